What follows belongs to an exercise in optimizing a design on an open flow for small area; a production flow would make more cautious choices.
At most, simulation tests tie the RTL to the original design; equivalence was not proved.
The runs stand in the order in which they began. Some may have run side by side, so a run need not build on the results above it, and the first need not be the original design.
The series may have gaps, and a smaller design here may also do less where the tests do not look.
Function not checked in run 9: the RTL went through the layout flow alone.
In runs 12 to 16 the design's own scripts or RTL, not TritonCTS, make the clock network.
No driver is modelled on the clock port, so clock power and skew are understated where the tree is cut down; a real chip needs a root buffer or a tree.
No activity file was given, so power comes from the tool's default toggle rates.

$ cat design.v
`timescale 1ns / 1ps
module BTr (
    input wire clk,               
    input wire reset,             
    input wire rx,                
    output reg [7:0] data_out,    
    output reg ready              
);
    parameter CLK_FREQ = 50000000;  
    parameter BAUD_RATE = 9600;     
    localparam BAUD_COUNT = (CLK_FREQ / (BAUD_RATE * 16)) - 1;
    reg [15:0] baud_counter;        
    reg [3:0] bit_index;            
    reg [7:0] data_reg;             
    reg [1:0] state;                
    localparam IDLE = 2'b00,        
               RECEIVE_START = 2'b01,  
               RECEIVE_DATA = 2'b10,   
               RECEIVE_STOP = 2'b11;   
    always @(posedge clk or posedge reset) begin
        if (reset) begin
            data_out <= 0;           
            ready <= 0;              
            baud_counter <= 0;       
            bit_index <= 0;          
            state <= IDLE;           
        end else begin
            case (state)
                IDLE: begin
                    if (rx == 0) begin   
                        baud_counter <= 0;  
                        state <= RECEIVE_START;  
                    end
                end
                RECEIVE_START: begin
                    if (baud_counter < BAUD_COUNT) begin
                        baud_counter <= baud_counter + 1;  
                    end else begin
                        baud_counter <= 0;  
                        state <= RECEIVE_DATA;  
                        bit_index <= 0;  
                    end
                end
                RECEIVE_DATA: begin
                    if (baud_counter < BAUD_COUNT) begin
                        baud_counter <= baud_counter + 1;  
                    end else begin
                        baud_counter <= 0;  
                        data_reg[bit_index] <= rx;  
                        if (bit_index < 7) begin
                            bit_index <= bit_index + 1;  
                        end else begin
                            state <= RECEIVE_STOP;  
                        end
                    end
                end
                RECEIVE_STOP: begin
                    if (baud_counter < BAUD_COUNT) begin
                        baud_counter <= baud_counter + 1;  
                    end else begin
                        ready <= 1;            
                        data_out <= data_reg;  
                        state <= IDLE;         
                    end
                end
            endcase
        end
    end
endmodule
`timescale 1ns / 1ps
module BTt (
    input wire clk,               
    input wire reset,             
    input wire [7:0] data_in,     
    input wire send,              
    output reg tx,                
    output reg busy               
);
    parameter CLK_FREQ = 50000000;  
    parameter BAUD_RATE = 9600;     
    localparam BAUD_COUNT = (CLK_FREQ / (BAUD_RATE * 16)) - 1;
    reg [3:0] bit_index;           
    reg [15:0] baud_counter;        
    reg [7:0] data_reg;             
    localparam IDLE = 2'b00,        
               SEND_START = 2'b01,  
               SEND_DATA = 2'b10,   
               SEND_STOP = 2'b11;   
    reg [1:0] state;                
    always @(posedge clk or posedge reset) begin
        if (reset) begin
            tx <= 1;                 
            busy <= 0;               
            state <= IDLE;           
            baud_counter <= 0;       
            bit_index <= 0;          
        end else begin
            case (state)
                IDLE: begin
                    if (send && !busy) begin
                        data_reg <= data_in;   
                        busy <= 1;             
                        baud_counter <= 0;     
                        state <= SEND_START;   
                        tx <= 0;               
                    end
                end
                SEND_START: begin
                    if (baud_counter < BAUD_COUNT) begin
                        baud_counter <= baud_counter + 1;  
                    end else begin
                        baud_counter <= 0;         
                        state <= SEND_DATA;       
                        bit_index <= 0;           
                    end
                end
                SEND_DATA: begin
                    if (baud_counter < BAUD_COUNT) begin
                        baud_counter <= baud_counter + 1;  
                    end else begin
                        baud_counter <= 0;                     
                        tx <= data_reg[bit_index];            
                        if (bit_index < 7) begin
                            bit_index <= bit_index + 1;       
                        end else begin
                            state <= SEND_STOP;               
                        end
                    end
                end
                SEND_STOP: begin
                    if (baud_counter < BAUD_COUNT) begin
                        baud_counter <= baud_counter + 1;  
                    end else begin
                        tx <= 1;                
                        busy <= 0;              
                        state <= IDLE;          
                    end
                end
            endcase
        end
    end
endmodule
`timescale 1ns / 1ps
module Leds (
    input wire clk,               
    input wire reset,             
    input wire [2:0] cmd,         
    output reg [2:0] leds         
);
    parameter CLK_FREQ = 50000000;  
    parameter LED_TOGGLE_TIME = 30;  
    localparam COUNT_MAX = CLK_FREQ * LED_TOGGLE_TIME;  
    reg [31:0] counter;            
    reg toggle;                    
    always @(posedge clk or posedge reset) begin
        if (reset) begin
            leds <= 3'b000;          
            counter <= 0;            
            toggle <= 0;             
        end else begin
            if (counter < COUNT_MAX - 1) begin
                counter <= counter + 1;  
            end else begin
                counter <= 0;            
                toggle <= ~toggle;       
            end
            if (toggle) begin
                leds <= 3'b111;          
            end else begin
                leds <= 3'b000;          
            end
            if (cmd) begin
                leds <= cmd;             
            end
        end
    end
endmodule
`timescale 1ns / 1ps
module Motor (
    input wire clk,                 
    input wire reset,               
    input wire [1:0] cmd,           
    input wire TopeA,               
    input wire TopeB,               
    output reg motor_up,            
    output reg motor_down,          
    output reg TopeA_S,             
    output reg TopeB_S              
);
    always @(posedge clk or posedge reset) begin
        if (reset) begin
            motor_up <= 0;
            motor_down <= 0;
            TopeA_S <= 0;
            TopeB_S <= 0;
        end else begin
            TopeA_S <= TopeA;  
            TopeB_S <= TopeB;  
            case (cmd)
                2'b01: begin  
                    if (!TopeA) begin  
                        motor_up <= 1;   
                        motor_down <= 0;  
                    end else begin
                        motor_up <= 0;    
                    end
                end
                2'b10: begin  
                    if (!TopeB) begin  
                        motor_down <= 1;  
                        motor_up <= 0;    
                    end else begin
                        motor_down <= 0;  
                    end
                end
                default: begin  
                    motor_up <= 0;      
                    motor_down <= 0;    
                end
            endcase
        end
    end
endmodule
`timescale 1ns / 1ps
module Move (
    input wire clk,                
    input wire reset,              
    input wire motion_detected,    
    output reg buzzer              
);
    parameter DEBOUNCE_TIME = 2500;  
    reg [11:0] debounce_counter;  
    reg motion_state;             
    always @(posedge clk or posedge reset) begin
        if (reset) begin
            buzzer <= 0;            
            debounce_counter <= 0;  
            motion_state <= 0;      
        end else begin
            if (motion_detected) begin
                if (debounce_counter < DEBOUNCE_TIME) begin
                    debounce_counter <= debounce_counter + 1;  
                end else begin
                    motion_state <= 1;  
                end
            end else begin
                debounce_counter <= 0;  
                motion_state <= 0;       
            end
            buzzer <= motion_state;
        end
    end
endmodule
`timescale 1ns / 1ps
module House (
    input wire clk,                 
    input wire reset,               
    input wire rx,                  
    output wire tx,                 
    input wire motion_detected,     
    input wire TopeA,               
    input wire TopeB,               
    output reg motor_up,            
    output reg motor_down,          
    output reg buzzer,              
    output reg led1,                
    output reg led2,                
    output reg led3                 
);
    reg [7:0] data_out;             
    wire ready;                     
    wire [7:0] data_in;             
    wire busy;                      
    wire TopeA_S;                   
    wire TopeB_S;                   
    reg [1:0] motor_cmd;            
    reg [2:0] led_cmd;              
    wire [2:0] leds;                
    BTr receiver (
        .clk(clk),
        .reset(reset),
        .rx(rx),
        .data_out(data_in),         
        .ready(ready)
    );
    BTt transmitter (
        .clk(clk),
        .reset(reset),
        .data_in(data_out),         
        .send(ready),               
        .tx(tx),
        .busy(busy)
    );
    Leds #(.CLK_FREQ(1000)) led_controller (
        .clk(clk),
        .reset(reset),
        .cmd(led_cmd),              
        .leds(leds)                 
    );
    Motor motor_controller (
        .clk(clk),
        .reset(reset),
        .cmd(motor_cmd),            
        .TopeA(TopeA),              
        .TopeB(TopeB),              
        .TopeA_S(TopeA_S),          
        .TopeB_S(TopeB_S)           
    );
    Move motion_detector (
        .clk(clk),
        .reset(reset),
        .motion_detected(motion_detected)  
    );
    always @(posedge clk or posedge reset) begin
        if (reset) begin
            motor_cmd <= 2'b00;  
            led_cmd <= 3'b000;    
            motor_up <= 1'b0;      
            motor_down <= 1'b0;    
            buzzer <= 1'b0;        
            led1 <= 1'b0;          
            led2 <= 1'b0;          
            led3 <= 1'b0;          
        end else begin
            motor_cmd <= data_in[1:0];  
            led_cmd <= data_in[7:5];  
            motor_up <= (motor_cmd == 2'b01);    
            motor_down <= (motor_cmd == 2'b10);  
            buzzer <= motion_detected;
            led1 <= leds[0];
            led2 <= leds[1];
            led3 <= leds[2];
        end
    end
    always @(posedge clk or posedge reset) begin
        if (reset) begin
            data_out <= 8'b00000000;  
        end else begin
            data_out[7:5] <= leds;     
            data_out[4]   <= TopeA_S;  
            data_out[3]   <= TopeB_S;  
            data_out[2:0] = 3'b000;    
        end
    end
endmodule
$ cat run.sh
#!/bin/bash
# synth_recipe.tcl (not shown) runs the flow's synth.tcl, then flattens the netlist and writes it again
# the make line also repeats each setting of config.mk as NAME=value (left out here)
make -C /OpenROAD-flow-scripts/flow DESIGN_CONFIG=/design/flow/config.mk WORK_HOME=/design/flow/orfs CLKGATE_MAP_FILE= SYNTH_SCRIPT=/design/flow/synth_recipe.tcl finish
$ cat config.mk
export PLATFORM = sky130hd
export DESIGN_NAME = House
export DESIGN_NICKNAME = House
export VERILOG_FILES = /design/flow/design.v
export SDC_FILE = /design/flow/constraint.sdc
export NUM_CORES = 4
export LEC_CHECK = 0
export CAP_MARGIN = 20
export CORE_MARGIN = 2
export CORE_UTILIZATION = 40
export SLEW_MARGIN = 20
$ cat constraint.sdc
create_clock -name core_clock -period 10.0 [get_ports {clk}]
set_input_delay 2.0000 -clock core_clock [delete_from_list [all_inputs] [get_ports {clk}]]
set_output_delay 2.0000 -clock core_clock [all_outputs]
set_load 0.01 [all_outputs]
==> flow_metrics.py, run 1 <==
metrics = {
    "detailed_routing": {
        "viasPerCell": 5.162,
        "ant_nets": 0,
        "vias": 3438,
        "wl_um": 8972,
        "drc": 0,
        "first_pass_iters": 5,
        "initialDrtViolationCount": 186,
        "wl_per_cell_um": 13.47,
    },
    "place": {
        "place_area_um2": 5441,
        "io_buffers": 12,
        "gp_congestion": 0.8124,
        "dp_hpwl_um": 6234,
        "dp.cells": 634,
    },
    "global_routing": {
        "antenna_found_initial": 0,
        "grt_pass1_vias": 3463,
        "track_usage_pct": 15.28,
        "grt_pass1_wl_um": 15970,
        "gr-total-overflow": 0,
        "grt_max_degree": 56,
    },
    "worst_setup_path": {
        "start_kind": "flop",
        "reg2reg_depth": 5,
        "path_delay_family": "flip-flops",
        "cp_num_buf_inv": 1,
        "endpoint_kind": "primary output",
        "crit_arrival_ns": 1.48,
        "r2r_start": "receiver.bit_index[0]$_DFFE_PP0P_",
        "crit_chain": "clkdlybuf4s50_1",
        "worst-setup-path-type": "reg -> out",
        "crit_slowest_cell": "dfstp_2",
        "r2r-end": "receiver.data_reg[0]$_DFFE_PP_",
        "cp_slowest_stage_delay_ns": 0.54,
        "required_ns": 8.00,
        "reg2reg_setup_slack_ns": 7.74,
        "worst-path-max-fanout": 3,
    },
    "floorplan": {
        "die_h_um": 116.7,
        "start_util_pct": 40.58,
        "io_pins": 13,
        "fp-row-count": 41,
        "coreArea_um2": 12520,
        "fp.dieW_um": 116.7,
        "die_area_um2": 13620,
    },
    "synth": {
        "seq_area_frac_synth_pct": 56.67,
        "synthFlopType": "dfrtp_1",
        "post-synth-top-count-cell": "dfrtp_1",
        "synth_area_leaders": "dfrtp_1, edfxtp_1, ha_1, nor2_1, nand2_1",
        "yosysWarnings": 6,
        "yosysTopAreaCell": "dfrtp_1",
        "synth_area_um2": 5080,
        "post_synth.cell_area_avg_um2": 11.49,
        "yosys_register_bits": 113,
        "synthArstFlopShare_pct": 91.15,
        "synth_edf_count": 10,
        "synth_commonest_cells": "dfrtp_1, nor2_1, nand2_1, ha_1, and3_1",
        "postSynthCellCount": 442,
        "yosysTopAreaCellShare_pct": 50.25,
        "ys_types": 60,
    },
    "timing": {
        "skew_ns": 0.005598,
        "hold_viol": 0,
        "rsz0062_at_grt": "false",
        "min_period_ns": 3.480,
        "relSlewSlack_pct": 52.92,
        "fmax_mhz": 287.3,
        "min_period_over_period_pct": 34.80,
        "totalNegativeSetupSlack_ns": 0,
        "drv_slew": 0,
        "finalSetupViolations": 0,
        "tightestPinTransition_ns": 0.7008,
    },
    "layout": {
        "finalNetCount": 509,
        "utilization_pct": 48.72,
        "largest_register": "led_controller.counter",
        "num-fill-cells": 1165,
        "multi_input_area_um2": 2168,
        "drive_gt1_share_pct": 11.54,
        "final_cells": 666,
        "diodes": 0,
        "largestRegisters": "led_controller.counter (32), receiver.baud_counter (16), transmitter.baud_counter (16)",
        "regArea_um2": 2879,
        "area_growth_pct": 20.05,
        "stdcell_area_um2": 6098,
        "largest_reg_flops": 32,
    },
    "cts": {
        "cts_buffers": 17,
        "postCtsSetupBuffers": 0,
        "clkSlewWorstSetupHoldPaths_ns": 0.06,
        "hold_buffers": 0,
        "clock_latency_ns": 0.41,
        "clk_root_buffer_cell": "clkbuf_16",
        "cts_sinks": 113,
        "tritoncts": "yes",
        "clk_path_buf_depth": 2,
        "cts_resized": 0,
        "cts_max_level": 4,
    },
    "power": {
        "power_density_nw_per_um2": 187.9,
        "p_leak_nw": 2.724,
        "peakVddDrop_mv": 0.1464,
    },
    "hold_path": {
        "hp-class": "reg -> reg",
        "hold_path_depth": 0,
        "holdPathEnd": "data_out[6]$_DFF_PP0_",
        "hold_start": "led_controller.leds[1]$_DFF_PP0_",
    },
    "job": {
        "max_cap_violations": 0,
    },
    "outcome": {
        "outcome": "finished clean",
    },
}
-- layout by cell type, fill, tap and decap left out, types with 4 or more instances in the layout --
cell / instances
a21oi_1: 14
a22o_1: 14
a31oi_1: 5
a41oi_1: 6
and2_1: 12
and3_1: 15
bufinv_16: 5
clkbuf_16: 17
clkdlybuf4s50_1: 12
conb_1: 17
dfrtp_1: 102
edfxtp_1: 10
ha_1: 22
inv_1: 12
inv_6: 4
mux2_2: 9
nand2_1: 33
nand2b_1: 6
nand3_1: 13
nor2_1: 38
nor2b_1: 13
nor3_1: 8
nor4_1: 10
o21ai_0: 12
o21ai_1: 7
o31ai_1: 7
xnor2_1: 4
xor2_1: 10
-- power breakdown --
part | total [W] | internal (W) | switching [W]
sequential | 0.000469 | 0.000467 | 0.00000139
combinational | 0.0000123 | 0.00000280 | 0.00000948
clock | 0.000665 | 0.000445 | 0.000220
-- per-layer routing --
metal	up-vias	routed length (um)	track usage, %
met5	-	0	0
met4	0	117	5.569
met3	9	337	6.331
met2	44	4415	25.05
met1	1704	4102	18.11
li1	1681	-	-
-- worst max path at each step --
stage	start	endpoint	slack, ns	depth (start not counted)
detailed placement	reset	receiver.data_reg[7]$_DFFE_PP_	6.20	3
global route	transmitter.tx$_DFFE_PP1P_	tx	6.48	1
floorplan	reset	receiver.data_reg[0]$_DFFE_PP_	5.03	2
finish	transmitter.tx$_DFFE_PP1P_	tx	6.52	1
CTS	transmitter.tx$_DFFE_PP1P_	tx	6.49	1
global placement	reset	receiver.data_reg[0]$_DFFE_PP_	6.24	3
-- layout make-up --
cell class,instances,share of cell area (%)
clock inverter,15,3.796
multi-input combinational,323,35.56
tap,172,3.529
inverter,13,0.8412
sequential,113,47.21
timing repair buffer,13,2.093
clock buffer,17,6.976
-- logic make-up after synthesis --
| kind of cell | Yosys count | synth area share [%] |
|---|---|---|
| other cells | 1 | 0.07382 |
| flops | 113 | 56.68 |
| mux | 10 | 2.438 |
| compound gates | 91 | 13.52 |
| fa+ha+maj | 22 | 5.419 |
| buf+inv | 22 | 1.823 |
| xor+xnor | 14 | 2.414 |
| simple gates | 169 | 17.64 |
-- per-stage QoR --
stage                     worst slack, ns  hold WS [ns]  total power, W
after floorplan                     5.031        0.3312       0.0004837
after global placement              6.240        0.3330       0.0004896
after detailed placement            6.200        0.3356       0.0004899
after CTS                           6.493        0.3482        0.001162
after global routing                6.478        0.3527        0.001186
final                               6.520        0.3450        0.001146
==> inputs of run 2 (changes only) <==
==> design.v (replaced) <==
`timescale 1ns / 1ps
`timescale 1ns / 1ps
`timescale 1ns / 1ps
`timescale 1ns / 1ps
`timescale 1ns / 1ps
`timescale 1ns / 1ps
module House (
    input  wire clk,
    input  wire reset,
    input  wire rx,
    output wire tx,
    input  wire motion_detected,
    input  wire TopeA,
    input  wire TopeB,
    output reg  motor_up,
    output reg  motor_down,
    output reg  buzzer,
    output wire led1,
    output wire led2,
    output wire led3
);
    reg       rbusy;
    reg [8:0] rcnt;
    reg [3:0] rph;
    reg [4:0] rdat;             
    wire rterm = (rcnt == 9'd324);
    wire rlast = rph[3] & rph[0];                      
    wire pub   = rbusy & rterm & rlast;
    wire rsamp = (rph == 4'd1) | (rph == 4'd2) | (rph == 4'd6) |
                 (rph == 4'd7) | (rph == 4'd8);
    always @(posedge clk or posedge reset)
        if (reset)
            rbusy <= 1'b0;
        else if (!rbusy)
            rbusy <= ~rx;
        else if (rterm & rlast)
            rbusy <= 1'b0;
    always @(posedge clk) begin
        if (!rbusy) begin
            rcnt <= 9'd0;
            rph  <= 4'd0;
        end else if (rterm) begin
            rcnt <= 9'd0;
            rph  <= rph + 4'd1;
        end else
            rcnt <= rcnt + 9'd1;
        if (rbusy & rterm & rsamp)
            rdat <= {rx, rdat[4:1]};
    end
    reg p1, p2, p3;
    reg [2:0] lcmd;
    always @(posedge clk)
        p1 <= pub;
    always @(posedge clk or posedge reset)
        if (reset) begin
            p2 <= 1'b0;
            p3 <= 1'b0;
            motor_up <= 1'b0;
            motor_down <= 1'b0;
            lcmd <= 3'b000;
            buzzer <= 1'b0;
        end else begin
            p2 <= p1;
            p3 <= p2;
            if (p2) begin
                motor_up   <= rdat[0] & ~rdat[1];
                motor_down <= rdat[1] & ~rdat[0];
            end
            if (p3)
                lcmd <= rdat[4:2];
            buzzer <= motion_detected;
        end
    reg [14:0] lcnt;
    reg        ltog;
    wire lwrap = (lcnt == 15'd29999);
    always @(posedge clk or posedge reset)
        if (reset) begin
            lcnt <= 15'h7ffe;
            ltog <= 1'b0;
        end else begin
            lcnt <= lwrap ? 15'd0 : lcnt + 15'd1;
            if (lwrap)
                ltog <= ~ltog;
        end
    wire [2:0] leds = (lcmd != 3'b000) ? lcmd : {3{ltog}};
    assign led1 = leds[0];
    assign led2 = leds[1];
    assign led3 = leds[2];
    reg [3:0] tph;
    reg [8:0] tcnt;
    reg [4:0] tdat;             
    wire tterm  = (tcnt == 9'd324);
    wire tnever = (tph == 4'd15);
    wire tgap   = (tph == 4'd10);
    wire tstart = tgap | (tnever & p1);
    wire ttope  = ((tph == 4'd9) & (tcnt == 9'd323)) |
                  (tnever & rbusy & rlast & (rcnt == 9'd323));
    always @(posedge clk or posedge reset)
        if (reset)
            tph <= 4'd15;
        else if (tstart)
            tph <= 4'd0;
        else if (!tnever & tterm)
            tph <= tph + 4'd1;
    always @(posedge clk) begin
        if (tnever | tgap | tterm)
            tcnt <= 9'd0;
        else
            tcnt <= tcnt + 9'd1;
        if (ttope)
            tdat[1:0] <= {TopeA, TopeB};
        if (tstart)
            tdat[4:2] <= leds;
    end
    reg tbit;
    always @(*)
        case (tph)
            4'd5:    tbit = tdat[0];
            4'd6:    tbit = tdat[1];
            4'd7:    tbit = tdat[2];
            4'd8:    tbit = tdat[3];
            4'd9:    tbit = tdat[4];
            4'd10,
            4'd15:   tbit = 1'b1;
            default: tbit = 1'b0;
        endcase
    assign tx = tbit;
endmodule
==> run 2 against run 1 <==
Against the previous run: synthesized cell count down 41%; count of clock-buffer cells in the layout is 3 lower; fmax down 19%; worst setup slack worse by 0.82 ns; final area shrank 46%; sequential share of layout area shrank 1.0 points; critical path depth is 6 higher; critical endpoint unchanged.
==> flow_metrics.py, run 2 <==
metrics = {
    "outcome": {
        "outcome": "finished clean",
    },
    "cts": {
        "postCtsSetupBuffers": 0,
        "cts_buffers": 9,
        "cts_sinks": 62,
        "tritoncts": "yes",
        "clk_root_buffer_cell": "clkbuf_8",
        "clkSlewWorstSetupHoldPaths_ns": 0.07,
        "clk_path_buf_depth": 2,
        "clock_latency_ns": 0.33,
        "cts_max_level": 3,
        "hold_buffers": 0,
        "cts_resized": 0,
    },
    "timing": {
        "drv_slew": 0,
        "skew_ns": 0.008450,
        "hold_viol": 0,
        "rsz0062_at_grt": "false",
        "min_period_over_period_pct": 43.04,
        "fmax_mhz": 232.3,
        "min_period_ns": 4.304,
        "relSlewSlack_pct": 60.28,
        "totalNegativeSetupSlack_ns": 0,
        "finalSetupViolations": 0,
        "tightestPinTransition_ns": 0.5881,
    },
    "worst_setup_path": {
        "cp_slowest_stage_delay_ns": 0.57,
        "worst-setup-path-type": "reg -> out",
        "start_kind": "flop",
        "worst-path-max-fanout": 5,
        "required_ns": 8.00,
        "path_delay_family": "flip-flops",
        "crit_chain": "inv_1, ha_1, a222oi_1, nor3b_1, a21oi_1, nand2_1, clkdlybuf4s50_1",
        "crit_slowest_cell": "dfstp_2",
        "endpoint_kind": "primary output",
        "crit_arrival_ns": 2.30,
        "cp_num_buf_inv": 2,
    },
    "detailed_routing": {
        "ant_nets": 0,
        "first_pass_iters": 4,
        "initialDrtViolationCount": 79,
        "wl_per_cell_um": 12.26,
        "viasPerCell": 4.824,
        "vias": 1862,
        "drc": 0,
        "wl_um": 4731,
    },
    "synth": {
        "synth_commonest_cells": "nor2_1, dfxtp_1, dfstp_2, xor2_1, inv_1",
        "synth_edf_count": 10,
        "synth_area_um2": 2825,
        "synth_compound_area_share_pct": 4.562,
        "synthArstFlopShare_pct": 46.77,
        "post-synth-top-count-cell": "nor2_1",
        "yosys_register_bits": 62,
        "synthMuxAreaShare_pct": 2.259,
        "synthFlopType": "dfxtp_1",
        "synth_xor_area_share_pct": 9.300,
        "post_synth.cell_area_avg_um2": 10.78,
        "synth_area_leaders": "dfstp_2, dfxtp_1, edfxtp_1, dfrtp_1, ha_1",
        "synth_fa_ha_area_share_pct": 5.757,
        "postSynthCellCount": 262,
        "yosys.area_share.simple_pct": 21.92,
        "synth_top_family_by_area": "simple AND/OR/NAND/NOR gates",
        "seq_area_frac_synth_pct": 53.41,
        "yosysWarnings": 1,
        "ys_types": 47,
        "yosysTopAreaCellShare_pct": 16.74,
        "yosysTopAreaCell": "dfstp_2",
    },
    "hold_path": {
        "hp-class": "reg -> reg",
    },
    "floorplan": {
        "die_h_um": 88.04,
        "start_util_pct": 41.36,
        "fp.dieW_um": 88.04,
        "coreArea_um2": 6832,
        "io_pins": 13,
        "fp-row-count": 30,
        "die_area_um2": 7751,
    },
    "place": {
        "io_buffers": 12,
        "dp_hpwl_um": 3318,
        "gp_congestion": 0.8008,
    },
    "layout": {
        "drive_gt1_share_pct": 17.93,
        "layout_commonest_cell": "nor2_1",
        "largest_register": "lcnt",
        "largest_reg_flops": 15,
        "area_growth_pct": 15.59,
        "finalNetCount": 304,
        "largestRegisters": "lcnt (15), rcnt (9), tcnt (9)",
        "diodes": 0,
        "most-common-layout-cells": "nor2_1, dfxtp_1, dfstp_2",
    },
    "global_routing": {
        "grt_max_degree": 30,
        "antenna_found_initial": 0,
        "gr-total-overflow": 0,
        "grt_pass1_vias": 1788,
        "track_usage_pct": 13.80,
        "grt_pass1_wl_um": 8183,
    },
    "job": {
        "max_cap_violations": 0,
    },
}
[run 2: cell types whose count changed after synthesis, moves of 11 or more]
cell and change:
dfstp_2 +17, and3_1 -13, dfrtp_1 -91, a22o_1 -14, dfxtp_1 +23, and2_1 -11
nand2_1 -20
[run 2: cell families (layout without fill, tap and decap cells)]
logic type	count (synthesis)	after routing
buf+inv	19	47
fa+ha+maj	13	13
compound gates	20	20
flops	62	62
mux	6	6
simple gates	112	112
xor+xnor	30	30
[run 2: final cells by class]
cell class / instances / area, um^2
flip-flops and latches: 62 / 1509
fillers: 654 / 3566
multi-input cells: 181 / 1237
clock buffers: 14 / 183.9
well taps: 96 / 120.1
repair buffers: 15 / 142.6
inverters: 16 / 60.06
clock inverters: 2 / 12.51
[run 2: metrics by stage]
| stage | instances | util [%] | area, um^2 | setup WS [ns] | hold slack [ns] |
|---|---|---|---|---|---|
| 3_5_place_dp | 370 | 44.93 | 3069 | 6.070 | 0.3709 |
| 3_3_place_gp | 370 | 44.93 | 3069 | 6.112 | 0.3725 |
| 2_1_floorplan | 262 | - | 2825 | 6.642 | 0.3326 |
| 5_1_grt | 386 | 47.80 | 3266 | 5.592 | 0.3796 |
| 4_1_cts | 386 | 47.80 | 3266 | 5.702 | 0.3737 |
| 6_report | 386 | 47.80 | 3266 | 5.696 | 0.3713 |
[run 2: final timing paths]
path	slack [ns]	start	to	cells past startpoint
max in group asynchronous	7.64	reset	tph[0]$_DFFE_PP1P_	3
worst max-delay path	5.70	tph[1]$_DFFE_PP1P_	tx	7
worst max register to register	7.83	lcnt[1]$_DFF_PP1_	ltog$_DFFE_PP0N_	6
worst min-delay path	0.37	p1$_DFF_P_	p2$_DFF_PP0_	0
worst min register to register	0.37	p1$_DFF_P_	p2$_DFF_PP0_	0
min in group asynchronous	2.04	reset	buzzer$_DFF_PP0_	3
[run 2: per-layer routing]
layer | wire [um] | track usage (%) | up-vias | share of wire, %
met3 | 117 | 3.110 | 7 | 2.5
li1 | - | - | 947 | -
met5 | 0 | 0 | - | 0
met4 | 70 | 7.438 | 0 | 1.5
met1 | 2438 | 19.35 | 888 | 52
met2 | 2105 | 19.83 | 20 | 44
Power of run 2 is not shown: the default activity estimate is doubtful for this run.
==> inputs of run 3 (changes only) <==
--- a/design.v
+++ b/design.v
@@ -23,7 +23,7 @@
     reg [8:0] rcnt;
     reg [3:0] rph;
     reg [4:0] rdat;             
-    wire rterm = (rcnt == 9'd324);
+    wire rterm = (rcnt == 9'h10e);
     wire rlast = rph[3] & rph[0];                      
     wire pub   = rbusy & rterm & rlast;
     wire rsamp = (rph == 4'd1) | (rph == 4'd2) | (rph == 4'd6) |
@@ -36,23 +36,22 @@
         else if (rterm & rlast)
             rbusy <= 1'b0;
     always @(posedge clk) begin
-        if (!rbusy) begin
+        if (!rbusy | rterm)
             rcnt <= 9'd0;
-            rph  <= 4'd0;
-        end else if (rterm) begin
-            rcnt <= 9'd0;
-            rph  <= rph + 4'd1;
-        end else
-            rcnt <= rcnt + 9'd1;
+        else
+            rcnt <= {rcnt[7:0], ~(rcnt[8] ^ rcnt[4])};
+        if (!rbusy)
+            rph <= 4'd0;
+        else if (rterm)
+            rph <= rph + 4'd1;
         if (rbusy & rterm & rsamp)
             rdat <= {rx, rdat[4:1]};
     end
     reg p1, p2, p3;
     reg [2:0] lcmd;
-    always @(posedge clk)
-        p1 <= pub;
     always @(posedge clk or posedge reset)
         if (reset) begin
+            p1 <= 1'b0;
             p2 <= 1'b0;
             p3 <= 1'b0;
             motor_up <= 1'b0;
@@ -60,6 +59,7 @@
             lcmd <= 3'b000;
             buzzer <= 1'b0;
         end else begin
+            p1 <= pub;
             p2 <= p1;
             p3 <= p2;
             if (p2) begin
@@ -70,17 +70,16 @@
                 lcmd <= rdat[4:2];
             buzzer <= motion_detected;
         end
-    reg [14:0] lcnt;
+    reg [14:0] lq;
     reg        ltog;
-    wire lwrap = (lcnt == 15'd29999);
+    wire lwrap = (lq == 15'h4144);
     always @(posedge clk or posedge reset)
         if (reset) begin
-            lcnt <= 15'h7ffe;
+            lq   <= 15'h00a6;
             ltog <= 1'b0;
         end else begin
-            lcnt <= lwrap ? 15'd0 : lcnt + 15'd1;
-            if (lwrap)
-                ltog <= ~ltog;
+            lq   <= {lq[13:4], lq[3] ^ lwrap, lq[2:0], lq[14] ^ lq[3]};
+            ltog <= ltog ^ lwrap;
         end
     wire [2:0] leds = (lcmd != 3'b000) ? lcmd : {3{ltog}};
     assign led1 = leds[0];
@@ -89,12 +88,12 @@
     reg [3:0] tph;
     reg [8:0] tcnt;
     reg [4:0] tdat;             
-    wire tterm  = (tcnt == 9'd324);
+    wire tterm  = (tcnt == 9'h10e);
     wire tnever = (tph == 4'd15);
     wire tgap   = (tph == 4'd10);
     wire tstart = tgap | (tnever & p1);
-    wire ttope  = ((tph == 4'd9) & (tcnt == 9'd323)) |
-                  (tnever & rbusy & rlast & (rcnt == 9'd323));
+    wire ttope  = ((tph == 4'd9) & (tcnt == 9'h187)) |
+                  (tnever & rbusy & rlast & (rcnt == 9'h187));
     always @(posedge clk or posedge reset)
         if (reset)
             tph <= 4'd15;
@@ -106,7 +105,7 @@
         if (tnever | tgap | tterm)
             tcnt <= 9'd0;
         else
-            tcnt <= tcnt + 9'd1;
+            tcnt <= {tcnt[7:0], ~(tcnt[8] ^ tcnt[4])};
         if (ttope)
             tdat[1:0] <= {TopeA, TopeB};
         if (tstart)
==> run 3 against run 2 <==
Against the previous run: via count fell by 25%; critical path type unchanged; sequential cell count is the same; count of clock-buffer cells in the layout shrank 2; critical path depth down 1; first-iteration DRC count rose by 100%; register-to-register slack got worse by 0.06 ns; still clean on timing, DRC and antenna; non-clock buffer count down 3; global-route usage up 1.2 points; core utilization increased by 1.2 points; synthesized cell count shrank 32%; final area shrank 17%; fmax rose by 2.0%.
==> flow_metrics.py, run 3 <==
metrics = {
    "timing": {
        "rsz0062_at_grt": "false",
        "tightestPinTransition_ns": 0.7214,
        "relSlewSlack_pct": 51.81,
        "finalSetupViolations": 0,
        "setup_slack_ns": 5.778,
        "min_period_ns": 4.222,
        "hold_viol": 0,
        "fmax_mhz": 236.9,
        "min_period_over_period_pct": 42.22,
        "totalNegativeSetupSlack_ns": 0,
        "skew_ns": 0.005842,
        "drv_slew": 0,
    },
    "worst_setup_path": {
        "crit_chain": "inv_1, ha_1, a222oi_1, nand2b_1, nand3_1, clkdlybuf4s50_1",
        "path_delay_family": "buffers and inverters",
        "required_ns": 8.00,
        "worst-path-max-fanout": 4,
        "r2r-end": "rdat[0]$_DFFE_PP_",
        "endpoint_kind": "primary output",
        "reg2reg_depth": 3,
        "cp_slowest_stage_delay_ns": 0.56,
        "reg2reg_setup_slack_ns": 7.77,
        "worst-setup-path-type": "reg -> out",
        "crit_slowest_cell": "dfstp_2",
        "crit_arrival_ns": 2.22,
        "start_kind": "flop",
        "cp_num_buf_inv": 2,
        "crit_path_start": "tph[0]$_DFFE_PP1P_",
        "r2r_start": "rcnt[4]$_SDFF_PP0_",
    },
    "synth": {
        "post_synth.cell_area_avg_um2": 12.83,
        "synth_area_um2": 2296,
        "yosysTopAreaCell": "dfrtp_1",
        "yosysTopAreaCellShare_pct": 23.98,
        "synth_area_leaders": "dfrtp_1, dfxtp_1, edfxtp_1, dfstp_2, ha_1",
        "yosysWarnings": 1,
        "synth_commonest_cells": "dfrtp_1, dfxtp_1, and2_1, edfxtp_1, inv_1",
        "ys_types": 39,
        "synthFlopType": "dfxtp_1",
        "synthArstFlopShare_pct": 48.39,
        "yosys_register_bits": 62,
        "seq_area_frac_synth_pct": 65.40,
        "postSynthCellCount": 179,
        "synth_edf_count": 10,
    },
    "layout": {
        "drive_gt1_share_pct": 14.15,
        "area_growth_pct": 18.15,
        "utilization_pct": 48.96,
        "largestRegisters": "lq (15), rcnt (9), tcnt (9)",
        "multi_input_area_um2": 752.0,
        "largest_reg_flops": 15,
        "most-common-layout-cells": "dfrtp_1, dfxtp_1, and2_1",
        "regArea_um2": 1501,
        "num-fill-cells": 520,
        "largest_register": "lq",
        "finalNetCount": 214,
        "stdcell_area_um2": 2713,
        "diodes": 0,
    },
    "place": {
        "place_area_um2": 2497,
        "io_buffers": 12,
        "dp_slack_ns": 6.129,
        "gp_congestion": 0.8560,
        "dp_hpwl_um": 2739,
    },
    "hold_path": {
        "hp-class": "reg -> reg",
        "hold_start": "lq[1]$_DFF_PP1_",
        "hold_path_depth": 0,
        "holdPathEnd": "lq[2]$_DFF_PP1_",
    },
    "floorplan": {
        "io_pins": 13,
        "die_area_um2": 6362,
        "coreArea_um2": 5540,
        "die_h_um": 79.76,
        "fp.dieW_um": 79.76,
        "start_util_pct": 41.44,
        "fp-row-count": 27,
    },
    "cts": {
        "hold_buffers": 0,
        "cts_buffers": 9,
        "cts_max_level": 3,
        "cts_sinks": 62,
        "clk_root_buffer_cell": "clkbuf_8",
        "clkSlewWorstSetupHoldPaths_ns": 0.06,
        "clk_path_buf_depth": 2,
        "cts_resized": 0,
        "postCtsSetupBuffers": 0,
        "clock_latency_ns": 0.33,
        "tritoncts": "yes",
    },
    "global_routing": {
        "grt_pass1_wl_um": 7031,
        "grt_pass1_vias": 1509,
        "grt_max_degree": 31,
        "track_usage_pct": 15.05,
        "gr-total-overflow": 0,
        "antenna_found_initial": 0,
    },
    "detailed_routing": {
        "drc": 0,
        "initialDrtViolationCount": 158,
        "ant_nets": 0,
        "wl_um": 3920,
        "vias": 1389,
        "first_pass_iters": 4,
        "wl_per_cell_um": 14.15,
        "viasPerCell": 5.014,
    },
    "job": {
        "max_cap_violations": 0,
    },
    "outcome": {
        "outcome": "finished clean",
    },
}
[run 3: kinds of logic after synthesis]
group           count (synthesis)  synth area share (%)
buf+inv                        11                 1.852
compound gates                 23                 6.757
simple gates                   65                 17.44
flops                          62                 65.40
mux                             4                 1.907
xor+xnor                        6                 2.289
fa+ha+maj                       8                 4.360
[run 3: worst max-delay path by stage]
stage	slack [ns]	end	depth (start not counted)
floorplan	6.70	tx	5
global placement	6.19	tx	6
detailed placement	6.13	tx	6
CTS	5.75	tx	6
global route	5.63	tx	6
finish	5.78	tx	6
[run 3: cell type report]
type | count | area share [%]
sequential | 62 | 55.35
clock buffer | 12 | 5.351
timing repair buffer | 12 | 4.428
tap | 72 | 3.321
inverter | 9 | 1.245
clock inverter | 4 | 2.583
multi-input combinational | 106 | 27.72
[run 3: metal layers]
layer / wire length, um / part of all wire (%) / GRT usage (%)
met5: 0 / 0 / 0
met4: 46 / 1.2 / 5.085
met3: 178 / 4.5 / 7.466
met2: 1996 / 51 / 24.71
met1: 1698 / 43 / 17.07
[run 3: per-stage QoR]
stage	cells	hold WS (ns)
global placement	261	0.3581
global route	277	0.3795
floorplan	179	0.3466
detailed placement	261	0.3594
finish	277	0.3707
CTS	277	0.3716
Power of run 3 is not shown: the default activity estimate is doubtful for this run.
==> inputs of run 4 (changes only) <==
==> flow/run.sh (new file) <==
#!/bin/bash
set -euo pipefail
export BUFFER_PORTS_ARGS="-buffer_cell sky130_fd_sc_hd__buf_1"
export CTS_ARGS="-sink_clustering_enable -repair_clock_nets -dont_use_dummy_load -buf_list sky130_fd_sc_hd__clkbuf_4 -sink_clustering_size 20 -sink_clustering_max_diameter 100"
bash standard.sh > standard.log 2>&1
==> standard.sh (new file) <==
#!/bin/bash
# synth_recipe.tcl (not shown) runs the flow's synth.tcl, then flattens the netlist and writes it again
# the make line also repeats each setting of config.mk as NAME=value (left out here)
make -C /OpenROAD-flow-scripts/flow DESIGN_CONFIG=/design/flow/config.mk WORK_HOME=/design/flow/orfs CLKGATE_MAP_FILE= SYNTH_SCRIPT=/design/flow/synth_recipe.tcl "${@:-finish}"
removed: run.sh
==> run 4 against run 3 <==
Against the previous run: first-iteration DRC count decreased by 29%; area after synthesis unchanged; final area decreased by 7.2%; via count decreased by 4.4%; global-route usage decreased by 1.4 points; die area unchanged; largest cell class unchanged.
==> flow_metrics.py, run 4 <==
metrics = {
    "outcome": {
        "outcome": "finished clean",
    },
    "synth": {
        "yosysTopAreaCellShare_pct": 23.98,
        "synth_edf_count": 10,
        "synth_compound_area_share_pct": 6.757,
        "synthMuxAreaShare_pct": 1.907,
        "synthArstFlopShare_pct": 48.39,
        "yosysWarnings": 1,
        "yosysTopAreaCell": "dfrtp_1",
        "synth_area_leaders": "dfrtp_1, dfxtp_1, edfxtp_1, dfstp_2, ha_1",
        "seq_area_frac_synth_pct": 65.40,
        "synth_fa_ha_area_share_pct": 4.360,
        "synth_area_um2": 2296,
        "synth_top_family_by_area": "simple AND/OR/NAND/NOR gates",
        "ys_types": 39,
        "synthFlopType": "dfxtp_1",
        "post_synth.cell_area_avg_um2": 12.83,
        "yosys.area_share.simple_pct": 17.44,
        "synth_commonest_cells": "dfrtp_1, dfxtp_1, and2_1, edfxtp_1, inv_1",
        "yosys_register_bits": 62,
        "synth_xor_area_share_pct": 2.289,
        "postSynthCellCount": 179,
    },
    "detailed_routing": {
        "vias": 1328,
        "wl_met1_um": 1714,
        "first_pass_iters": 4,
        "wl_met2_um": 1618,
        "drc": 0,
        "initialDrtViolationCount": 112,
        "wl_um": 3583,
        "ant_nets": 0,
        "viasPerCell": 4.900,
        "highest_layer": "met4",
        "dr_wl_met3_um": 156,
        "wl_per_cell_um": 13.22,
    },
    "layout": {
        "area_growth_pct": 9.646,
        "largestRegisters": "lq (15), rcnt (9), tcnt (9)",
        "largest_register": "lq",
        "most-common-layout-cells": "dfrtp_1, dfxtp_1, and2_1",
        "stdcell_area_um2": 2517,
        "diodes": 0,
        "drive_gt1_share_pct": 12.06,
        "largest_reg_flops": 15,
        "finalNetCount": 215,
    },
    "floorplan": {
        "fp.dieW_um": 79.76,
        "die_h_um": 79.76,
        "io_pins": 13,
        "coreArea_um2": 5540,
        "start_util_pct": 41.44,
        "die_area_um2": 6362,
        "fp-row-count": 27,
    },
    "global_routing": {
        "grt_max_degree": 20,
        "track_usage_pct": 13.60,
        "grt_pass1_wl_um": 6320,
        "antenna_found_initial": 0,
        "grt_pass1_vias": 1328,
        "gr-total-overflow": 0,
    },
    "timing": {
        "relSlewSlack_pct": 57.21,
        "drv_slew": 0,
        "fmax_mhz": 258.3,
        "rsz0062_at_grt": "false",
        "skew_ns": 0.02458,
        "finalSetupViolations": 0,
        "tightestPinTransition_ns": 0.6405,
        "min_period_ns": 3.871,
        "totalNegativeSetupSlack_ns": 0,
        "min_period_over_period_pct": 38.71,
        "hold_viol": 0,
    },
    "worst_setup_path": {
        "worst-path-max-fanout": 5,
        "crit_arrival_ns": 1.87,
        "reg2reg_setup_slack_ns": 7.82,
        "worst-setup-path-type": "reg -> out",
        "required_ns": 8.00,
        "r2r-end": "rdat[0]$_DFFE_PP_",
        "endpoint_kind": "primary output",
        "r2r_start": "rcnt[4]$_SDFF_PP0_",
        "crit_path_start": "tph[0]$_DFFE_PP1P_",
        "start_kind": "flop",
        "reg2reg_depth": 3,
    },
    "job": {
        "max_cap_violations": 0,
    },
    "cts": {
        "cts_sinks": 62,
        "cts_resized": 0,
        "clock_latency_ns": 0.40,
        "cts_buffers": 9,
        "postCtsSetupBuffers": 0,
        "clkSlewWorstSetupHoldPaths_ns": 0.08,
        "clk_path_buf_depth": 2,
        "tritoncts": "yes",
        "clk_root_buffer_cell": "clkbuf_4",
        "cts_max_level": 3,
        "hold_buffers": 0,
    },
    "hold_path": {
        "holdPathEnd": "lq[11]$_DFF_PP0_",
        "hold_start": "lq[10]$_DFF_PP0_",
        "hp-class": "reg -> reg",
        "hold_path_depth": 0,
    },
    "place": {
        "place_area_um2": 2450,
        "io_buffers": 12,
        "gp_congestion": 0.8345,
        "dp_hpwl_um": 2580,
    },
    "power": {
        "power_density_nw_per_um2": 148.1,
        "p_leak_nw": 1.076,
        "peakVddDrop_mv": 0.07268,
    },
}
==> run 4: final cells by class <==
type,count,area [um^2]
multi-input combinational,106,752.0
sequential,62,1501
inverter,9,33.78
tap,72,90.09
timing repair buffer,13,72.57
clock buffer,9,67.56
fill,522,3023
==> run 4: logic make-up after synthesis <==
logic type | count (synthesis)
buf+inv | 11
fa+ha+maj | 8
mux | 4
xor+xnor | 6
flops | 62
simple gates | 65
compound gates | 23
==> run 4: worst max path at each step <==
stage / cells after the start / to / slack, ns
floorplan: 5 / tx / 6.70
global placement: 6 / tx / 6.54
detailed placement: 6 / tx / 6.50
CTS: 6 / tx / 6.07
global route: 6 / tx / 5.91
finish: 6 / tx / 6.13
==> run 4: power by group <==
| part | leakage [nW] | switching [W] | internal, W |
|---|---|---|---|
| combinational | 0.385 | 0.00000289 | 0.00000162 |
| sequential | 0.650 | 0.0000000403 | 0.000255 |
| clock | 0.0414 | 0.0000718 | 0.0000417 |
==> run 4: layer usage <==
metal  vias to the layer above  GRT usage, %
met5                         -             0
met2                        17         19.58
li1                        676             -
met4                         0         7.288
met1                       624         16.63
met3                        11         6.787
==> run 4: worst max-delay path, cell delays in order, from the launching register on <==
cell	delay, ns
dfstp_2	0.56
inv_1	0.09
ha_1	0.21
nor2b_1	0.14
o21ai_1	0.24
nand3_1	0.12
buf_1	0.14
==> run 4: metrics by stage <==
| step | hold slack (ns) | cells | utilization [%] | setup WS [ns] | total power (W) |
|---|---|---|---|---|---|
| after global placement | 0.3546 | 261 | 43.72 | 6.540 | 0.0002634 |
| after CTS | 0.3666 | 271 | 45.44 | 6.066 | 0.0003815 |
| final | 0.3642 | 271 | 45.44 | 6.129 | 0.0003727 |
| after global routing | 0.3780 | 271 | 45.44 | 5.905 | 0.0003904 |
| after detailed placement | 0.3530 | 262 | 44.22 | 6.503 | 0.0002647 |
| after floorplan | 0.3466 | 179 | - | 6.696 | 0.0002619 |
==> inputs of run 5 (changes only) <==
==> flow/run.sh (replaced) <==
#!/bin/bash
set -euo pipefail
export BUFFER_PORTS_ARGS="-buffer_cell sky130_fd_sc_hd__buf_1"
export CTS_ARGS="-sink_clustering_enable -repair_clock_nets -dont_use_dummy_load"
bash standard.sh > standard.log 2>&1
==> run 5 against run 4 <==
Against the previous run: largest cell class unchanged; total power increased by 12%; via count increased by 0.23%; synthesized cell count unchanged; global-route usage decreased by 0.052 points; core utilization increased by 1.0 points.
==> flow_metrics.py, run 5 <==
metrics = {
    "outcome": {
        "outcome": "finished clean",
    },
    "synth": {
        "seq_area_frac_synth_pct": 65.40,
        "ys_types": 39,
        "synthFlopType": "dfxtp_1",
        "yosys.area_share.simple_pct": 17.44,
        "synth_commonest_cells": "dfrtp_1, dfxtp_1, and2_1, edfxtp_1, inv_1",
        "synthMuxAreaShare_pct": 1.907,
        "synth_edf_count": 10,
        "synth_top_family_by_area": "simple AND/OR/NAND/NOR gates",
        "post_synth.cell_area_avg_um2": 12.83,
        "synth_area_um2": 2296,
        "yosysTopAreaCellShare_pct": 23.98,
        "postSynthCellCount": 179,
        "synth_compound_area_share_pct": 6.757,
        "synthArstFlopShare_pct": 48.39,
        "yosys_register_bits": 62,
        "synth_area_leaders": "dfrtp_1, dfxtp_1, edfxtp_1, dfstp_2, ha_1",
        "yosysTopAreaCell": "dfrtp_1",
        "synth_xor_area_share_pct": 2.289,
        "synth_fa_ha_area_share_pct": 4.360,
        "yosysWarnings": 1,
    },
    "worst_setup_path": {
        "worst-path-max-fanout": 5,
        "path_delay_family": "flip-flops",
        "crit_arrival_ns": 1.81,
        "required_ns": 8.00,
        "worst-setup-path-type": "reg -> out",
        "endpoint_kind": "primary output",
        "start_kind": "flop",
        "crit_slowest_cell": "dfstp_2",
        "cp_num_buf_inv": 2,
        "cp_slowest_stage_delay_ns": 0.56,
        "crit_chain": "inv_1, ha_1, nor2b_1, o21ai_1, nand3_1, buf_1",
    },
    "place": {
        "io_buffers": 12,
        "dp_hpwl_um": 2580,
        "gp_congestion": 0.8345,
        "dp.cells": 262,
        "place_area_um2": 2450,
    },
    "cts": {
        "cts_max_level": 3,
        "clock_latency_ns": 0.33,
        "postCtsSetupBuffers": 0,
        "clk_root_buffer_cell": "clkbuf_8",
        "clkSlewWorstSetupHoldPaths_ns": 0.06,
        "hold_buffers": 0,
        "clk_path_buf_depth": 2,
        "cts_sinks": 62,
        "cts_buffers": 9,
        "cts_resized": 0,
        "tritoncts": "yes",
    },
    "timing": {
        "skew_ns": 0.01268,
        "hold_viol": 0,
        "min_period_ns": 3.814,
        "fmax_mhz": 262.2,
        "min_period_over_period_pct": 38.14,
        "fin_hold_ws_ns": 0.3618,
        "finalSetupViolations": 0,
        "tightestPinTransition_ns": 0.6421,
        "totalNegativeSetupSlack_ns": 0,
        "drv_slew": 0,
        "relSlewSlack_pct": 57.11,
        "rsz0062_at_grt": "false",
    },
    "detailed_routing": {
        "first_pass_iters": 4,
        "wl_per_cell_um": 13.34,
        "initialDrtViolationCount": 99,
        "wl_um": 3614,
        "vias": 1331,
        "drc": 0,
        "viasPerCell": 4.911,
        "ant_nets": 0,
    },
    "power": {
        "p_leak_nw": 1.099,
        "power_density_nw_per_um2": 162.1,
        "total_power_w": 0.0004171,
        "peakVddDrop_mv": 0.07094,
    },
    "hold_path": {
        "hp-class": "reg -> reg",
    },
    "layout": {
        "final_cells": 271,
        "largest_reg_flops": 15,
        "largest_register": "lq",
        "finalNetCount": 215,
        "most-common-layout-cells": "dfrtp_1, dfxtp_1, and2_1",
        "area_growth_pct": 12.10,
        "diodes": 0,
        "stdcell_area_um2": 2574,
        "drive_gt1_share_pct": 12.06,
        "largestRegisters": "lq (15), rcnt (9), tcnt (9)",
    },
    "floorplan": {
        "start_util_pct": 41.44,
        "die_area_um2": 6362,
        "die_h_um": 79.76,
        "io_pins": 13,
        "fp.dieW_um": 79.76,
        "coreArea_um2": 5540,
        "fp-row-count": 27,
    },
    "global_routing": {
        "gr-total-overflow": 0,
        "antenna_found_initial": 0,
        "track_usage_pct": 13.55,
        "grt_pass1_vias": 1333,
        "grt_pass1_wl_um": 6327,
        "grt_max_degree": 20,
    },
    "job": {
        "max_cap_violations": 0,
    },
}
[run 5: cell counts after synthesis]
No cell type changed its count.
[run 5: final timing paths]
| path | from | end | slack [ns] | depth (start not counted) |
|---|---|---|---|---|
| worst max register to register | rcnt[4]$_SDFF_PP0_ | rdat[0]$_DFFE_PP_ | 7.83 | 3 |
| max in group asynchronous | reset | tph[2]$_DFFE_PP1P_ | 7.78 | 3 |
| worst max-delay path | tph[0]$_DFFE_PP1P_ | tx | 6.19 | 6 |
| worst min-delay path | lq[6]$_DFF_PP0_ | lq[7]$_DFF_PP1_ | 0.36 | 0 |
| min in group asynchronous | reset | rbusy$_DFF_PP0_ | 1.66 | 2 |
| worst min register to register | lq[6]$_DFF_PP0_ | lq[7]$_DFF_PP1_ | 0.36 | 0 |
[run 5: kinds of logic (layout without fill, tap and decap cells)]
kind of cell	after synthesis	in the layout
fa+ha+maj	8	8
flops	62	62
compound gates	23	23
xor+xnor	6	6
mux	4	4
simple gates	65	65
buf+inv	11	31
[run 5: routing by layer]
| metal | vias to the layer above | global-route usage, % | routed length (um) |
|---|---|---|---|
| met5 | - | 0 | 0 |
| met4 | 0 | 7.288 | 93 |
| met3 | 8 | 6.109 | 149 |
| met2 | 18 | 19.66 | 1634 |
| met1 | 636 | 16.84 | 1737 |
| li1 | 669 | - | - |
[run 5: through the flow]
step / util (%) / worst slack [ns]
after global routing: 46.45 / 5.995
final: 46.45 / 6.186
after detailed placement: 44.22 / 6.503
after floorplan: - / 6.696
after CTS: 46.45 / 6.142
after global placement: 43.72 / 6.540
[run 5: report_power, final]
part / total [W] / leakage, nW / switching, W / internal (W)
Clock: 0.000157 / 0.0647 / 0.0000776 / 0.0000797
Sequential: 0.000255 / 0.650 / 0.0000000403 / 0.000255
Combinational: 0.00000451 / 0.385 / 0.00000288 / 0.00000162
[run 5: cell type report]
type                       count  area (um^2)
timing repair buffer          13        72.57
multi-input combinational    106        752.0
fill                         514         2967
inverter                       9        33.78
clock buffer                   9        123.9
tap                           72        90.09
sequential                    62         1501
==> inputs of run 6 (changes only) <==
==> flow/run.sh (replaced) <==
#!/bin/bash
set -euo pipefail
export BUFFER_PORTS_ARGS="-buffer_cell sky130_fd_sc_hd__buf_2"
export CTS_ARGS="-sink_clustering_enable -repair_clock_nets -dont_use_dummy_load -buf_list sky130_fd_sc_hd__clkbuf_4 -sink_clustering_size 30 -sink_clustering_max_diameter 200"
bash standard.sh > standard.log 2>&1
==> run 6 against run 5 <==
Against the previous run: still clean on timing, DRC and antenna; synthesized cell count did not move; sequential share of layout area is 1.6 points higher; final area fell by 2.7%; hold slack gained 0.011 ns; count of clock-buffer cells in the layout unchanged; global-route usage grew 0.50 points; non-clock buffer count decreased by 1; final cell count shrank 0.37%; core utilization is 1.2 points lower; critical path type unchanged; largest cell class unchanged; highest routed layer unchanged.
==> flow_metrics.py, run 6 <==
metrics = {
    "layout": {
        "finalNetCount": 214,
        "largest_reg_flops": 15,
        "most-common-layout-cells": "dfrtp_1, dfxtp_1, and2_1",
        "multi_input_area_um2": 752.0,
        "area_growth_pct": 9.101,
        "num-fill-cells": 536,
        "drive_gt1_share_pct": 18.18,
        "largest_register": "lq",
        "largestRegisters": "lq (15), rcnt (9), tcnt (9)",
        "final_cells": 270,
        "regArea_um2": 1501,
        "diodes": 0,
    },
    "global_routing": {
        "met1_usage_pct": 16.81,
        "track_usage_pct": 14.05,
        "antenna_found_initial": 0,
        "grt_max_degree": 31,
        "grt_pass1_vias": 1436,
        "grt_pass1_wl_um": 6665,
        "grtUsageMet2_pct": 22.18,
        "gr-usage-met3_pct": 6.448,
        "gr-total-overflow": 0,
        "grt_busiest_layer": "met2",
    },
    "worst_setup_path": {
        "worst-setup-path-type": "reg -> out",
        "crit_path_start": "tph[0]$_DFFE_PP1P_",
        "path_delay_family": "flip-flops",
        "cp_num_buf_inv": 2,
        "crit_slowest_cell": "dfstp_2",
        "worst-path-max-fanout": 5,
        "start_kind": "flop",
        "endpoint_kind": "primary output",
        "r2r_start": "rcnt[4]$_SDFF_PP0_",
        "cp_slowest_stage_delay_ns": 0.58,
        "crit_arrival_ns": 1.92,
        "required_ns": 8.00,
        "crit_chain": "inv_1, ha_1, nor2b_1, o21ai_1, nand3_1, buf_2",
    },
    "timing": {
        "totalNegativeSetupSlack_ns": 0,
        "tightestPinTransition_ns": 0.7304,
        "min_period_ns": 3.922,
        "rsz0062_at_grt": "false",
        "relSlewSlack_pct": 51.21,
        "skew_ns": 0.02865,
        "finalSetupViolations": 0,
        "hold_viol": 0,
        "min_period_over_period_pct": 39.22,
        "drv_slew": 0,
        "fmax_mhz": 255.0,
    },
    "floorplan": {
        "fp-row-count": 27,
        "io_pins": 13,
        "die_area_um2": 6362,
        "die_h_um": 79.76,
        "coreArea_um2": 5540,
        "fp.dieW_um": 79.76,
        "start_util_pct": 41.44,
    },
    "synth": {
        "postSynthCellCount": 179,
        "synth_commonest_cells": "dfrtp_1, dfxtp_1, and2_1, edfxtp_1, inv_1",
        "post_synth.cell_area_avg_um2": 12.83,
        "yosysTopAreaCell": "dfrtp_1",
        "yosys_register_bits": 62,
        "synth_area_leaders": "dfrtp_1, dfxtp_1, edfxtp_1, dfstp_2, ha_1",
        "yosysWarnings": 1,
        "yosysTopAreaCellShare_pct": 23.98,
        "seq_area_frac_synth_pct": 65.40,
        "synthArstFlopShare_pct": 48.39,
        "synth_edf_count": 10,
        "synth_area_um2": 2296,
        "ys_types": 39,
        "synthFlopType": "dfxtp_1",
    },
    "cts": {
        "tritoncts": "yes",
        "cts_sinks": 62,
        "clock_latency_ns": 0.38,
        "hold_buffers": 0,
        "clk_root_buffer_cell": "clkbuf_4",
        "postCtsSetupBuffers": 0,
        "clk_path_buf_depth": 2,
        "cts_buffers": 9,
        "cts_max_level": 3,
        "cts_resized": 0,
        "clkSlewWorstSetupHoldPaths_ns": 0.08,
    },
    "detailed_routing": {
        "first_pass_iters": 4,
        "viasPerCell": 5.078,
        "initialDrtViolationCount": 58,
        "vias": 1371,
        "ant_nets": 0,
        "wl_per_cell_um": 14.03,
        "wl_um": 3789,
        "drc": 0,
    },
    "hold_path": {
        "hp-class": "reg -> reg",
        "hold_start": "lq[1]$_DFF_PP1_",
    },
    "job": {
        "max_cap_violations": 0,
    },
    "place": {
        "dp.cells": 261,
        "io_buffers": 12,
        "dp_hpwl_um": 2733,
        "gp_congestion": 0.8380,
    },
    "outcome": {
        "outcome": "finished clean",
    },
}
-- run 6: final timing paths --
kind	slack (ns)	to	cells after the start
worst max-delay path	6.08	tx	6
worst min-delay path	0.37	lq[2]$_DFF_PP1_	0
worst max register to register	7.78	rdat[0]$_DFFE_PP_	3
worst min register to register	0.37	lq[2]$_DFF_PP1_	0
max in group asynchronous	7.92	tph[3]$_DFFE_PP1P_	2
min in group asynchronous	1.66	lcmd[0]$_DFFE_PP0P_	2
-- run 6: stage by stage --
stage | hold WS (ns) | utilization, % | setup WS (ns) | cell area (um^2)
floorplan | 0.3466 | - | 6.696 | 2296
global placement | 0.3575 | 43.99 | 6.533 | 2437
detailed placement | 0.3608 | 43.99 | 6.481 | 2437
CTS | 0.3750 | 45.21 | 6.049 | 2505
global route | 0.3796 | 45.21 | 5.936 | 2505
finish | 0.3724 | 45.21 | 6.078 | 2505
-- run 6: kinds of logic (layout without fill, tap and decap cells) --
family,after synthesis,after routing,synth area share [%]
fa+ha+maj,8,8,4.360
flops,62,62,65.40
buf+inv,11,30,1.852
mux,4,4,1.907
simple gates,65,65,17.44
xor+xnor,6,6,2.289
compound gates,23,23,6.757
-- run 6: final cells by class --
cell class              instances  share of cell area (%)
repair buffers                 12                   2.398
well taps                      72                   3.596
flip-flops and latches         62                   59.94
clock buffers                   9                   2.697
multi-input cells             106                   30.02
inverters                       9                   1.349
-- run 6: routing by layer --
layer  share of wire, %  wire [um]
met2                 49       1870
met3                3.5        132
met5                  0          0
met1                 45       1709
met4                2.0         76
Power of run 6 is not shown: the default activity estimate is doubtful for this run.
==> inputs of run 7 (changes only) <==
==> flow/run.sh (replaced) <==
#!/bin/bash
set -euo pipefail
export BUFFER_PORTS_ARGS="-buffer_cell sky130_fd_sc_hd__buf_1"
export CTS_ARGS="-sink_clustering_enable -repair_clock_nets -dont_use_dummy_load -buf_list sky130_fd_sc_hd__clkbuf_8 -sink_clustering_size 64 -sink_clustering_max_diameter 500"
bash standard.sh > standard.log 2>&1
--- a/config.mk
+++ b/config.mk
@@ -5,7 +5,7 @@
 export SDC_FILE = /design/flow/constraint.sdc
 export NUM_CORES = 4
 export LEC_CHECK = 0
-export CAP_MARGIN = 20
+export CAP_MARGIN = 0
 export CORE_MARGIN = 2
 export CORE_UTILIZATION = 40
-export SLEW_MARGIN = 20
+export SLEW_MARGIN = 0
==> run 7 against run 6 <==
Against the previous run: still clean on timing, DRC and antenna; count of clock-buffer cells in the layout is the same; final area grew 1.6%; via count shrank 2.2%; largest cell class unchanged.
==> flow_metrics.py, run 7 <==
metrics = {
    "outcome": {
        "outcome": "finished clean",
    },
    "synth": {
        "yosysTopAreaCell": "dfrtp_1",
        "synth_edf_count": 10,
        "synthFlopType": "dfxtp_1",
        "post_synth.cell_area_avg_um2": 12.83,
        "synthArstFlopShare_pct": 48.39,
        "ys_types": 39,
        "yosysWarnings": 1,
        "synth_area_um2": 2296,
        "postSynthCellCount": 179,
        "seq_area_frac_synth_pct": 65.40,
        "synth_area_leaders": "dfrtp_1, dfxtp_1, edfxtp_1, dfstp_2, ha_1",
        "synth_commonest_cells": "dfrtp_1, dfxtp_1, and2_1, edfxtp_1, inv_1",
        "yosys_register_bits": 62,
        "yosysTopAreaCellShare_pct": 23.98,
    },
    "cts": {
        "cts_max_level": 3,
        "tritoncts": "yes",
        "hold_buffers": 0,
        "postCtsSetupBuffers": 0,
        "clkSlewWorstSetupHoldPaths_ns": 0.06,
        "clk_root_buffer_cell": "clkbuf_8",
        "clock_latency_ns": 0.33,
        "cts_buffers": 9,
        "cts_resized": 0,
        "cts_sinks": 62,
        "clk_path_buf_depth": 2,
    },
    "floorplan": {
        "die_h_um": 79.76,
        "coreArea_um2": 5540,
        "start_util_pct": 41.44,
        "io_pins": 13,
        "die_area_um2": 6362,
        "fp-row-count": 27,
        "fp.dieW_um": 79.76,
    },
    "detailed_routing": {
        "initialDrtViolationCount": 89,
        "first_pass_iters": 5,
        "wl_um": 3633,
        "viasPerCell": 4.967,
        "ant_nets": 0,
        "drc": 0,
        "vias": 1341,
        "wl_per_cell_um": 13.46,
    },
    "global_routing": {
        "grt_pass1_vias": 1294,
        "antenna_found_initial": 0,
        "track_usage_pct": 13.51,
        "gr-total-overflow": 0,
        "grt_pass1_wl_um": 6168,
        "grt_max_degree": 31,
    },
    "worst_setup_path": {
        "required_ns": 8.00,
        "worst-path-max-fanout": 4,
        "worst-setup-path-type": "reg -> out",
        "crit_arrival_ns": 1.86,
        "start_kind": "flop",
        "endpoint_kind": "primary output",
        "reg2reg_setup_slack_ns": 7.85,
    },
    "place": {
        "gp_congestion": 0.8345,
        "dp_hpwl_um": 2509,
        "dp_slack_ns": 6.489,
        "io_buffers": 12,
    },
    "layout": {
        "drive_gt1_share_pct": 11.62,
        "finalNetCount": 214,
        "most-common-layout-cells": "dfrtp_1, dfxtp_1, and2_1",
        "diodes": 0,
        "largest_register": "lq",
        "area_growth_pct": 10.90,
        "largestRegisters": "lq (15), rcnt (9), tcnt (9)",
        "largest_reg_flops": 15,
    },
    "timing": {
        "drv_slew": 0,
        "min_period_over_period_pct": 38.57,
        "tightestPinTransition_ns": 1.066,
        "skew_ns": 0.02513,
        "fmax_mhz": 259.3,
        "rsz0062_at_grt": "false",
        "relSlewSlack_pct": 28.86,
        "finalSetupViolations": 0,
        "hold_viol": 0,
        "min_period_ns": 3.857,
        "setup_slack_ns": 6.143,
        "totalNegativeSetupSlack_ns": 0,
    },
    "job": {
        "max_cap_violations": 0,
    },
    "hold_path": {
        "hp-class": "reg -> reg",
    },
}
==> run 7: cell counts after synthesis <==
No cell type changed its count.
==> run 7: logic make-up after synthesis <==
group                    after synthesis  synth area share, %
AND/OR/NAND/NOR                       65                17.44
multiplexers                           4                1.907
adder cells (fa/ha/maj)                8                4.360
AO/OA/AOI/OAI                         23                6.757
buffers and inverters                 11                1.852
XOR/XNOR                               6                2.289
flip-flops                            62                65.40
==> run 7: final timing paths <==
kind                                    start                      to  depth (start not counted)
max reg2reg                rcnt[4]$_SDFF_PP0_       rdat[4]$_DFFE_PP_                          3
min reg2reg                   lq[6]$_DFF_PP0_         lq[7]$_DFF_PP1_                          0
max                        tph[0]$_DFFE_PP1P_                      tx                          6
max in group asynchronous               reset        lq[12]$_DFF_PP0_                          2
min                           lq[6]$_DFF_PP0_         lq[7]$_DFF_PP1_                          0
min in group asynchronous               reset  motor_down$_DFFE_PP0P_                          2
==> run 7: cell type report <==
type	instances	area, um^2
Timing Repair Buffer	12	45.04
Tap cell	72	90.09
Fill cell	517	2994
Sequential cell	62	1501
Inverter	9	33.78
Multi-Input combinational cell	106	752.0
Clock buffer	9	123.9
==> run 7: critical path, stage by stage (launching register included) <==
cell and delay, ns:
dfstp_2 0.56, inv_1 0.09, ha_1 0.21, a222oi_1 0.30
nand2b_1 0.15, nand3_1 0.08, buf_1 0.15
==> run 7: per-layer routing <==
metal / routed length [um] / GRT usage [%] / up-vias
li1: - / - / 665
met1: 1729 / 17.30 / 646
met2: 1628 / 18.15 / 23
met3: 192 / 7.919 / 7
met4: 82 / 6.271 / 0
met5: 0 / 0 / -
==> run 7: through the flow <==
| step | std cells | utilization [%] | cell area (um^2) | hold WS [ns] |
|---|---|---|---|---|
| 4_1_cts | 270 | 45.96 | 2546 | 0.3593 |
| 3_5_place_dp | 261 | 43.72 | 2422 | 0.3530 |
| 3_3_place_gp | 261 | 43.72 | 2422 | 0.3546 |
| 6_report | 270 | 45.96 | 2546 | 0.3591 |
| 2_1_floorplan | 179 | - | 2296 | 0.3466 |
| 5_1_grt | 270 | 45.96 | 2546 | 0.3716 |
Power of run 7 is not shown: the default activity estimate is doubtful for this run.
==> inputs of run 8 (changes only) <==
==> flow/run.sh (replaced) <==
#!/bin/bash
set -euo pipefail
export BUFFER_PORTS_ARGS="-buffer_cell sky130_fd_sc_hd__buf_1"
export CTS_ARGS="-sink_clustering_enable -repair_clock_nets -dont_use_dummy_load -buf_list sky130_fd_sc_hd__clkbuf_4"
bash standard.sh > standard.log 2>&1
==> run 8 against run 7 <==
Against the previous run: wire length fell by 0.80%; clock skew rose by 0.013 ns; register-to-register slack barely moved; fmax fell by 1.4%; final area fell by 2.2%; critical endpoint unchanged.
==> flow_metrics.py, run 8 <==
metrics = {
    "detailed_routing": {
        "drc": 0,
        "viasPerCell": 4.919,
        "first_pass_iters": 6,
        "wl_per_cell_um": 13.35,
        "initialDrtViolationCount": 90,
        "wl_um": 3604,
        "vias": 1328,
        "ant_nets": 0,
    },
    "global_routing": {
        "grt_max_degree": 31,
        "antenna_found_initial": 0,
        "track_usage_pct": 13.12,
        "gr-total-overflow": 0,
        "grt_pass1_wl_um": 6092,
        "grt_pass1_vias": 1290,
    },
    "timing": {
        "finalSetupViolations": 0,
        "min_period_over_period_pct": 39.11,
        "tightestPinTransition_ns": 1.097,
        "fmax_mhz": 255.7,
        "drv_slew": 0,
        "skew_ns": 0.03769,
        "rsz0062_at_grt": "false",
        "totalNegativeSetupSlack_ns": 0,
        "relSlewSlack_pct": 26.81,
        "hold_viol": 0,
        "min_period_ns": 3.911,
    },
    "job": {
        "max_cap_violations": 0,
    },
    "hold_path": {
        "hp-class": "reg -> reg",
        "hold_path_depth": 0,
        "holdPathEnd": "lq[7]$_DFF_PP1_",
        "hold_start": "lq[6]$_DFF_PP0_",
    },
    "layout": {
        "largest_reg_flops": 15,
        "drive_gt1_share_pct": 11.62,
        "most-common-layout-cells": "dfrtp_1, dfxtp_1, and2_1",
        "diodes": 0,
        "finalNetCount": 214,
        "largestRegisters": "lq (15), rcnt (9), tcnt (9)",
        "area_growth_pct": 8.447,
        "largest_register": "lq",
    },
    "cts": {
        "clock_latency_ns": 0.40,
        "cts_sinks": 62,
        "clkSlewWorstSetupHoldPaths_ns": 0.09,
        "clk_root_buffer_cell": "clkbuf_4",
        "cts_buffers": 9,
        "clk_path_buf_depth": 2,
        "tritoncts": "yes",
        "postCtsSetupBuffers": 0,
        "hold_buffers": 0,
        "cts_resized": 0,
        "cts_max_level": 3,
    },
    "worst_setup_path": {
        "crit_chain": "inv_1, ha_1, a222oi_1, nand2b_1, nand3_1, buf_1",
        "worst-path-max-fanout": 4,
        "crit_slowest_cell": "dfstp_2",
        "start_kind": "flop",
        "worst-setup-path-type": "reg -> out",
        "cp_slowest_stage_delay_ns": 0.56,
        "r2r_start": "rcnt[4]$_SDFF_PP0_",
        "r2r-end": "rdat[4]$_DFFE_PP_",
        "required_ns": 8.00,
        "reg2reg_depth": 3,
        "reg2reg_setup_slack_ns": 7.84,
        "crit_arrival_ns": 1.91,
        "endpoint_kind": "primary output",
    },
    "synth": {
        "synth_edf_count": 10,
        "synth_area_um2": 2296,
        "synth_area_leaders": "dfrtp_1, dfxtp_1, edfxtp_1, dfstp_2, ha_1",
        "synth_commonest_cells": "dfrtp_1, dfxtp_1, and2_1, edfxtp_1, inv_1",
        "postSynthCellCount": 179,
        "yosys_register_bits": 62,
        "yosysTopAreaCell": "dfrtp_1",
        "yosysWarnings": 1,
        "ys_types": 39,
        "yosysTopAreaCellShare_pct": 23.98,
        "seq_area_frac_synth_pct": 65.40,
        "post_synth.cell_area_avg_um2": 12.83,
        "synthArstFlopShare_pct": 48.39,
        "synthFlopType": "dfxtp_1",
    },
    "place": {
        "gp_congestion": 0.8345,
        "dp_hpwl_um": 2509,
        "io_buffers": 12,
    },
    "outcome": {
        "outcome": "finished clean",
    },
    "floorplan": {
        "die_area_um2": 6362,
        "io_pins": 13,
        "coreArea_um2": 5540,
        "die_h_um": 79.76,
        "fp-row-count": 27,
        "start_util_pct": 41.44,
        "fp.dieW_um": 79.76,
    },
}
run 8: per-stage QoR:
step	cell area (um^2)	std cells	hold WS (ns)	utilization [%]	setup WS, ns
6_report	2490	270	0.3602	44.94	6.089
5_1_grt	2490	270	0.3762	44.94	5.927
4_1_cts	2490	270	0.3612	44.94	6.059
3_5_place_dp	2422	261	0.3530	43.72	6.489
3_3_place_gp	2422	261	0.3546	43.72	6.540
2_1_floorplan	2296	179	0.3466	-	6.696
run 8: final cells by class:
| cell class | instances | area (um^2) |
|---|---|---|
| multi-input cells | 106 | 752.0 |
| inverters | 9 | 33.78 |
| fillers | 523 | 3050 |
| flip-flops and latches | 62 | 1501 |
| repair buffers | 12 | 45.04 |
| well taps | 72 | 90.09 |
| clock buffers | 9 | 67.56 |
run 8: how the worst max path moves through the flow:
stage,from,end,slack [ns],depth (start not counted)
2_1_floorplan,tph[0]$_DFFE_PP1P_,tx,6.70,5
3_3_place_gp,tph[0]$_DFFE_PP1P_,tx,6.54,6
3_5_place_dp,tph[0]$_DFFE_PP1P_,tx,6.49,6
4_1_cts,tph[0]$_DFFE_PP1P_,tx,6.06,6
5_1_grt,tph[0]$_DFFE_PP1P_,tx,5.93,6
6_report,tph[0]$_DFFE_PP1P_,tx,6.09,6
run 8: cells by family (layout without fill, tap and decap cells):
| group | Yosys count | in the layout | synth area share, % |
|---|---|---|---|
| AO/OA/AOI/OAI | 23 | 23 | 6.757 |
| flip-flops | 62 | 62 | 65.40 |
| adder cells (fa/ha/maj) | 8 | 8 | 4.360 |
| buffers and inverters | 11 | 30 | 1.852 |
| AND/OR/NAND/NOR | 65 | 65 | 17.44 |
| XOR/XNOR | 6 | 6 | 2.289 |
| multiplexers | 4 | 4 | 1.907 |
run 8: worst max-delay path: cells and delay by family (launching register included):
kind | cells | cell delay (ns)
flip-flops | 1 | 0.56
AO/OA/AOI/OAI | 1 | 0.30
buffers and inverters | 2 | 0.24
AND/OR/NAND/NOR | 2 | 0.23
adder cells (fa/ha/maj) | 1 | 0.21
run 8: routing by layer:
layer  global-route usage (%)  wire (um)  up-vias
met5                        0          0        -
met1                    17.30       1765      635
li1                         -          -      666
met3                    6.561        180        9
met2                    17.56       1565       18
met4                    6.780         93        0
Power of run 8 is not shown: the default activity estimate is doubtful for this run.
==> inputs of run 9 (changes only) <==
--- a/design.v
+++ b/design.v
@@ -24,10 +24,9 @@
     reg [3:0] rph;
     reg [4:0] rdat;             
     wire rterm = (rcnt == 9'h10e);
-    wire rlast = rph[3] & rph[0];                      
+    wire rlast = ~rph[3] & rph[2] & ~rph[1];           
     wire pub   = rbusy & rterm & rlast;
-    wire rsamp = (rph == 4'd1) | (rph == 4'd2) | (rph == 4'd6) |
-                 (rph == 4'd7) | (rph == 4'd8);
+    wire rsamp = rph[3];
     always @(posedge clk or posedge reset)
         if (reset)
             rbusy <= 1'b0;
@@ -41,9 +40,9 @@
         else
             rcnt <= {rcnt[7:0], ~(rcnt[8] ^ rcnt[4])};
         if (!rbusy)
-            rph <= 4'd0;
+            rph <= 4'b0110;
         else if (rterm)
-            rph <= rph + 4'd1;
+            rph <= {rph[2:0], ~(rph[2] & (rph[1] ^ rph[3]))};
         if (rbusy & rterm & rsamp)
             rdat <= {rx, rdat[4:1]};
     end
@@ -89,18 +88,18 @@
     reg [8:0] tcnt;
     reg [4:0] tdat;             
     wire tterm  = (tcnt == 9'h10e);
-    wire tnever = (tph == 4'd15);
-    wire tgap   = (tph == 4'd10);
+    wire tnever = (~tph[0] & tph[1] & tph[2] & ~tph[3]);
+    wire tgap   = (tph[1] & tph[2] & tph[3]);
+    wire tp9    = (tph[0] & tph[1] & tph[2]);
+    wire tfb    = (~tph[2] & ~tph[3]) | (~tph[0] & ~tph[1] & tph[3]);
     wire tstart = tgap | (tnever & p1);
-    wire ttope  = ((tph == 4'd9) & (tcnt == 9'h187)) |
+    wire ttope  = (tp9 & (tcnt == 9'h187)) |
                   (tnever & rbusy & rlast & (rcnt == 9'h187));
     always @(posedge clk or posedge reset)
         if (reset)
-            tph <= 4'd15;
-        else if (tstart)
-            tph <= 4'd0;
-        else if (!tnever & tterm)
-            tph <= tph + 4'd1;
+            tph <= 4'b0110;
+        else if (tstart | (~tnever & tterm))
+            tph <= {tph[2:0], tfb};
     always @(posedge clk) begin
         if (tnever | tgap | tterm)
             tcnt <= 9'd0;
@@ -111,17 +110,5 @@
         if (tstart)
             tdat[4:2] <= leds;
     end
-    reg tbit;
-    always @(*)
-        case (tph)
-            4'd5:    tbit = tdat[0];
-            4'd6:    tbit = tdat[1];
-            4'd7:    tbit = tdat[2];
-            4'd8:    tbit = tdat[3];
-            4'd9:    tbit = tdat[4];
-            4'd10,
-            4'd15:   tbit = 1'b1;
-            default: tbit = 1'b0;
-        endcase
-    assign tx = tbit;
+    assign tx = ((~tph[0] & tph[1] & tph[2])) | (((~tph[0] & ~tph[1] & ~tph[3])) & tdat[0]) | (((~tph[0] & ~tph[1] & ~tph[2])) & tdat[1]) | (((~tph[1] & ~tph[2] & ~tph[3])) & tdat[2]) | (((tph[0] & tph[1] & ~tph[2])) & tdat[3]) | (((tph[0] & tph[1] & tph[2])) & tdat[4]);
 endmodule
==> flow/run.sh (replaced) <==
#!/bin/bash
# The standard layout (standard.sh) with these changes:
#  - synthesis: the standard flow's own script, but Yosys's ABC step maps the logic with
#    an area-oriented script (flow/abc_area.script); registers are untouched
#  - port buffers are sky130_fd_sc_hd__buf_1
#  - clock tree: clkbuf_4 buffers only, no dummy loads
# Every tool's output goes to logs under orfs/logs and to standard.log.
set -euo pipefail
W=$PWD
{
  echo "proc abc {args} {"
  echo "  set i [lsearch \$args -script]"
  echo "  if {\$i >= 0} { lset args [expr {\$i + 1}] $W/flow/abc_area.script }"
  echo "  yosys abc {*}\$args"
  echo "}"
  cat synth_recipe.tcl
} > my_synth.tcl
sed "s#SYNTH_SCRIPT=[^ ]*#SYNTH_SCRIPT=$W/my_synth.tcl#" standard.sh > my_standard.sh
grep -q "SYNTH_SCRIPT=$W/my_synth.tcl" my_standard.sh
export BUFFER_PORTS_ARGS="-buffer_cell sky130_fd_sc_hd__buf_1"
export CTS_ARGS="-sink_clustering_enable -repair_clock_nets -dont_use_dummy_load -buf_list sky130_fd_sc_hd__clkbuf_4"
bash my_standard.sh > standard.log 2>&1
==> flow/abc_area.script (new file) <==
strash
ifraig
scorr
dc2
strash
&get -n
&st
&syn2
&dch -f
&nf -R 1000
&put
topo
dnsize -c
==> run 9 against run 8 <==
Against the previous run: non-clock buffer count grew 1; synthesized cell count is 13% lower; global-route usage is 0.095 points lower; count of clock-buffer cells in the layout did not move; first-iteration DRC count decreased by 48%; worst setup slack better by 0.25 ns; final area shrank 7.8%; area after synthesis down 9.1%; hold slack improved by 0.015 ns; clock skew decreased by 0.017 ns; critical path depth decreased by 1; die area decreased by 8.7%.
==> flow_metrics.py, run 9 <==
metrics = {
    "cts": {
        "tritoncts": "yes",
        "cts_sinks": 62,
        "cts_resized": 0,
        "clk_root_buffer_cell": "clkbuf_4",
        "clkSlewWorstSetupHoldPaths_ns": 0.10,
        "postCtsSetupBuffers": 0,
        "clk_path_buf_depth": 2,
        "hold_buffers": 0,
        "cts_max_level": 3,
        "cts_buffers": 9,
        "clock_latency_ns": 0.39,
    },
    "power": {
        "power_density_nw_per_um2": 161.8,
        "peakVddDrop_mv": 0.05809,
        "p_leak_nw": 0.9076,
    },
    "synth": {
        "seq_area_frac_synth_pct": 71.82,
        "yosysWarnings": 1,
        "synth_area_leaders": "dfrtp_1, dfxtp_1, edfxtp_1, dfstp_2, and2_0",
        "post_synth.cell_area_avg_um2": 13.38,
        "synth_area_um2": 2087,
        "post-synth-top-count-cell": "dfrtp_1",
        "yosysTopAreaCellShare_pct": 28.78,
        "synthFlopType": "dfrtp_1",
        "synthArstFlopShare_pct": 48.39,
        "synth_edf_count": 10,
        "postSynthCellCount": 156,
        "yosys_register_bits": 62,
        "synth_commonest_cells": "dfrtp_1, dfxtp_1, and2_0, edfxtp_1, nand2_1",
        "ys_types": 33,
        "yosysTopAreaCell": "dfrtp_1",
    },
    "worst_setup_path": {
        "worst-setup-path-type": "reg -> out",
        "crit_slowest_cell": "dfstp_2",
        "r2r-end": "tph[2]$_DFFE_PP1P_",
        "worst-path-max-fanout": 6,
        "path_delay_family": "flip-flops",
        "endpoint_kind": "primary output",
        "crit_arrival_ns": 1.66,
        "r2r_start": "tph[1]$_DFFE_PP1P_",
        "required_ns": 8.00,
        "reg2reg_depth": 5,
        "start_kind": "flop",
        "reg2reg_setup_slack_ns": 7.96,
        "cp_slowest_stage_delay_ns": 0.59,
        "crit_chain": "nor2_1, a32o_1, a21oi_1, o221ai_1, buf_1",
        "cp_num_buf_inv": 1,
    },
    "timing": {
        "drv_slew": 0,
        "relSlewSlack_pct": 31.18,
        "hold_viol": 0,
        "finalSetupViolations": 0,
        "fmax_mhz": 273.0,
        "fin_hold_ws_ns": 0.3755,
        "rsz0062_at_grt": "false",
        "totalNegativeSetupSlack_ns": 0,
        "min_period_over_period_pct": 36.62,
        "skew_ns": 0.02107,
        "tightestPinTransition_ns": 1.026,
        "min_period_ns": 3.662,
    },
    "detailed_routing": {
        "first_pass_iters": 4,
        "ant_nets": 0,
        "wl_um": 3293,
        "viasPerCell": 4.891,
        "wl_per_cell_um": 13.28,
        "drc": 0,
        "initialDrtViolationCount": 47,
        "vias": 1213,
    },
    "floorplan": {
        "fp.dieW_um": 76.23,
        "die_area_um2": 5811,
        "die_h_um": 76.23,
        "io_pins": 13,
        "coreArea_um2": 5075,
        "fp-row-count": 26,
        "start_util_pct": 41.12,
    },
    "global_routing": {
        "grt_max_degree": 31,
        "grt_pass1_wl_um": 5616,
        "grt_pass1_vias": 1214,
        "antenna_found_initial": 0,
        "grtUsageMet2_pct": 19.12,
        "grt_busiest_layer": "met2",
        "track_usage_pct": 13.03,
        "met1_usage_pct": 14.91,
        "gr-total-overflow": 0,
        "gr-usage-met3_pct": 7.227,
    },
    "place": {
        "gp_congestion": 0.7514,
        "place_area_um2": 2227,
        "io_buffers": 12,
        "dp_hpwl_um": 2284,
    },
    "layout": {
        "largest_reg_flops": 15,
        "utilization_pct": 45.22,
        "area_growth_pct": 9.952,
        "largestRegisters": "lq (15), rcnt (9), tcnt (9)",
        "layout_commonest_cell": "dfrtp_1",
        "num-fill-cells": 493,
        "stdcell_area_um2": 2295,
        "diodes": 0,
        "finalNetCount": 186,
        "multi_input_area_um2": 569.3,
        "most-common-layout-cells": "dfrtp_1, dfxtp_1, and2_0",
        "regArea_um2": 1499,
        "drive_gt1_share_pct": 8.989,
        "largest_register": "lq",
    },
    "job": {
        "max_cap_violations": 0,
    },
    "hold_path": {
        "hold_start": "lq[1]$_DFF_PP1_",
        "hp-class": "reg -> reg",
        "holdPathEnd": "lq[2]$_DFF_PP1_",
        "hold_path_depth": 0,
    },
    "outcome": {
        "outcome": "finished clean",
    },
}
==> run 9: changes by cell type in the layout (fill, tap and decap cells not counted), moves of 6 or more <==
cell | before | now
and2_1 | 15 | 0
and2_0 | 0 | 14
inv_1 | 9 | 0
ha_1 | 8 | 0
nand2_1 | 4 | 10
==> run 9: area by class of cell <==
class,count,share of cell area (%)
Clock buffer,9,2.944
Inverter,5,0.8179
Multi-Input combinational cell,89,24.81
Sequential cell,62,65.32
Tap cell,70,3.817
Timing Repair Buffer,13,2.290
==> run 9: worst max-delay path by stage <==
stage               endpoint          startpoint  slack (ns)  cells after the start
floorplan                 tx  tph[1]$_DFFE_PP1P_        6.94                      4
global placement          tx  tph[1]$_DFFE_PP1P_        6.83                      5
detailed placement        tx  tph[1]$_DFFE_PP1P_        6.77                      5
CTS                       tx  tph[1]$_DFFE_PP1P_        6.31                      5
global route              tx  tph[1]$_DFFE_PP1P_        6.25                      5
finish                    tx  tph[1]$_DFFE_PP1P_        6.34                      5
==> run 9: where the power goes <==
part,total (W),internal [W],switching (W)
Sequential,0.000255,0.000255,0.0000000411
Clock,0.000113,0.0000417,0.0000717
Combinational,0.00000323,0.000000547,0.00000268
Total,0.000371,0.000297,0.0000744
==> run 9: layer usage <==
metal  up-vias  part of all wire (%)
li1        595                     -
met5         -                     0
met4         0                   1.4
met3         4                   5.3
met2        25                    48
met1       589                    45
==> run 9: worst reg2reg max path: stages, from the launching register on <==
cell      delay [ns]
dfstp_2         0.59
nand2_1         0.11
a21oi_1         0.34
o21a_1          0.27
o21bai_1        0.26
mux2_1          0.37
==> run 9: through the flow <==
step	std cells	total power [W]	setup WS (ns)
floorplan	156	0.0002619	6.935
global placement	239	0.0002633	6.826
detailed placement	239	0.0002634	6.773
CTS	248	0.0003785	6.313
global route	248	0.0003932	6.250
finish	248	0.0003713	6.338
==> run 9: logic make-up after synthesis <==
kind of cell	synth area share (%)
flops	71.82
mux	3.117
xor+xnor	1.679
simple gates	17.33
compound gates	5.156
buf+inv	0.8994
==> inputs of run 10 (changes only) <==
--- a/design.v
+++ b/design.v
@@ -88,16 +88,16 @@
     reg [8:0] tcnt;
     reg [4:0] tdat;             
     wire tterm  = (tcnt == 9'h10e);
-    wire tnever = (~tph[0] & tph[1] & tph[2] & ~tph[3]);
-    wire tgap   = (tph[1] & tph[2] & tph[3]);
-    wire tp9    = (tph[0] & tph[1] & tph[2]);
-    wire tfb    = (~tph[2] & ~tph[3]) | (~tph[0] & ~tph[1] & tph[3]);
+    wire tnever = (~tph[1] & ~tph[2] & ~tph[3]);
+    wire tgap   = (~tph[1] & ~tph[2] & tph[3]);
+    wire tp9    = (~tph[0] & ~tph[1]);
+    wire tfb    = (tph[0] & ~tph[3]) | (~tph[1] & ~tph[2]) | (~tph[0] & tph[3]);
     wire tstart = tgap | (tnever & p1);
     wire ttope  = (tp9 & (tcnt == 9'h187)) |
                   (tnever & rbusy & rlast & (rcnt == 9'h187));
     always @(posedge clk or posedge reset)
         if (reset)
-            tph <= 4'b0110;
+            tph <= 4'b0001;
         else if (tstart | (~tnever & tterm))
             tph <= {tph[2:0], tfb};
     always @(posedge clk) begin
@@ -110,5 +110,5 @@
         if (tstart)
             tdat[4:2] <= leds;
     end
-    assign tx = ((~tph[0] & tph[1] & tph[2])) | (((~tph[0] & ~tph[1] & ~tph[3])) & tdat[0]) | (((~tph[0] & ~tph[1] & ~tph[2])) & tdat[1]) | (((~tph[1] & ~tph[2] & ~tph[3])) & tdat[2]) | (((tph[0] & tph[1] & ~tph[2])) & tdat[3]) | (((tph[0] & tph[1] & tph[2])) & tdat[4]);
+    assign tx = ((~tph[1] & ~tph[2])) | (((~tph[0] & ~tph[2])) & tdat[0]) | (((~tph[1] & tph[2] & ~tph[3])) & tdat[1]) | (((tph[0] & tph[1] & ~tph[2] & tph[3])) & tdat[2]) | (((~tph[0] & ~tph[3])) & tdat[3]) | (((~tph[0] & ~tph[1])) & tdat[4]);
 endmodule
==> run 10 against run 9 <==
Against the previous run: die area fell by 0.79%; clock skew fell by 0.0045 ns; synthesized cell count rose by 1.3%; non-clock buffer count did not move; sequential power barely moved; register-to-register slack improved by 0.14 ns; largest cell class unchanged.
==> flow_metrics.py, run 10 <==
metrics = {
    "outcome": {
        "outcome": "finished clean",
    },
    "floorplan": {
        "die_area_um2": 5765,
        "fp.dieW_um": 75.93,
        "coreArea_um2": 5042,
        "fp-row-count": 26,
        "die_h_um": 75.93,
        "start_util_pct": 41.04,
        "io_pins": 13,
    },
    "power": {
        "total_power_w": 0.0003706,
        "peakVddDrop_mv": 0.07257,
        "p_leak_nw": 0.9136,
        "power_density_nw_per_um2": 162.7,
    },
    "timing": {
        "tightestPinTransition_ns": 0.9914,
        "fmax_mhz": 281.2,
        "rsz0062_at_grt": "false",
        "relSlewSlack_pct": 33.50,
        "drv_slew": 0,
        "totalNegativeSetupSlack_ns": 0,
        "skew_ns": 0.01653,
        "hold_viol": 0,
        "setup_slack_ns": 6.443,
        "finalSetupViolations": 0,
        "min_period_over_period_pct": 35.57,
        "min_period_ns": 3.557,
    },
    "detailed_routing": {
        "ant_nets": 0,
        "wl_per_cell_um": 12.86,
        "initialDrtViolationCount": 70,
        "viasPerCell": 4.896,
        "vias": 1224,
        "first_pass_iters": 4,
        "drc": 0,
        "wl_um": 3215,
    },
    "layout": {
        "most-common-layout-cells": "dfrtp_1, dfxtp_1, and2_0",
        "largestRegisters": "lq (15), rcnt (9), tcnt (9)",
        "diodes": 0,
        "utilization_pct": 45.16,
        "area_growth_pct": 10.04,
        "layout_commonest_cell": "dfrtp_1",
        "drive_gt1_share_pct": 8.333,
        "largest_reg_flops": 15,
        "stdcell_area_um2": 2277,
        "largest_register": "lq",
        "finalNetCount": 188,
    },
    "global_routing": {
        "grt_pass1_wl_um": 5678,
        "track_usage_pct": 13.19,
        "antenna_found_initial": 0,
        "grt_max_degree": 31,
        "grt_pass1_vias": 1260,
        "gr-total-overflow": 0,
    },
    "worst_setup_path": {
        "endpoint_kind": "primary output",
        "reg2reg_setup_slack_ns": 8.10,
        "reg2reg_depth": 5,
        "start_kind": "flop",
        "worst-setup-path-type": "reg -> out",
        "worst-path-max-fanout": 3,
        "crit_arrival_ns": 1.56,
        "r2r-end": "rdat[0]$_DFFE_PP_",
        "r2r_start": "rcnt[8]$_SDFF_PP0_",
        "required_ns": 8.00,
    },
    "cts": {
        "clk_root_buffer_cell": "clkbuf_4",
        "hold_buffers": 0,
        "clock_latency_ns": 0.39,
        "tritoncts": "yes",
        "clkSlewWorstSetupHoldPaths_ns": 0.09,
        "cts_max_level": 3,
        "clk_path_buf_depth": 2,
        "cts_buffers": 9,
        "postCtsSetupBuffers": 0,
        "cts_resized": 0,
        "cts_sinks": 62,
    },
    "synth": {
        "synthFlopType": "dfrtp_1",
        "synth_area_um2": 2069,
        "seq_area_frac_synth_pct": 72.37,
        "post_synth.cell_area_avg_um2": 13.10,
        "yosysTopAreaCell": "dfrtp_1",
        "yosys_register_bits": 62,
        "ys_types": 31,
        "postSynthCellCount": 158,
        "yosysWarnings": 1,
        "synth_commonest_cells": "dfrtp_1, dfxtp_1, and2_0, nand2_1",
        "post-synth-top-count-cell": "dfrtp_1",
        "synth_area_leaders": "dfrtp_1, dfxtp_1, edfxtp_1, dfstp_2, and2_0",
        "synthArstFlopShare_pct": 48.39,
        "yosysTopAreaCellShare_pct": 30.23,
        "synth_edf_count": 10,
    },
    "place": {
        "io_buffers": 12,
        "gp_congestion": 0.8518,
        "dp_slack_ns": 6.852,
        "place_area_um2": 2210,
        "dp_hpwl_um": 2259,
    },
    "hold_path": {
        "hold_start": "lq[1]$_DFF_PP1_",
        "holdPathEnd": "lq[2]$_DFF_PP1_",
        "hold_path_depth": 0,
        "hp-class": "reg -> reg",
    },
    "job": {
        "max_cap_violations": 0,
    },
}
-- run 10: cell types whose count changed after synthesis, sizes merged, moves of 2 or more --
cell    delta
nor2       +3
a211oi     +2
a31oi      +2
nand3      +2
nor2b      -2
o21bai     -2
-- run 10: area by class of cell --
class | count | area, um^2
sequential | 62 | 1498
clock buffer | 9 | 67.56
inverter | 4 | 15.01
timing repair buffer | 13 | 52.55
tap | 70 | 87.58
fill | 474 | 2765
multi-input combinational | 92 | 556.8
-- run 10: critical path, stage by stage, from the launching register on --
cell and delay [ns]:
dfrtp_1 0.40, nor4b_1 0.39, or2_0 0.22, buf_1 0.17
-- run 10: worst max-delay path by stage --
| stage | start | to | cells past startpoint |
|---|---|---|---|
| 3_3_place_gp | tph[0]$_DFFE_PP1P_ | tx | 4 |
| 5_1_grt | lcmd[0]$_DFFE_PP0P_ | led3 | 3 |
| 3_5_place_dp | lcmd[0]$_DFFE_PP0P_ | led3 | 3 |
| 4_1_cts | lcmd[0]$_DFFE_PP0P_ | led3 | 3 |
| 6_report | lcmd[0]$_DFFE_PP0P_ | led3 | 3 |
| 2_1_floorplan | tph[0]$_DFFE_PP1P_ | tx | 3 |
-- run 10: power breakdown --
| group | internal (W) | switching, W |
|---|---|---|
| clock | 0.0000417 | 0.0000711 |
| sequential | 0.000255 | 0.0000000418 |
| combinational | 0.000000547 | 0.00000264 |
| total | 0.000297 | 0.0000738 |
-- run 10: kinds of logic after synthesis --
family          Yosys count  share of synthesized area (%)
flops                    62                          72.37
buf+inv                   4                         0.7253
mux                       5                          2.600
simple gates             66                          17.90
compound gates           17                          4.716
xor+xnor                  4                          1.693
-- run 10: routing by layer --
metal / up-vias / routed length (um) / GRT usage (%)
met5: - / 0 / 0
met4: 0 / 63 / 8.727
met3: 9 / 156 / 5.357
met2: 24 / 1541 / 19.64
met1: 593 / 1453 / 15.78
li1: 598 / - / -
-- run 10: stage by stage --
stage / std cells / hold WS [ns]
6_report: 250 / 0.3766
3_3_place_gp: 241 / 0.3593
2_1_floorplan: 158 / 0.3466
3_5_place_dp: 241 / 0.3573
4_1_cts: 250 / 0.3746
5_1_grt: 250 / 0.3751
==> inputs of run 11 (changes only) <==
==> flow/abc_area.script (replaced) <==
strash
&get -n
&st
&deepsyn -T 20
&dch -f
&nf -R 1000
&put
topo
dnsize -c
==> run 11 against run 10 <==
Against the previous run: still clean; sequential cell count stayed put; sequential power about the same; register-to-register slack lost 0.19 ns; global-route usage rose by 0.85 points; non-clock buffer count shrank 1; core utilization decreased by 0.20 points; largest power group unchanged; highest routed layer unchanged.
==> flow_metrics.py, run 11 <==
metrics = {
    "outcome": {
        "outcome": "finished clean",
    },
    "synth": {
        "seq_area_frac_synth_pct": 72.46,
        "yosysWarnings": 1,
        "synth_fa_ha_area_share_pct": 0,
        "synthArstFlopShare_pct": 48.39,
        "synth_top_family_by_area": "simple AND/OR/NAND/NOR gates",
        "synth_area_leaders": "dfrtp_1, dfxtp_1, edfxtp_1, dfstp_2, and2_0",
        "post_synth.cell_area_avg_um2": 13.00,
        "post-synth-top-count-cell": "dfrtp_1",
        "synth_commonest_cells": "dfrtp_1, dfxtp_1",
        "synthMuxAreaShare_pct": 2.179,
        "synth_area_um2": 2067,
        "synth_compound_area_share_pct": 5.569,
        "synth_xor_area_share_pct": 1.271,
        "yosysTopAreaCell": "dfrtp_1",
        "postSynthCellCount": 159,
        "yosys_register_bits": 62,
        "synth_edf_count": 10,
        "yosysTopAreaCellShare_pct": 30.27,
        "yosys.area_share.simple_pct": 16.89,
        "synthFlopType": "dfrtp_1",
        "ys_types": 31,
    },
    "layout": {
        "layout_commonest_cell": "dfrtp_1",
        "largestRegisters": "lq (15), rcnt (9), tcnt (9)",
        "most-common-layout-cells": "dfrtp_1, dfxtp_1, buf_1",
        "area_growth_pct": 9.685,
        "finalNetCount": 188,
        "largest_reg_flops": 15,
        "diodes": 0,
        "drive_gt1_share_pct": 7.778,
        "largest_register": "lq",
        "stdcell_area_um2": 2267,
    },
    "power": {
        "pwr-share-comb_pct": 0.9,
        "p_seq_share_pct": 69.3,
        "p_sw_w": 0.00007072,
        "peakVddDrop_mv": 0.09778,
        "power_frac_clock_pct": 29.9,
        "p_leak_nw": 0.9247,
        "power.internal_w": 0.0002969,
        "power_density_nw_per_um2": 162.1,
        "switching_share_pct": 19.24,
    },
    "worst_setup_path": {
        "r2r_start": "rcnt[8]$_SDFF_PP0_",
        "cp_num_buf_inv": 2,
        "worst-setup-path-type": "reg -> out",
        "reg2reg_depth": 6,
        "cp_slowest_stage_delay_ns": 0.57,
        "crit_slowest_cell": "dfstp_2",
        "endpoint_kind": "primary output",
        "crit_chain": "clkinv_1, a22oi_1, o22ai_1, buf_1",
        "r2r-end": "rdat[1]$_DFFE_PP_",
        "required_ns": 8.00,
        "crit_arrival_ns": 1.44,
        "worst-path-max-fanout": 5,
        "reg2reg_setup_slack_ns": 7.91,
        "start_kind": "flop",
        "path_delay_family": "flip-flops",
    },
    "detailed_routing": {
        "first_pass_iters": 4,
        "initialDrtViolationCount": 68,
        "ant_nets": 0,
        "wl_per_cell_um": 12.51,
        "viasPerCell": 4.708,
        "wl_um": 3128,
        "drc": 0,
        "vias": 1177,
    },
    "timing": {
        "min_period_over_period_pct": 34.40,
        "skew_ns": 0.02721,
        "drv_slew": 0,
        "rsz0062_at_grt": "false",
        "relSlewSlack_pct": 33.78,
        "hold_viol": 0,
        "totalNegativeSetupSlack_ns": 0,
        "finalSetupViolations": 0,
        "min_period_ns": 3.440,
        "fmax_mhz": 290.7,
        "tightestPinTransition_ns": 0.9872,
    },
    "hold_path": {
        "hold_path_depth": 0,
        "holdPathEnd": "lq[13]$_DFF_PP0_",
        "hold_start": "lq[12]$_DFF_PP0_",
        "hp-class": "reg -> reg",
    },
    "global_routing": {
        "grt_pass1_vias": 1230,
        "grt_pass1_wl_um": 5644,
        "grt_max_degree": 31,
        "gr-total-overflow": 0,
        "antenna_found_initial": 0,
        "track_usage_pct": 14.04,
    },
    "floorplan": {
        "fp.dieW_um": 75.89,
        "die_area_um2": 5759,
        "coreArea_um2": 5042,
        "die_h_um": 75.89,
        "io_pins": 13,
        "fp-row-count": 26,
        "start_util_pct": 40.99,
    },
    "place": {
        "gp_congestion": 0.7815,
        "place_area_um2": 2200,
        "dp_hpwl_um": 2292,
        "io_buffers": 12,
    },
    "cts": {
        "clock_latency_ns": 0.38,
        "postCtsSetupBuffers": 0,
        "tritoncts": "yes",
        "cts_buffers": 9,
        "cts_sinks": 62,
        "clkSlewWorstSetupHoldPaths_ns": 0.08,
        "cts_max_level": 3,
        "clk_path_buf_depth": 2,
        "clk_root_buffer_cell": "clkbuf_4",
        "hold_buffers": 0,
        "cts_resized": 0,
    },
    "job": {
        "max_cap_violations": 0,
    },
}
==> run 11: how the worst max path moves through the flow <==
stage / to / slack [ns] / startpoint / cells past startpoint
2_1_floorplan: tx / 7.10 / tph[0]$_DFFE_PP1P_ / 3
3_3_place_gp: tx / 6.99 / tph[0]$_DFFE_PP1P_ / 4
3_5_place_dp: tx / 6.96 / tph[0]$_DFFE_PP1P_ / 4
4_1_cts: tx / 6.52 / tph[0]$_DFFE_PP1P_ / 4
5_1_grt: tx / 6.40 / tph[0]$_DFFE_PP1P_ / 4
6_report: tx / 6.56 / tph[0]$_DFFE_PP1P_ / 4
==> run 11: power groups by stage <==
stage               clock (W)  sequential (W)  combinational (W)
floorplan                   0        0.000260         0.00000178
global placement            0        0.000260         0.00000326
detailed placement          0        0.000260         0.00000336
CTS                  0.000116        0.000255         0.00000338
global route         0.000127        0.000255         0.00000378
finish               0.000110        0.000255         0.00000314
==> run 11: final cells by class <==
class,instances,area (um^2)
fillers,471,2775
flip-flops and latches,62,1498
multi-input cells,88,535.5
well taps,70,87.58
clock buffers,9,67.56
repair buffers,12,45.04
inverters,9,33.78
==> run 11: metrics by stage <==
stage,hold slack [ns],instances,worst slack (ns),total power (W),util [%]
after floorplan,0.3466,159,7.103,0.0002619,-
after global placement,0.3575,241,6.987,0.0002632,43.62
after detailed placement,0.3597,241,6.962,0.0002633,43.62
after CTS,0.3719,250,6.523,0.0003743,44.96
after global routing,0.3796,250,6.404,0.0003855,44.96
final,0.3688,250,6.560,0.0003676,44.96
==> run 11: routing by layer <==
layer	global-route usage [%]	vias to the layer above	wire (um)
met3	5.159	10	85
li1	-	590	-
met2	21.55	15	1550
met1	16.20	562	1399
met4	9.942	0	93
met5	0	-	0
==> run 11: logic make-up (layout without fill, tap and decap cells) <==
logic type | after synthesis | count (layout)
buffers and inverters | 9 | 30
muxes | 4 | 4
xor gates and xnor gates | 3 | 3
and+or+nand+nor | 62 | 62
AOI/OAI and AO/OA | 19 | 19
DFF | 62 | 62
==> inputs of run 12 (changes only) <==
--- a/flow/run.sh
+++ b/flow/run.sh
@@ -3,7 +3,7 @@
 #  - synthesis: the standard flow's own script, but Yosys's ABC step maps the logic with
 #    an area-oriented script (flow/abc_area.script); registers are untouched
 #  - port buffers are sky130_fd_sc_hd__buf_1
-#  - clock tree: clkbuf_4 buffers only, no dummy loads
+#  - clock tree: flow/small_cts.tcl replaces TritonCTS
 # Every tool's output goes to logs under orfs/logs and to standard.log.
 set -euo pipefail
 W=$PWD
@@ -18,5 +18,5 @@
 sed "s#SYNTH_SCRIPT=[^ ]*#SYNTH_SCRIPT=$W/my_synth.tcl#" standard.sh > my_standard.sh
 grep -q "SYNTH_SCRIPT=$W/my_synth.tcl" my_standard.sh
 export BUFFER_PORTS_ARGS="-buffer_cell sky130_fd_sc_hd__buf_1"
-export CTS_ARGS="-sink_clustering_enable -repair_clock_nets -dont_use_dummy_load -buf_list sky130_fd_sc_hd__clkbuf_4"
+export PRE_CTS_TCL=$W/flow/small_cts.tcl
 bash my_standard.sh > standard.log 2>&1
==> flow/small_cts.tcl (new file) <==
# Clock tree for a small design: split the clock sinks into K groups by
# k-means on their placed locations and drive each group with one clock
# buffer fed straight from the clock port.
proc my_small_cts {K cell} {
  set block [ord::get_db_block]
  set dbu [$block getDbUnitsPerMicron]
  set pins {}; set xy {}
  foreach p [get_pins -of_objects [get_nets clk]] {
    if {[get_property $p direction] != "input"} continue
    set b [[[sta::sta_to_db_pin $p] getInst] getBBox]
    lappend pins $p
    lappend xy [list [expr ([$b xMin]+[$b xMax])/2.0/$dbu] [expr ([$b yMin]+[$b yMax])/2.0/$dbu]]
  }
  set n [llength $pins]
  # initial centres: spread along sorted x+y
  set order [lsort -real -indices [lmap q $xy {expr [lindex $q 0]+[lindex $q 1]}]]
  set cs {}
  for {set k 0} {$k < $K} {incr k} {
    lappend cs [lindex $xy [lindex $order [expr int(($k+0.5)*$n/$K)]]]
  }
  for {set it 0} {$it < 50} {incr it} {
    set asg {}
    foreach q $xy {
      set best 0; set bd 1e30
      for {set k 0} {$k < $K} {incr k} {
        set c [lindex $cs $k]
        set d [expr abs([lindex $q 0]-[lindex $c 0])+abs([lindex $q 1]-[lindex $c 1])]
        if {$d < $bd} {set bd $d; set best $k}
      }
      lappend asg $best
    }
    set ncs {}
    for {set k 0} {$k < $K} {incr k} {
      set sx 0; set sy 0; set m 0
      foreach q $xy a $asg { if {$a == $k} { set sx [expr $sx+[lindex $q 0]]; set sy [expr $sy+[lindex $q 1]]; incr m } }
      if {$m == 0} { lappend ncs [lindex $cs $k] } else { lappend ncs [list [expr $sx/$m] [expr $sy/$m]] }
    }
    set cs $ncs
  }
  for {set k 0} {$k < $K} {incr k} {
    set lp {}
    foreach p $pins a $asg { if {$a == $k} { lappend lp $p } }
    if {[llength $lp] == 0} continue
    puts "clock group $k: [llength $lp] sinks at [lindex $cs $k]"
    insert_buffer -buffer_cell $cell -net clk -load_pins $lp -location [lindex $cs $k] \
      -buffer_name clkbuf_leaf_$k -net_name clknet_leaf_$k
  }
  set_propagated_clock [all_clocks]
}

# Used in place of TritonCTS (this file is sourced as the PRE_CTS_TCL hook):
# the clock port drives three clkbuf_8 buffers, one per group of nearby
# registers.
proc clock_tree_synthesis {args} {
  my_small_cts 3 sky130_fd_sc_hd__clkbuf_8
}
==> run 12 against run 11 <==
Against the previous run: core utilization decreased by 0.52 points; final cell count decreased by 2.4%; global-route usage decreased by 2.1 points; sequential share of layout area increased by 0.77 points; total power decreased by 6.7%; register-to-register slack got worse by 0.05 ns; via count decreased by 0.85%; die area unchanged; wire length decreased by 1.9%; worst setup slack improved by 0.18 ns; largest power group unchanged; final area decreased by 1.2%.
==> flow_metrics.py, run 12 <==
metrics = {
    "outcome": {
        "outcome": "finished clean",
    },
    "detailed_routing": {
        "drc": 0,
        "viasPerCell": 4.783,
        "wl_per_cell_um": 12.58,
        "first_pass_iters": 4,
        "initialDrtViolationCount": 79,
        "vias": 1167,
        "wl_um": 3069,
        "ant_nets": 0,
    },
    "cts": {
        "clock_latency_ns": 0.18,
        "cts_resized": 0,
        "hold_buffers": 0,
        "clkSlewWorstSetupHoldPaths_ns": 0.13,
        "postCtsSetupBuffers": 0,
    },
    "layout": {
        "drive_gt1_share_pct": 4.598,
        "largest_register": "lq",
        "utilization_pct": 44.44,
        "diodes": 0,
        "layout_commonest_cell": "dfrtp_1",
        "most-common-layout-cells": "dfrtp_1, dfxtp_1, buf_1",
        "finalNetCount": 182,
        "largestRegisters": "lq (15), rcnt (9), tcnt (9)",
        "area_growth_pct": 8.414,
        "largest_reg_flops": 15,
    },
    "floorplan": {
        "coreArea_um2": 5042,
        "fp.dieW_um": 75.89,
        "die_area_um2": 5759,
        "io_pins": 13,
        "fp-row-count": 26,
        "start_util_pct": 40.99,
        "die_h_um": 75.89,
    },
    "worst_setup_path": {
        "r2r_start": "rcnt[8]$_SDFF_PP0_",
        "reg2reg_setup_slack_ns": 7.86,
        "crit_arrival_ns": 1.26,
        "start_kind": "flop",
        "required_ns": 8.00,
        "endpoint_kind": "primary output",
        "crit_slowest_cell": "dfstp_2",
        "worst-setup-path-type": "reg -> out",
        "crit_chain": "clkinv_1, a22oi_1, o22ai_1, buf_1",
        "worst-path-max-fanout": 5,
        "cp_slowest_stage_delay_ns": 0.59,
        "crit_path_start": "tph[0]$_DFFE_PP1P_",
        "path_delay_family": "flip-flops",
        "cp_num_buf_inv": 2,
    },
    "synth": {
        "post-synth-top-count-cell": "dfrtp_1",
        "yosysTopAreaCellShare_pct": 30.27,
        "synth_area_um2": 2067,
        "yosysTopAreaCell": "dfrtp_1",
        "yosysWarnings": 1,
        "postSynthCellCount": 159,
        "post_synth.cell_area_avg_um2": 13.00,
        "ys_types": 31,
        "synth_commonest_cells": "dfrtp_1, dfxtp_1",
        "seq_area_frac_synth_pct": 72.46,
        "synth_area_leaders": "dfrtp_1, dfxtp_1, edfxtp_1, dfstp_2, and2_0",
        "synthFlopType": "dfrtp_1",
        "yosys_register_bits": 62,
        "synthArstFlopShare_pct": 48.39,
        "synth_edf_count": 10,
    },
    "timing": {
        "relSlewSlack_pct": 34.00,
        "finalSetupViolations": 0,
        "min_period_ns": 3.262,
        "fmax_mhz": 306.5,
        "skew_ns": 0.02695,
        "rsz0062_at_grt": "false",
        "tightestPinTransition_ns": 0.9839,
        "totalNegativeSetupSlack_ns": 0,
        "hold_viol": 0,
        "min_period_over_period_pct": 32.62,
        "drv_slew": 0,
    },
    "power": {
        "switching_share_pct": 17.35,
        "peakVddDrop_mv": 0.08940,
        "total_power_w": 0.0003428,
        "pwr-share-comb_pct": 0.9,
        "power.internal_w": 0.0002833,
        "p_leak_nw": 0.9049,
        "p_sw_w": 0.00005947,
        "power_frac_clock_pct": 24.8,
        "power_density_nw_per_um2": 153.0,
        "p_seq_share_pct": 74.3,
    },
    "job": {
        "max_cap_violations": 0,
    },
    "hold_path": {
        "hp-class": "reg -> reg",
        "hold_start": "lq[1]$_DFF_PP1_",
    },
    "global_routing": {
        "grt_pass1_vias": 1178,
        "grt_max_degree": 31,
        "gr-total-overflow": 0,
        "track_usage_pct": 11.92,
        "antenna_found_initial": 0,
        "grt_pass1_wl_um": 5451,
    },
    "place": {
        "gp_congestion": 0.7815,
        "io_buffers": 12,
        "dp_hpwl_um": 2292,
    },
}
-- run 12: changes by cell type in the layout (fill, tap and decap cells not counted) --
| cell | previous run | this run |
|---|---|---|
| clkbuf_4 | 9 | 0 |
| clkbuf_8 | 0 | 3 |
-- run 12: kinds of logic after synthesis --
| kind of cell | count (synthesis) | share of synthesized area (%) |
|---|---|---|
| flip-flops | 62 | 72.46 |
| AND/OR/NAND/NOR | 62 | 16.89 |
| AO/OA/AOI/OAI | 19 | 5.569 |
| buffers and inverters | 9 | 1.634 |
| multiplexers | 4 | 2.179 |
| XOR/XNOR | 3 | 1.271 |
-- run 12: layout make-up, without the clock buffers --
| type | instances | area (um^2) |
|---|---|---|
| fillers | 470 | 2801 |
| flip-flops and latches | 62 | 1498 |
| multi-input cells | 88 | 535.5 |
| well taps | 70 | 87.58 |
| repair buffers | 12 | 45.04 |
| inverters | 9 | 33.78 |
-- run 12: worst paths after layout --
path | end | depth (start not counted)
max in group asynchronous | p1$_DFF_PP0_ | 2
max | tx | 4
min in group asynchronous | tph[1]$_DFFE_PP0P_ | 2
max reg2reg | rdat[1]$_DFFE_PP_ | 6
min reg2reg | lq[2]$_DFF_PP1_ | 0
min | lq[2]$_DFF_PP1_ | 0
-- run 12: power groups by stage --
stage          Sequential [W]   Clock, W  Combinational, W
5_1_grt              0.000255  0.0000977        0.00000378
4_1_cts              0.000255  0.0000878        0.00000338
3_5_place_dp         0.000260          0        0.00000336
2_1_floorplan        0.000260          0        0.00000178
3_3_place_gp         0.000260          0        0.00000326
6_report             0.000255  0.0000849        0.00000315
-- run 12: through the flow --
stage | cells | cell area (um^2) | hold slack [ns] | worst slack [ns]
floorplan | 159 | 2067 | 0.3466 | 7.103
global placement | 241 | 2200 | 0.3575 | 6.987
detailed placement | 241 | 2200 | 0.3597 | 6.962
CTS | 244 | 2241 | 0.3792 | 6.731
global route | 244 | 2241 | 0.3883 | 6.608
finish | 244 | 2241 | 0.3777 | 6.738
-- run 12: layer usage --
layer / global-route usage [%] / routed length (um)
met1: 16.20 / 1387
met2: 20.88 / 1552
met3: 1.190 / 77
met4: 2.339 / 51
met5: 0 / 0
==> inputs of run 13 (changes only) <==
--- a/flow/small_cts.tcl
+++ b/flow/small_cts.tcl
@@ -49,8 +49,8 @@
 }
 
 # Used in place of TritonCTS (this file is sourced as the PRE_CTS_TCL hook):
-# the clock port drives three clkbuf_8 buffers, one per group of nearby
+# the clock port drives four clkbuf_8 buffers, one per group of nearby
 # registers.
 proc clock_tree_synthesis {args} {
-  my_small_cts 3 sky130_fd_sc_hd__clkbuf_8
+  my_small_cts 4 sky130_fd_sc_hd__clkbuf_8
 }
==> run 13 against run 12 <==
Against the previous run: still clean on timing, DRC and antenna; hold slack lost 0.0023 ns; final cell count grew 0.41%; register-to-register slack is essentially flat; worst setup slack gained 0.032 ns; sequential power is essentially flat; sequential cell count is the same; critical path type unchanged; largest cell class unchanged.
==> flow_metrics.py, run 13 <==
metrics = {
    "outcome": {
        "outcome": "finished clean",
    },
    "timing": {
        "fmax_mhz": 309.6,
        "min_period_ns": 3.230,
        "tightestPinTransition_ns": 0.9880,
        "skew_ns": 0.02326,
        "hold_viol": 0,
        "totalNegativeSetupSlack_ns": 0,
        "rsz0062_at_grt": "false",
        "min_period_over_period_pct": 32.30,
        "relSlewSlack_pct": 33.73,
        "drv_slew": 0,
        "fin_hold_ws_ns": 0.3754,
        "finalSetupViolations": 0,
    },
    "global_routing": {
        "antenna_found_initial": 0,
        "grt_pass1_vias": 1177,
        "grt_max_degree": 31,
        "grt_pass1_wl_um": 5540,
        "track_usage_pct": 12.22,
        "gr-total-overflow": 0,
    },
    "floorplan": {
        "fp-row-count": 26,
        "die_area_um2": 5759,
        "die_h_um": 75.89,
        "io_pins": 13,
        "coreArea_um2": 5042,
        "start_util_pct": 40.99,
        "fp.dieW_um": 75.89,
    },
    "layout": {
        "stdcell_area_um2": 2255,
        "drive_gt1_share_pct": 5.143,
        "largest_reg_flops": 15,
        "diodes": 0,
        "area_growth_pct": 9.080,
        "largestRegisters": "lq (15), rcnt (9), tcnt (9)",
        "most-common-layout-cells": "dfrtp_1, dfxtp_1, buf_1",
        "final_cells": 245,
        "utilization_pct": 44.71,
        "num-fill-cells": 468,
        "finalNetCount": 183,
        "largest_register": "lq",
        "layout_commonest_cell": "dfrtp_1",
    },
    "worst_setup_path": {
        "crit_chain": "clkinv_1, a22oi_1, o22ai_1, buf_1",
        "crit_arrival_ns": 1.23,
        "path_delay_family": "flip-flops",
        "cp_num_buf_inv": 2,
        "start_kind": "flop",
        "cp_slowest_stage_delay_ns": 0.58,
        "endpoint_kind": "primary output",
        "required_ns": 8.00,
        "crit_slowest_cell": "dfstp_2",
        "worst-path-max-fanout": 5,
        "worst-setup-path-type": "reg -> out",
    },
    "cts": {
        "clock_latency_ns": 0.16,
        "clkSlewWorstSetupHoldPaths_ns": 0.10,
        "cts_resized": 0,
        "postCtsSetupBuffers": 0,
        "hold_buffers": 0,
    },
    "detailed_routing": {
        "wl_um": 3124,
        "wl_met2_um": 1546,
        "drc": 0,
        "wl_per_cell_um": 12.75,
        "vias": 1167,
        "initialDrtViolationCount": 101,
        "ant_nets": 0,
        "first_pass_iters": 4,
        "highest_layer": "met4",
        "wl_met1_um": 1415,
        "dr_wl_met3_um": 97,
        "viasPerCell": 4.763,
    },
    "synth": {
        "post-synth-top-count-cell": "dfrtp_1",
        "synthFlopType": "dfrtp_1",
        "synth_commonest_cells": "dfrtp_1, dfxtp_1",
        "post_synth.cell_area_avg_um2": 13.00,
        "yosysWarnings": 1,
        "ys_types": 31,
        "seq_area_frac_synth_pct": 72.46,
        "postSynthCellCount": 159,
        "synth_area_um2": 2067,
        "yosysTopAreaCell": "dfrtp_1",
        "synth_area_leaders": "dfrtp_1, dfxtp_1, edfxtp_1, dfstp_2, and2_0",
        "synthArstFlopShare_pct": 48.39,
        "yosysTopAreaCellShare_pct": 30.27,
        "yosys_register_bits": 62,
        "synth_edf_count": 10,
    },
    "place": {
        "io_buffers": 12,
        "dp.cells": 241,
        "place_area_um2": 2200,
        "dp_hpwl_um": 2292,
        "gp_congestion": 0.7815,
    },
    "power": {
        "peakVddDrop_mv": 0.1060,
        "p_leak_nw": 0.9121,
        "power_density_nw_per_um2": 155.6,
    },
    "job": {
        "max_cap_violations": 0,
    },
    "hold_path": {
        "hp-class": "reg -> reg",
    },
}
## run 13: cell counts after synthesis
Identical to the previous run, type by type.
## run 13: routing by layer
layer	track usage, %	vias up
met3	1.455	7
li1	-	577
met4	2.144	0
met1	16.35	566
met2	21.65	17
met5	0	-
## run 13: power by group
part,internal [W],switching [W],leakage [nW],total [W]
combinational,0.000000546,0.00000260,0.225,0.00000315
sequential,0.000255,0.0000000413,0.658,0.000255
clock,0.0000369,0.0000562,0.0288,0.0000931
## run 13: cells by family after synthesis
kind of cell	after synthesis	share of synthesized area (%)
flip-flops	62	72.46
AND/OR/NAND/NOR	62	16.89
AO/OA/AOI/OAI	19	5.569
buffers and inverters	9	1.634
multiplexers	4	2.179
XOR/XNOR	3	1.271
## run 13: layout make-up, without the clock buffers
| type | count | area [um^2] | area share [%] |
|---|---|---|---|
| timing repair buffer | 12 | 45.04 | 1.998 |
| multi-input combinational | 88 | 535.5 | 23.75 |
| sequential | 62 | 1498 | 66.43 |
| inverter | 9 | 33.78 | 1.498 |
| tap | 70 | 87.58 | 3.885 |
## run 13: final timing paths
kind / start / to / slack (ns) / cells past startpoint
worst max-delay path: tph[0]$_DFFE_PP1P_ / tx / 6.77 / 4
worst min-delay path: lq[1]$_DFF_PP1_ / lq[2]$_DFF_PP1_ / 0.38 / 0
worst max register to register: rcnt[8]$_SDFF_PP0_ / rdat[2]$_DFFE_PP_ / 7.87 / 6
worst min register to register: lq[1]$_DFF_PP1_ / lq[2]$_DFF_PP1_ / 0.38 / 0
max in group asynchronous: reset / lcmd[1]$_DFFE_PP0P_ / 7.61 / 2
min in group asynchronous: reset / p2$_DFF_PP0_ / 1.91 / 2
## run 13: per-stage QoR
stage | power, W | worst slack, ns
final | 0.0003509 | 6.770
after global routing | 0.0003657 | 6.636
after CTS | 0.0003550 | 6.758
after detailed placement | 0.0002633 | 6.962
after global placement | 0.0002632 | 6.987
after floorplan | 0.0002619 | 7.103
==> inputs of run 14 (changes only) <==
--- a/flow/small_cts.tcl
+++ b/flow/small_cts.tcl
@@ -49,8 +49,8 @@
 }
 
 # Used in place of TritonCTS (this file is sourced as the PRE_CTS_TCL hook):
-# the clock port drives four clkbuf_8 buffers, one per group of nearby
+# the clock port drives two clkbuf_16 buffers, one per group of nearby
 # registers.
 proc clock_tree_synthesis {args} {
-  my_small_cts 4 sky130_fd_sc_hd__clkbuf_8
+  my_small_cts 2 sky130_fd_sc_hd__clkbuf_16
 }
==> run 14 against run 13 <==
Against the previous run: still clean on timing, DRC and antenna; first-iteration DRC count decreased by 37%; fmax decreased by 0.29%; sequential power about the same; synthesized cell count unchanged; area after synthesis unchanged; total power increased by 0.52%; core utilization decreased by 0.099 points; sequential cell count unchanged; wire length decreased by 1.4%; final cell count decreased by 0.82%; sequential share of layout area increased by 0.15 points; final area decreased by 0.22%; critical path type unchanged.
==> flow_metrics.py, run 14 <==
metrics = {
    "layout": {
        "finalNetCount": 181,
        "regArea_um2": 1498,
        "drive_gt1_share_pct": 4.046,
        "largest_register": "lq",
        "multi_input_area_um2": 535.5,
        "largest_reg_flops": 15,
        "diodes": 0,
        "largestRegisters": "lq (15), rcnt (9), tcnt (9)",
        "num-fill-cells": 469,
        "area_growth_pct": 8.838,
        "most-common-layout-cells": "dfrtp_1, dfxtp_1, buf_1",
        "stdcell_area_um2": 2250,
        "layout_commonest_cell": "dfrtp_1",
    },
    "floorplan": {
        "io_pins": 13,
        "start_util_pct": 40.99,
        "fp-row-count": 26,
        "coreArea_um2": 5042,
        "die_area_um2": 5759,
        "die_h_um": 75.89,
        "fp.dieW_um": 75.89,
    },
    "synth": {
        "yosysWarnings": 1,
        "synth_edf_count": 10,
        "synth_commonest_cells": "dfrtp_1, dfxtp_1",
        "ys_types": 31,
        "yosys_register_bits": 62,
        "postSynthCellCount": 159,
        "synth_area_um2": 2067,
        "post_synth.cell_area_avg_um2": 13.00,
        "seq_area_frac_synth_pct": 72.46,
        "yosysTopAreaCellShare_pct": 30.27,
        "synthFlopType": "dfrtp_1",
        "synth_area_leaders": "dfrtp_1, dfxtp_1, edfxtp_1, dfstp_2, and2_0",
        "yosysTopAreaCell": "dfrtp_1",
        "post-synth-top-count-cell": "dfrtp_1",
        "synthArstFlopShare_pct": 48.39,
    },
    "timing": {
        "tightestPinTransition_ns": 0.9880,
        "min_period_ns": 3.240,
        "skew_ns": 0.005500,
        "hold_viol": 0,
        "rsz0062_at_grt": "false",
        "finalSetupViolations": 0,
        "fmax_mhz": 308.7,
        "totalNegativeSetupSlack_ns": 0,
        "setup_slack_ns": 6.760,
        "min_period_over_period_pct": 32.40,
        "drv_slew": 0,
        "relSlewSlack_pct": 33.73,
    },
    "detailed_routing": {
        "initialDrtViolationCount": 64,
        "drc": 0,
        "ant_nets": 0,
        "wl_um": 3080,
        "first_pass_iters": 4,
        "viasPerCell": 4.745,
        "wl_per_cell_um": 12.67,
        "vias": 1153,
    },
    "place": {
        "dp_slack_ns": 6.962,
        "io_buffers": 12,
        "gp_congestion": 0.7815,
        "place_area_um2": 2200,
        "dp_hpwl_um": 2292,
    },
    "worst_setup_path": {
        "worst-setup-path-type": "reg -> out",
        "reg2reg_depth": 6,
        "worst-path-max-fanout": 5,
        "r2r-end": "rdat[1]$_DFFE_PP_",
        "endpoint_kind": "primary output",
        "crit_arrival_ns": 1.24,
        "r2r_start": "rcnt[8]$_SDFF_PP0_",
        "required_ns": 8.00,
        "start_kind": "flop",
        "reg2reg_setup_slack_ns": 7.90,
    },
    "hold_path": {
        "hold_path_depth": 0,
        "hold_start": "lq[1]$_DFF_PP1_",
        "hp-class": "reg -> reg",
        "holdPathEnd": "lq[2]$_DFF_PP1_",
    },
    "power": {
        "total_power_w": 0.0003527,
        "power_density_nw_per_um2": 156.8,
        "p_leak_nw": 0.9079,
        "peakVddDrop_mv": 0.09195,
    },
    "global_routing": {
        "grt_max_degree": 34,
        "track_usage_pct": 11.86,
        "grt_pass1_wl_um": 5430,
        "grt_pass1_vias": 1176,
        "gr-total-overflow": 0,
        "antenna_found_initial": 0,
    },
    "cts": {
        "cts_resized": 0,
        "postCtsSetupBuffers": 0,
        "hold_buffers": 0,
        "clock_latency_ns": 0.17,
        "clkSlewWorstSetupHoldPaths_ns": 0.11,
    },
    "outcome": {
        "outcome": "finished clean",
    },
    "job": {
        "max_cap_violations": 0,
    },
}
[run 14: kinds of logic (layout without fill, tap and decap cells)]
| kind of cell | count (synthesis) | in the layout | synth area share, % |
|---|---|---|---|
| flops | 62 | 62 | 72.46 |
| simple gates | 62 | 62 | 16.89 |
| compound gates | 19 | 19 | 5.569 |
| buf+inv | 9 | 23 | 1.634 |
| mux | 4 | 4 | 2.179 |
| xor+xnor | 3 | 3 | 1.271 |
[run 14: how the worst max path moves through the flow]
stage	startpoint	to	slack, ns	cells after the start
floorplan	tph[0]$_DFFE_PP1P_	tx	7.10	3
global placement	tph[0]$_DFFE_PP1P_	tx	6.99	4
detailed placement	tph[0]$_DFFE_PP1P_	tx	6.96	4
CTS	tph[0]$_DFFE_PP1P_	tx	6.76	4
global route	tph[0]$_DFFE_PP1P_	tx	6.64	4
finish	tph[0]$_DFFE_PP1P_	tx	6.76	4
[run 14: worst max-delay path, stage by stage (launching register included)]
cell	delay [ns]
dfstp_2	0.58
clkinv_1	0.10
a22oi_1	0.16
o22ai_1	0.10
buf_1	0.14
[run 14: stage by stage]
| stage | utilization (%) | hold slack (ns) | instances |
|---|---|---|---|
| after floorplan | - | 0.3466 | 159 |
| after global placement | 43.62 | 0.3575 | 241 |
| after detailed placement | 43.62 | 0.3597 | 241 |
| after CTS | 44.62 | 0.3784 | 243 |
| after global routing | 44.62 | 0.3877 | 243 |
| final | 44.62 | 0.3767 | 243 |
[run 14: metal layers]
layer  wire length, um  GRT usage (%)
met5                 0              0
met4                48          2.339
met3                47         0.6614
met2              1527          21.07
met1              1456          16.20
[run 14: layout make-up, without the clock buffers]
| class | instances | share of cell area [%] |
|---|---|---|
| multi-input cells | 88 | 23.80 |
| well taps | 70 | 3.893 |
| repair buffers | 12 | 2.002 |
| flip-flops and latches | 62 | 66.57 |
| inverters | 9 | 1.502 |
[run 14: power by group]
group          internal (W)   total (W)  switching [W]
registers          0.000255    0.000255   0.0000000422
clock network     0.0000372   0.0000949      0.0000577
logic           0.000000546  0.00000315     0.00000260
==> inputs of run 15 (changes only) <==
--- a/design.v
+++ b/design.v
@@ -19,31 +19,26 @@
     output wire led2,
     output wire led3
 );
-    reg       rbusy;
+    reg [3:0] rph;
     reg [8:0] rcnt;
-    reg [3:0] rph;
     reg [4:0] rdat;             
     wire rterm = (rcnt == 9'h10e);
-    wire rlast = ~rph[3] & rph[2] & ~rph[1];           
-    wire pub   = rbusy & rterm & rlast;
-    wire rsamp = rph[3];
+    wire ridle = (~rph[0] & rph[1] & rph[2]);
+    wire rlast = (rph[0] & rph[1] & rph[2]);
+    wire rsamp = (~rph[1] & ~rph[2]) | (~rph[2] & ~rph[3]);
+    wire rfb   = (~rph[2] & ~rph[3]) | (~rph[0] & ~rph[1] & rph[3]);
+    wire pub   = rlast & rterm;
     always @(posedge clk or posedge reset)
         if (reset)
-            rbusy <= 1'b0;
-        else if (!rbusy)
-            rbusy <= ~rx;
-        else if (rterm & rlast)
-            rbusy <= 1'b0;
+            rph <= 4'b1110;
+        else if (ridle ? ~rx : rterm)
+            rph <= {rph[2:0], rfb};
     always @(posedge clk) begin
-        if (!rbusy | rterm)
+        if (ridle | rterm)
             rcnt <= 9'd0;
         else
             rcnt <= {rcnt[7:0], ~(rcnt[8] ^ rcnt[4])};
-        if (!rbusy)
-            rph <= 4'b0110;
-        else if (rterm)
-            rph <= {rph[2:0], ~(rph[2] & (rph[1] ^ rph[3]))};
-        if (rbusy & rterm & rsamp)
+        if (rterm & rsamp)
             rdat <= {rx, rdat[4:1]};
     end
     reg p1, p2, p3;
@@ -94,7 +89,7 @@
     wire tfb    = (tph[0] & ~tph[3]) | (~tph[1] & ~tph[2]) | (~tph[0] & tph[3]);
     wire tstart = tgap | (tnever & p1);
     wire ttope  = (tp9 & (tcnt == 9'h187)) |
-                  (tnever & rbusy & rlast & (rcnt == 9'h187));
+                  (tnever & rlast & (rcnt == 9'h187));
     always @(posedge clk or posedge reset)
         if (reset)
             tph <= 4'b0001;
==> run 15 against run 14 <==
Against the previous run: critical path depth is 1 higher; clock skew up 0.0080 ns; total power decreased by 1.4%; synthesized cell count decreased by 1.9%; hold slack better by 0.0012 ns; final area shrank 0.28%; critical path type unchanged; sequential cell count shrank 1; register-to-register slack better by 0.02 ns; still clean on timing, DRC and antenna.
==> flow_metrics.py, run 15 <==
metrics = {
    "outcome": {
        "outcome": "finished clean",
    },
    "detailed_routing": {
        "initialDrtViolationCount": 33,
        "drc": 0,
        "wl_um": 3171,
        "wl_per_cell_um": 13.21,
        "vias": 1164,
        "viasPerCell": 4.850,
        "first_pass_iters": 4,
        "ant_nets": 0,
    },
    "timing": {
        "fmax_mhz": 294.7,
        "totalNegativeSetupSlack_ns": 0,
        "rsz0062_at_grt": "false",
        "drv_slew": 0,
        "min_period_over_period_pct": 33.94,
        "hold_viol": 0,
        "finalSetupViolations": 0,
        "relSlewSlack_pct": 26.22,
        "tightestPinTransition_ns": 1.100,
        "skew_ns": 0.01351,
        "min_period_ns": 3.394,
        "fin_hold_ws_ns": 0.3780,
    },
    "place": {
        "gp_congestion": 0.7965,
        "dp_hpwl_um": 2343,
        "io_buffers": 12,
        "place_area_um2": 2193,
    },
    "synth": {
        "synth_xor_area_share_pct": 1.275,
        "yosysTopAreaCellShare_pct": 30.36,
        "postSynthCellCount": 156,
        "seq_area_frac_synth_pct": 72.62,
        "synth_edf_count": 10,
        "synth_commonest_cells": "dfrtp_1, dfxtp_1, nor2_1, edfxtp_1, nor2b_1",
        "post_synth.cell_area_avg_um2": 13.21,
        "ys_types": 29,
        "yosys_register_bits": 61,
        "synthMuxAreaShare_pct": 2.186,
        "synth_area_um2": 2061,
        "synthFlopType": "dfrtp_1",
        "yosysTopAreaCell": "dfrtp_1",
        "yosysWarnings": 1,
        "synth_area_leaders": "dfrtp_1, dfxtp_1, edfxtp_1, dfstp_2, nor2b_1",
        "post-synth-top-count-cell": "dfrtp_1",
        "synth_compound_area_share_pct": 5.343,
        "synth_fa_ha_area_share_pct": 0,
        "synthArstFlopShare_pct": 54.10,
        "yosys.area_share.simple_pct": 17.49,
        "synth_top_family_by_area": "simple AND/OR/NAND/NOR gates",
    },
    "layout": {
        "stdcell_area_um2": 2243,
        "layout_commonest_cell": "dfrtp_1",
        "multi_input_area_um2": 541.8,
        "largest_reg_flops": 15,
        "area_growth_pct": 8.865,
        "num-fill-cells": 466,
        "diodes": 0,
        "regArea_um2": 1496,
        "most-common-layout-cells": "dfrtp_1, dfxtp_1, nor2_1",
        "largestRegisters": "lq (15), rcnt (9), tcnt (9)",
        "largest_register": "lq",
        "finalNetCount": 178,
        "drive_gt1_share_pct": 5.882,
    },
    "worst_setup_path": {
        "crit_chain": "nor2_1, a211oi_1, a211oi_1, o21ai_0, buf_1",
        "required_ns": 8.00,
        "crit_slowest_cell": "dfstp_2",
        "endpoint_kind": "primary output",
        "cp_slowest_stage_delay_ns": 0.60,
        "start_kind": "flop",
        "worst-setup-path-type": "reg -> out",
        "cpMostUsedCell": "a211oi_1",
        "crit_arrival_ns": 1.39,
        "worst-path-max-fanout": 7,
    },
    "hold_path": {
        "hp-class": "reg -> reg",
    },
    "global_routing": {
        "grt_pass1_vias": 1223,
        "antenna_found_initial": 0,
        "track_usage_pct": 11.93,
        "grt_pass1_wl_um": 5464,
        "gr-total-overflow": 0,
        "grt_max_degree": 34,
    },
    "power": {
        "power_density_nw_per_um2": 155.0,
        "peakVddDrop_mv": 0.09986,
        "p_leak_nw": 0.8999,
    },
    "cts": {
        "postCtsSetupBuffers": 0,
        "hold_buffers": 0,
        "clock_latency_ns": 0.17,
        "cts_resized": 0,
        "clkSlewWorstSetupHoldPaths_ns": 0.11,
    },
    "floorplan": {
        "fp-row-count": 26,
        "io_pins": 13,
        "die_area_um2": 5742,
        "start_util_pct": 40.87,
        "coreArea_um2": 5042,
        "die_h_um": 75.78,
        "fp.dieW_um": 75.78,
    },
    "job": {
        "max_cap_violations": 0,
    },
}
run 15: changes by cell type after synthesis, sizes merged, moves of 3 or more:
| cell | change |
|---|---|
| clkinv | -3 |
| dfxtp | -4 |
| and3 | -3 |
| nor2b | +6 |
| nand3 | -3 |
| nor2 | +4 |
| dfstp | +3 |
| nor3 | -3 |
run 15: worst paths after layout:
check,start,slack [ns],endpoint,cells after the start
setup reg to reg,rcnt[4]$_SDFF_PP0_,7.92,rdat[4]$_DFFE_PP_,4
hold reg to reg,lq[1]$_DFF_PP1_,0.38,lq[2]$_DFF_PP1_,0
setup / recovery,tph[0]$_DFFE_PP1P_,6.61,tx,5
hold / removal,lq[1]$_DFF_PP1_,0.38,lq[2]$_DFF_PP1_,0
max in group asynchronous,reset,7.57,rph[0]$_DFFE_PP0P_,2
min in group asynchronous,reset,1.93,lcmd[0]$_DFFE_PP0P_,2
run 15: logic make-up after synthesis:
family,Yosys count
buffers and inverters,6
flip-flops,61
AND/OR/NAND/NOR,63
multiplexers,4
AO/OA/AOI/OAI,19
XOR/XNOR,3
run 15: through the flow:
stage                     worst slack, ns  std cells  total power [W]  utilization, %
after floorplan                     6.985        156        0.0002581               -
after global placement              6.852        238        0.0002596           43.50
after detailed placement            6.800        238        0.0002598           43.50
after CTS                           6.584        240        0.0003529           44.49
after global routing                6.419        240        0.0003603           44.49
final                               6.606        240        0.0003478           44.49
run 15: layer usage:
metal  wire [um]  GRT usage [%]  share of wire (%)
met5           0              0                  0
met4          51          1.559                1.6
met3          89          1.058                2.8
met2        1567          21.74                 49
met1        1463          15.85                 46
run 15: report_power, final:
group	switching (W)	total, W	internal (W)
logic	0.00000290	0.00000345	0.000000550
clock network	0.0000562	0.0000933	0.0000371
registers	0.0000000639	0.000251	0.000251
total	0.0000592	0.000348	0.000289
run 15: critical path: cells and delay by family (launching register included):
kind,cells,cell delay (ns)
flops,1,0.60
simple gates,1,0.06
compound gates,3,0.39
buf+inv,1,0.17
run 15: area by class of cell, without the clock buffers:
class / count / share of cell area [%]
Multi-Input combinational cell: 89 / 24.15
Sequential cell: 61 / 66.70
Timing Repair Buffer: 12 / 2.008
Inverter: 6 / 1.004
Tap cell: 70 / 3.904
==> inputs of run 16 (changes only) <==
--- a/flow/run.sh
+++ b/flow/run.sh
@@ -2,7 +2,6 @@
 # The standard layout (standard.sh) with these changes:
 #  - synthesis: the standard flow's own script, but Yosys's ABC step maps the logic with
 #    an area-oriented script (flow/abc_area.script); registers are untouched
-#  - port buffers are sky130_fd_sc_hd__buf_1
 #  - clock tree: flow/small_cts.tcl replaces TritonCTS
 # Every tool's output goes to logs under orfs/logs and to standard.log.
 set -euo pipefail
==> run 16 against run 15 <==
Against the previous run: critical path depth unchanged; first-iteration DRC count unchanged; global-route usage unchanged; synthesized cell count unchanged; final cell count unchanged; clock skew unchanged; largest power group unchanged; highest routed layer unchanged.
==> flow_metrics.py, run 16 <==
metrics = {
    "worst_setup_path": {
        "worst-path-max-fanout": 7,
        "worst-setup-path-type": "reg -> out",
        "endpoint_kind": "primary output",
        "crit_arrival_ns": 1.39,
        "start_kind": "flop",
        "required_ns": 8.00,
    },
    "layout": {
        "largest_register": "lq",
        "finalNetCount": 178,
        "num-fill-cells": 466,
        "largestRegisters": "lq (15), rcnt (9), tcnt (9)",
        "largest_reg_flops": 15,
        "drive_gt1_share_pct": 5.882,
        "regArea_um2": 1496,
        "layout_commonest_cell": "dfrtp_1",
        "multi_input_area_um2": 541.8,
        "diodes": 0,
        "area_growth_pct": 8.865,
        "utilization_pct": 44.49,
        "most-common-layout-cells": "dfrtp_1, dfxtp_1, nor2_1",
    },
    "global_routing": {
        "gr-total-overflow": 0,
        "track_usage_pct": 11.93,
        "grt_pass1_vias": 1223,
        "antenna_found_initial": 0,
        "grt_max_degree": 34,
        "grt_pass1_wl_um": 5464,
    },
    "cts": {
        "clkSlewWorstSetupHoldPaths_ns": 0.11,
        "clock_latency_ns": 0.17,
        "postCtsSetupBuffers": 0,
        "cts_resized": 0,
        "hold_buffers": 0,
    },
    "timing": {
        "skew_ns": 0.01351,
        "hold_viol": 0,
        "rsz0062_at_grt": "false",
        "fmax_mhz": 294.7,
        "relSlewSlack_pct": 26.22,
        "finalSetupViolations": 0,
        "min_period_over_period_pct": 33.94,
        "min_period_ns": 3.394,
        "tightestPinTransition_ns": 1.100,
        "drv_slew": 0,
        "totalNegativeSetupSlack_ns": 0,
    },
    "place": {
        "io_buffers": 12,
        "gp_congestion": 0.7965,
        "dp_hpwl_um": 2343,
    },
    "synth": {
        "yosys_register_bits": 61,
        "yosysWarnings": 1,
        "synthFlopType": "dfrtp_1",
        "ys_types": 29,
        "seq_area_frac_synth_pct": 72.62,
        "post_synth.cell_area_avg_um2": 13.21,
        "synth_edf_count": 10,
        "yosysTopAreaCell": "dfrtp_1",
        "synth_area_um2": 2061,
        "postSynthCellCount": 156,
        "synth_area_leaders": "dfrtp_1, dfxtp_1, edfxtp_1, dfstp_2, nor2b_1",
        "yosysTopAreaCellShare_pct": 30.36,
        "synth_commonest_cells": "dfrtp_1, dfxtp_1, nor2_1, edfxtp_1, nor2b_1",
        "post-synth-top-count-cell": "dfrtp_1",
        "synthArstFlopShare_pct": 54.10,
    },
    "power": {
        "p_leak_nw": 0.8999,
        "peakVddDrop_mv": 0.09986,
        "total_power_w": 0.0003478,
        "power_density_nw_per_um2": 155.0,
    },
    "detailed_routing": {
        "dr_wl_met3_um": 89,
        "highest_layer": "met4",
        "first_pass_iters": 4,
        "wl_per_cell_um": 13.21,
        "wl_met1_um": 1463,
        "drc": 0,
        "viasPerCell": 4.850,
        "wl_met2_um": 1567,
        "initialDrtViolationCount": 33,
        "ant_nets": 0,
        "wl_um": 3171,
        "vias": 1164,
    },
    "floorplan": {
        "fp.dieW_um": 75.78,
        "die_h_um": 75.78,
        "coreArea_um2": 5042,
        "start_util_pct": 40.87,
        "io_pins": 13,
        "fp-row-count": 26,
        "die_area_um2": 5742,
    },
    "outcome": {
        "outcome": "finished clean",
    },
    "hold_path": {
        "hp-class": "reg -> reg",
    },
    "job": {
        "max_cap_violations": 0,
    },
}
## run 16: final timing paths
check,slack [ns],startpoint,to,depth (start not counted)
hold / removal,0.38,lq[1]$_DFF_PP1_,lq[2]$_DFF_PP1_,0
max in group asynchronous,7.57,reset,rph[0]$_DFFE_PP0P_,2
setup / recovery,6.61,tph[0]$_DFFE_PP1P_,tx,5
hold reg to reg,0.38,lq[1]$_DFF_PP1_,lq[2]$_DFF_PP1_,0
setup reg to reg,7.92,rcnt[4]$_SDFF_PP0_,rdat[4]$_DFFE_PP_,4
min in group asynchronous,1.93,reset,lcmd[0]$_DFFE_PP0P_,2
## run 16: critical path, cell delays in order, from the launching register on
cell and delay, ns:
dfstp_2 0.60, nor2_1 0.06, a211oi_1 0.21, a211oi_1 0.08, o21ai_0 0.10, buf_1 0.17
## run 16: metrics by stage
stage / area (um^2) / setup WS, ns / hold slack (ns) / cells
5_1_grt: 2243 / 6.419 / 0.3874 / 240
2_1_floorplan: 2061 / 6.985 / 0.3466 / 156
4_1_cts: 2243 / 6.584 / 0.3800 / 240
6_report: 2243 / 6.606 / 0.3780 / 240
3_5_place_dp: 2193 / 6.800 / 0.3594 / 238
3_3_place_gp: 2193 / 6.852 / 0.3581 / 238
## run 16: final cells by class, without the clock buffers
class,instances,area share (%)
sequential,61,66.70
inverter,6,1.004
multi-input combinational,89,24.15
timing repair buffer,12,2.008
tap,70,3.904
## run 16: cells by family after synthesis
logic type             synth area share, %
AO/OA/AOI/OAI                        5.342
XOR/XNOR                             1.275
buffers and inverters                1.093
flip-flops                           72.62
multiplexers                         2.186
AND/OR/NAND/NOR                      17.49
## run 16: where the power goes
part | internal, W | switching, W | total [W]
clock network | 0.0000371 | 0.0000562 | 0.0000933
registers | 0.000251 | 0.0000000639 | 0.000251
logic | 0.000000550 | 0.00000290 | 0.00000345
total | 0.000289 | 0.0000592 | 0.000348
## run 16: routing by layer
metal	track usage, %	up-vias
met2	21.74	13
li1	-	565
met4	1.559	0
met5	0	-
met1	15.85	581
met3	1.058	5

==> port drivers added, routing unchanged <==
Ports are ideal in the flow. The routed layouts listed here were re-timed in OpenROAD. Step 1 (the two cells are an assumption about what drives the block):
set clk [get_ports {clk}]
set_driving_cell -lib_cell sky130_fd_sc_hd__clkbuf_16 $clk
set_driving_cell -lib_cell sky130_fd_sc_hd__buf_2 [delete_from_list [all_inputs] $clk]
Step 2 adds t to the input delays and takes it off the output delays; t is the mean of the earliest and latest rising clock arrival at the registers after step 1. Input paths then give back, and output paths get back, about the clock's delay inside the block. Slacks: ideal ports / drivers / drivers and shift; pairs: ideal ports / drivers.
| run | t (ns) | setup WS [ns] | worst setup path at the end | worst slew at a driven data input, ns | cell pins on the clock port's net |
|---|---|---|---|---|---|
| run 1 | 0.449 | 6.520 / 6.481 / 6.216 | input to register | 0.06 | 1 |
| run 2 | 0.355 | 5.696 / 5.670 / 6.025 | register to output | 0.03 | 1 |
| run 3 | 0.355 | 5.778 / 5.750 / 6.105 | register to output | 0.03 | 1 |
| run 4 | 0.411 | 6.129 / 6.104 / 6.515 | register to output | 0.03 | 1 |
| run 5 | 0.353 | 6.186 / 6.158 / 6.511 | register to output | 0.03 | 1 |
| run 6 | 0.395 | 6.078 / 6.054 / 6.449 | register to output | 0.03 | 1 |
| run 7 | 0.354 | 6.143 / 6.112 / 6.466 | register to output | 0.03 | 1 |
| run 8 | 0.406 | 6.089 / 6.062 / 6.468 | register to output | 0.03 | 1 |
| run 9 | 0.404 | 6.338 / 6.312 / 6.717 | register to output | 0.03 | 1 |
| run 10 | 0.406 | 6.443 / 6.420 / 6.826 | register to output | 0.03 | 1 |
| run 11 | 0.391 | 6.560 / 6.537 / 6.927 | register to output | 0.03 | 1 |
| run 12 | 0.208 | 6.738 / 6.694 / 6.901 | register to output | 0.03 | 3 |
| run 13 | 0.199 | 6.770 / 6.717 / 6.915 | register to output | 0.03 | 4 |
| run 14 | 0.206 | 6.760 / 6.718 / 6.924 | register to output | 0.03 | 2 |
| run 15 | 0.211 | 6.606 / 6.559 / 6.770 | register to output | 0.03 | 2 |
| run 16 | 0.211 | 6.606 / 6.559 / 6.770 | register to output | 0.03 | 2 |
After both steps setup and hold are still met in every run listed. For run 1, which loses most, drivers alone change the setup slack by -0.039 ns; drivers and shift together by -0.304 ns.
